What follows belongs to an exercise in optimizing a design on an open flow for small area; a production flow would make more cautious choices.
Where RTL was checked, it was by simulation tests only, not by an equivalence proof against the original.
The runs stand in the order in which they began. Some may have run side by side, so a run need not build on the results above it, and the first need not be the original design.
The series may have gaps, and a smaller design here may also do less where the tests do not look.
The RTL of runs 2, 5 and 6 was laid out without a check of its function.

<file path="design/flow/design.v">
module NCO (clk, rst, step, out);
parameter STEP_SIZE = 16;
parameter ADDR_WIDTH = 8;
parameter LUT_WIDTH = 16; 
localparam FRACT_WIDTH = STEP_SIZE - ADDR_WIDTH;
input clk;
input rst;
input [STEP_SIZE - 1 : 0] step;
output reg [LUT_WIDTH - 1 : 0] out;
reg signed [LUT_WIDTH - 1 : 0] LUT [2 ** ADDR_WIDTH - 1 : 0];
reg [STEP_SIZE + FRACT_WIDTH - 1 : 0] ph_accum;
always @(posedge clk) begin
    if (rst)
        ph_accum <= 0;
    else
        ph_accum <= ph_accum + step;
end
initial begin
    $readmemh("nco_sine.hex", LUT);
end
wire dither;
assign dither = 0;
reg [ADDR_WIDTH - 1 : 0] addr;
always @(posedge clk) begin
    if (rst)
        addr <= 0;
    else
        addr <= ph_accum[ADDR_WIDTH + FRACT_WIDTH - 1 : FRACT_WIDTH];
end
always @ (posedge clk)
	begin
		out <= LUT[addr];
	end
endmodule
</file>
<file path="design/flow/nco_sine.hex">
0000
0192
0324
04b5
0646
07d6
0964
0af1
0c7c
0e06
0f8d
1112
1294
1413
1590
1709
187e
19ef
1b5d
1cc6
1e2b
1f8c
20e7
223d
238e
24da
2620
2760
289a
29ce
2afb
2c21
2d41
2e5a
2f6c
3076
3179
3274
3368
3453
3537
3612
36e5
37b0
3871
392b
39db
3a82
3b21
3bb6
3c42
3cc5
3d3f
3daf
3e15
3e72
3ec5
3f0f
3f4f
3f85
3fb1
3fd4
3fec
3ffb
4000
3ffb
3fec
3fd4
3fb1
3f85
3f4f
3f0f
3ec5
3e72
3e15
3daf
3d3f
3cc5
3c42
3bb6
3b21
3a82
39db
392b
3871
37b0
36e5
3612
3537
3453
3368
3274
3179
3076
2f6c
2e5a
2d41
2c21
2afb
29ce
289a
2760
2620
24da
238e
223d
20e7
1f8c
1e2b
1cc6
1b5d
19ef
187e
1709
1590
1413
1294
1112
0f8d
0e06
0c7c
0af1
0964
07d6
0646
04b5
0324
0192
0000
fe6e
fcdc
fb4b
f9ba
f82a
f69c
f50f
f384
f1fa
f073
eeee
ed6c
ebed
ea70
e8f7
e782
e611
e4a3
e33a
e1d5
e074
df19
ddc3
dc72
db26
d9e0
d8a0
d766
d632
d505
d3df
d2bf
d1a6
d094
cf8a
ce87
cd8c
cc98
cbad
cac9
c9ee
c91b
c850
c78f
c6d5
c625
c57e
c4df
c44a
c3be
c33b
c2c1
c251
c1eb
c18e
c13b
c0f1
c0b1
c07b
c04f
c02c
c014
c005
c000
c005
c014
c02c
c04f
c07b
c0b1
c0f1
c13b
c18e
c1eb
c251
c2c1
c33b
c3be
c44a
c4df
c57e
c625
c6d5
c78f
c850
c91b
c9ee
cac9
cbad
cc98
cd8c
ce87
cf8a
d094
d1a6
d2bf
d3df
d505
d632
d766
d8a0
d9e0
db26
dc72
ddc3
df19
e074
e1d5
e33a
e4a3
e611
e782
e8f7
ea70
ebed
ed6c
eeee
f073
f1fa
f384
f50f
f69c
f82a
f9ba
fb4b
fcdc
fe6e
</file>
<file path="design/flow/run.sh">
#!/bin/bash
# synth_recipe.tcl (not shown) runs the flow's synth.tcl, then flattens the netlist and writes it again
# the make line also repeats each setting of config.mk as NAME=value (left out here)
make -C /OpenROAD-flow-scripts/flow DESIGN_CONFIG=/design/flow/config.mk WORK_HOME=/design/flow/orfs CLKGATE_MAP_FILE= SYNTH_SCRIPT=/design/flow/synth_recipe.tcl finish
</file>
<file path="design/flow/config.mk">
export PLATFORM = sky130hd
export DESIGN_NAME = NCO
export DESIGN_NICKNAME = NCO
export VERILOG_FILES = /design/flow/design.v
export SDC_FILE = /design/flow/constraint.sdc
export NUM_CORES = 8
export LEC_CHECK = 0
export CAP_MARGIN = 20
export CORE_MARGIN = 2
export CORE_UTILIZATION = 40
export SLEW_MARGIN = 20
</file>
<file path="design/flow/constraint.sdc">
create_clock -name core_clock -period 4.0 [get_ports {clk}]
set_input_delay 0.8000 -clock core_clock [delete_from_list [all_inputs] [get_ports {clk}]]
set_output_delay 0.8000 -clock core_clock [all_outputs]
set_load 0.01 [all_outputs]
</file>
==> impl_metrics.ini, run 1 <==
[grt]
met1_usage_pct = 44.6
grt_pass1_vias = 7067
grt_pass1_wl_mm = 42.8
grt_antenna_before_repair = 1
grt_util_met2_pct = 50.8
grt_overflow = 0
top_usage_layer = met2
met3_usage_pct = 11.2
grt_start_max_net_pins = 105
grtUsageTotal_pct = 34.4

[logic_synthesis]
synth_xor_area_share_pct = 1.59
synth_flop_cell = dfxtp_1
synthArstFlopShare_pct = 0
syn_nets = 945
syn_inst = 896
yosysWarnings = 1
syn_area_per_cell_um2 = 6.77
synth_top_family_by_area = compound AO/OA/AOI/OAI gates
netlist-cell-type-count = 75
syn-cell-area_um2 = 6070
synth_fa_ha_area_share_pct = 6.51
synth_compound_area_share_pct = 42.9
synth_edf_count = 0
ys_seq_area_share_pct = 13.2
synth.area.mux_share_pct = 2.84
synthSimpleGateAreaFrac_pct = 24.4
synth_seq_cells = 40

[timing]
clock_skew_ps = 3.00
hold_viol = 0
setup_tns_ps = 0
slew_viol_final = 0
finalSetupViolCount = 0
rsz0062_at_grt = no
slew_headroom_pct = 30.3
finalCritPeriodShare_pct = 83.9
fmax_mhz = 298
worst_pin_slew_ps = 1040
final.min_clock_period_ps = 3350

[cts]
postCtsResizedCells = 0
clk_latency_ps = 300
cts_sinks = 40
numCtsBuffers = 5
clock-root-buffer = clkbuf_16
cts_tree = yes
htreeDepth = 2
cts.clk_slew.worst_paths_ps = 70
post_cts_buffers = 0
hold_buffers = 0
cts_max_path_buffers = 2

[floorplan]
die_h_um = 127
row_count = 45
core_um2 = 15000
ios = 34
design.die.area_um2 = 16200
fp.dieW_um = 127
start_util_pct = 40.4

[finish]
fin_cells = 1057
nFillCells = 1571
num_antenna_cells = 0
multiInputGateArea_um2 = 4750
stdcell_area_um2 = 6640
layout-drive-gt1-share_pct = 7.59
layout.nets = 917
seqCellArea_um2 = 812
area_growth_pct = 9.38

[placement]
place_area_um2 = 6470
place_hpwl_mm = 18.7
io_buffers = 33
place_inst = 1049
gp_congestion = 1.08

[drt]
dr.pass1.iters = 6
vias = 7759
drt_iter0_drc = 1842
detail-route-antenna-nets = 0
wl_mm = 27.9
drc_errors = 0
wl_per_cell_um = 26.4
viasPerCell = 7.34

[worst_setup_path]
start_kind = flip-flop
worst-path-buf-inv = 1
worstPathCellList = buf_4, ha_1, nand2_1, a41o_1, nor4b_1, a31oi_1, a2bb2oi_1
crit_family = simple AND/OR/NAND/NOR gates
critPathRequiredTime_ps = 4170
critPathMaxStageDelay_ps = 780
cp.arrival_ps = 3520
crit_fanout = 29
cp_slowest_cell = nor4b_1
critPathCaptureType = flip-flop
crit_type = flip-flop to flip-flop

[run]
drv_cap = 0

[outcome]
status = finished clean

[min_path]
hold_path_class = flip-flop to flip-flop
-- worst paths after layout --
check | from | end | slack (ps) | depth (start not counted)
setup / recovery | addr[1]$_SDFF_PP0_ | out[9]$_DFF_P_ | 650 | 7
hold / removal | ph_accum[10]$_SDFF_PP0_ | addr[2]$_SDFF_PP0_ | 460 | 1
setup reg to reg | addr[1]$_SDFF_PP0_ | out[9]$_DFF_P_ | 650 | 7
hold reg to reg | ph_accum[10]$_SDFF_PP0_ | addr[2]$_SDFF_PP0_ | 460 | 1
-- kinds of logic (layout without fill, tap and decap cells) --
| kind of cell | count (synthesis) | in the layout |
|---|---|---|
| adder cells (fa/ha/maj) | 31 | 31 |
| AND/OR/NAND/NOR | 301 | 301 |
| AO/OA/AOI/OAI | 383 | 383 |
| buffers and inverters | 117 | 90 |
| flip-flops | 40 | 40 |
| multiplexers | 13 | 13 |
| XOR/XNOR | 11 | 11 |
-- cell type report --
type | count | share of cell area [%]
multi-input combinational | 739 | 71.5
clock buffer | 5 | 1.88
sequential | 40 | 12.2
inverter | 17 | 0.961
timing repair buffer | 65 | 9.16
clock inverter | 3 | 0.697
tap | 188 | 3.54
-- synth_stat cells, types with 23 or more instances --
cell      instances  area [um2]
a211oi_1         39         293
clkbuf_1         44         165
buf_2            43         215
ha_1             30         375
nor2_1           71         267
nand3_1          23         115
nor3_1           31         155
o21ai_0          81         405
dfxtp_1          40         801
nor2b_1          32         200
a21oi_1          79         395
nand2b_1         23         144
nand2_1          72         270
-- metrics by stage --
stage / utilization [%] / setup slack [ps] / hold WS [ps]
after floorplan: - / 1340 / 442
after global placement: 43.0 / 716 / 449
after detailed placement: 43.0 / 736 / 451
after CTS: 44.2 / 1010 / 462
after global routing: 44.2 / 592 / 471
final: 44.2 / 646 / 461
-- cell usage in the layout, fill, tap and decap left out, types with 6 or more instances in the layout --
cell	n
dfxtp_1	35
o311ai_0	13
nand3_1	23
clkdlybuf4s50_1	33
o22ai_1	12
nor3_1	31
a211oi_1	39
nand2b_1	23
nor2b_1	32
a21oi_1	79
a21o_1	10
o21ai_0	81
a31oi_1	21
inv_1	15
a221oi_1	12
ha_1	30
nand4_1	6
or2_2	8
o211ai_1	12
and2_1	7
o31ai_1	7
nand2_1	72
a2111oi_0	7
buf_4	29
mux2i_1	6
a311oi_1	17
xnor2_1	6
nor2_1	71
-- flip-flops by register name (all words and copies together), names as in the netlist --
name,flops
ph_accum,16
out,16
addr,8
-- layer usage --
| metal | vias up | wire length (um) |
|---|---|---|
| li1 | 3360 | - |
| met1 | 3493 | 10300 |
| met2 | 736 | 11500 |
| met3 | 168 | 4050 |
| met4 | 2 | 1950 |
| met5 | - | 18 |
Power of run 1 is not shown: the default activity estimate is doubtful for this run.
==> run 2, diff against run 1 <==
==> design/flow/design.v (replaced) <==
module NCO (clk, rst, step, out);
input clk;
input rst;
input [15:0] step;
output [15:0] out;
reg [15:0] ph;
reg [7:0] addr;
wire [16:0] acc_c;
wire [15:0] acc_s;
assign acc_c[0] = 1'b0;
assign acc_s[0] = ph[0] ^ step[0] ^ acc_c[0];
assign acc_c[1] = (ph[0] & step[0]) | (acc_c[0] & (ph[0] ^ step[0]));
assign acc_s[1] = ph[1] ^ step[1] ^ acc_c[1];
assign acc_c[2] = (ph[1] & step[1]) | (acc_c[1] & (ph[1] ^ step[1]));
assign acc_s[2] = ph[2] ^ step[2] ^ acc_c[2];
assign acc_c[3] = (ph[2] & step[2]) | (acc_c[2] & (ph[2] ^ step[2]));
assign acc_s[3] = ph[3] ^ step[3] ^ acc_c[3];
assign acc_c[4] = (ph[3] & step[3]) | (acc_c[3] & (ph[3] ^ step[3]));
assign acc_s[4] = ph[4] ^ step[4] ^ acc_c[4];
assign acc_c[5] = (ph[4] & step[4]) | (acc_c[4] & (ph[4] ^ step[4]));
assign acc_s[5] = ph[5] ^ step[5] ^ acc_c[5];
assign acc_c[6] = (ph[5] & step[5]) | (acc_c[5] & (ph[5] ^ step[5]));
assign acc_s[6] = ph[6] ^ step[6] ^ acc_c[6];
assign acc_c[7] = (ph[6] & step[6]) | (acc_c[6] & (ph[6] ^ step[6]));
assign acc_s[7] = ph[7] ^ step[7] ^ acc_c[7];
assign acc_c[8] = (ph[7] & step[7]) | (acc_c[7] & (ph[7] ^ step[7]));
assign acc_s[8] = ph[8] ^ step[8] ^ acc_c[8];
assign acc_c[9] = (ph[8] & step[8]) | (acc_c[8] & (ph[8] ^ step[8]));
assign acc_s[9] = ph[9] ^ step[9] ^ acc_c[9];
assign acc_c[10] = (ph[9] & step[9]) | (acc_c[9] & (ph[9] ^ step[9]));
assign acc_s[10] = ph[10] ^ step[10] ^ acc_c[10];
assign acc_c[11] = (ph[10] & step[10]) | (acc_c[10] & (ph[10] ^ step[10]));
assign acc_s[11] = ph[11] ^ step[11] ^ acc_c[11];
assign acc_c[12] = (ph[11] & step[11]) | (acc_c[11] & (ph[11] ^ step[11]));
assign acc_s[12] = ph[12] ^ step[12] ^ acc_c[12];
assign acc_c[13] = (ph[12] & step[12]) | (acc_c[12] & (ph[12] ^ step[12]));
assign acc_s[13] = ph[13] ^ step[13] ^ acc_c[13];
assign acc_c[14] = (ph[13] & step[13]) | (acc_c[13] & (ph[13] ^ step[13]));
assign acc_s[14] = ph[14] ^ step[14] ^ acc_c[14];
assign acc_c[15] = (ph[14] & step[14]) | (acc_c[14] & (ph[14] ^ step[14]));
assign acc_s[15] = ph[15] ^ step[15] ^ acc_c[15];
assign acc_c[16] = (ph[15] & step[15]) | (acc_c[15] & (ph[15] ^ step[15]));
always @(posedge clk) begin
    if (rst) begin
        ph <= 16'd0;
        addr <= 8'd0;
    end else begin
        ph <= acc_s;
        addr <= ph[15:8];
    end
end
wire [5:0] k = addr[5:0];
wire kz = |k;
reg [5:0] bk;
reg bx, by;
always @(posedge clk) begin
    bk <= addr[6] ? 6'd0 - k : k;
    bx <= addr[7] & (addr[6] | kz);
    by <= addr[6] & ~kz;
end
wire [13:0] q;
nco_rom rom (.k(bk), .q(q));
wire xn = bx & (|bk);
wire [5:0] nz;
assign nz[0] = 1'b0;
assign nz[1] = q[0];
assign nz[2] = nz[1] | q[1];
assign nz[3] = nz[2] | q[2];
assign nz[4] = nz[3] | q[3];
assign nz[5] = nz[4] | q[4];
assign out[5:0] = q[5:0] ^ ({6{bx}} & nz);
assign out[13:6] = q[13:6] ^ {8{xn}};
assign out[14] = bx | by;
assign out[15] = bx;
endmodule
module nco_rom (k, q);
input [5:0] k;
output [13:0] q;
  wire new_n21, new_n22, new_n23, new_n24, new_n25, new_n26, new_n28,
    new_n29, new_n30, new_n31, new_n32, new_n33, new_n34, new_n35, new_n36,
    new_n37, new_n39, new_n40, new_n41, new_n42, new_n43, new_n44, new_n45,
    new_n46, new_n47, new_n48, new_n49, new_n50, new_n51, new_n52, new_n54,
    new_n55, new_n56, new_n57, new_n58, new_n59, new_n60, new_n61, new_n62,
    new_n63, new_n64, new_n65, new_n66, new_n67, new_n68, new_n69, new_n70,
    new_n71, new_n72, new_n73, new_n74, new_n75, new_n76, new_n77, new_n78,
    new_n79, new_n80, new_n81, new_n82, new_n83, new_n84, new_n85, new_n86,
    new_n87, new_n88, new_n89, new_n90, new_n92, new_n93, new_n94, new_n95,
    new_n96, new_n97, new_n98, new_n99, new_n100, new_n101, new_n102,
    new_n103, new_n104, new_n105, new_n106, new_n107, new_n108, new_n109,
    new_n110, new_n111, new_n112, new_n113, new_n114, new_n116, new_n117,
    new_n118, new_n119, new_n120, new_n121, new_n122, new_n123, new_n124,
    new_n125, new_n126, new_n127, new_n128, new_n129, new_n130, new_n131,
    new_n132, new_n133, new_n134, new_n135, new_n136, new_n137, new_n138,
    new_n139, new_n141, new_n142, new_n143, new_n144, new_n145, new_n146,
    new_n147, new_n148, new_n149, new_n150, new_n151, new_n152, new_n154,
    new_n155, new_n156, new_n157, new_n158, new_n159, new_n160, new_n161,
    new_n162, new_n163, new_n164, new_n165, new_n166, new_n167, new_n168,
    new_n169, new_n171, new_n172, new_n173, new_n174, new_n175, new_n176,
    new_n177, new_n178, new_n179, new_n180, new_n181, new_n182, new_n184,
    new_n185, new_n186, new_n187, new_n188, new_n189, new_n190, new_n191,
    new_n192, new_n193, new_n194, new_n195, new_n196, new_n197, new_n198,
    new_n199, new_n200, new_n202, new_n203, new_n204, new_n205, new_n206,
    new_n207, new_n208, new_n209, new_n210, new_n211, new_n212, new_n213,
    new_n214, new_n215, new_n216, new_n217, new_n218, new_n219, new_n220,
    new_n221, new_n222, new_n224, new_n225, new_n226, new_n227, new_n228,
    new_n229, new_n230, new_n231, new_n232, new_n233, new_n234, new_n236,
    new_n237, new_n238, new_n239, new_n240, new_n241, new_n242, new_n243,
    new_n244, new_n245, new_n246, new_n247, new_n248, new_n249, new_n250,
    new_n251, new_n253, new_n254, new_n255, new_n256, new_n257, new_n258,
    new_n259, new_n260, new_n261, new_n262, new_n263, new_n264, new_n265,
    new_n266, new_n267;
  assign new_n21 = ~k[5] & k[2];
  assign new_n22 = ~k[3] & k[1];
  assign new_n23 = new_n21 & new_n22;
  assign new_n24 = k[4] & new_n23;
  assign new_n25 = k[4] & k[3];
  assign new_n26 = ~k[5] & ~new_n25;
  assign q[13] = new_n24 | ~new_n26;
  assign new_n28 = ~k[4] & k[3];
  assign new_n29 = ~k[5] & ~new_n28;
  assign new_n30 = k[5] & k[3];
  assign new_n31 = k[1] & k[0];
  assign new_n32 = ~k[2] & ~new_n31;
  assign new_n33 = ~new_n30 & new_n32;
  assign new_n34 = ~new_n29 & ~new_n33;
  assign new_n35 = k[2] & k[1];
  assign new_n36 = k[4] & ~k[3];
  assign new_n37 = ~new_n35 & new_n36;
  assign q[12] = new_n34 | new_n37;
  assign new_n39 = k[5] & ~k[2];
  assign new_n40 = ~new_n21 & ~new_n39;
  assign new_n41 = new_n28 & ~new_n40;
  assign new_n42 = ~k[5] & new_n35;
  assign new_n43 = ~k[4] & ~k[3];
  assign new_n44 = ~new_n39 & new_n43;
  assign new_n45 = ~new_n42 & new_n44;
  assign new_n46 = ~new_n41 & ~new_n45;
  assign new_n47 = ~k[2] & new_n31;
  assign new_n48 = ~k[4] & new_n47;
  assign new_n49 = ~k[5] & ~k[2];
  assign new_n50 = new_n25 & new_n49;
  assign new_n51 = ~new_n24 & ~new_n50;
  assign new_n52 = ~new_n48 & new_n51;
  assign q[11] = new_n46 & new_n52;
  assign new_n54 = new_n46 & new_n48;
  assign new_n55 = k[4] & k[1];
  assign new_n56 = ~k[0] & new_n55;
  assign new_n57 = k[2] & new_n56;
  assign new_n58 = ~k[5] & new_n57;
  assign new_n59 = ~new_n54 & ~new_n58;
  assign new_n60 = k[4] & ~k[1];
  assign new_n61 = ~k[1] & ~k[0];
  assign new_n62 = ~new_n60 & ~new_n61;
  assign new_n63 = k[3] & new_n21;
  assign new_n64 = k[2] & new_n28;
  assign new_n65 = ~k[2] & new_n36;
  assign new_n66 = ~new_n64 & ~new_n65;
  assign new_n67 = ~new_n63 & new_n66;
  assign new_n68 = ~new_n62 & ~new_n67;
  assign new_n69 = ~k[4] & new_n30;
  assign new_n70 = new_n35 & new_n69;
  assign new_n71 = ~k[5] & ~k[3];
  assign new_n72 = ~k[2] & ~k[1];
  assign new_n73 = ~new_n35 & ~new_n72;
  assign new_n74 = new_n71 & ~new_n73;
  assign new_n75 = k[5] & ~k[1];
  assign new_n76 = k[2] & new_n75;
  assign new_n77 = ~k[4] & new_n76;
  assign new_n78 = ~new_n74 & ~new_n77;
  assign new_n79 = ~new_n70 & new_n78;
  assign new_n80 = k[2] & ~k[0];
  assign new_n81 = k[1] & new_n43;
  assign new_n82 = new_n80 & new_n81;
  assign new_n83 = ~k[5] & ~new_n31;
  assign new_n84 = ~k[2] & ~k[0];
  assign new_n85 = new_n60 & new_n84;
  assign new_n86 = ~new_n22 & ~new_n85;
  assign new_n87 = new_n83 & ~new_n86;
  assign new_n88 = ~new_n82 & ~new_n87;
  assign new_n89 = new_n79 & new_n88;
  assign new_n90 = ~new_n68 & new_n89;
  assign q[10] = new_n59 & new_n90;
  assign new_n92 = k[5] & new_n31;
  assign new_n93 = ~new_n28 & ~new_n36;
  assign new_n94 = ~new_n29 & ~new_n93;
  assign new_n95 = ~new_n92 & ~new_n94;
  assign new_n96 = k[4] & ~new_n73;
  assign new_n97 = ~new_n95 & ~new_n96;
  assign new_n98 = ~new_n47 & ~new_n97;
  assign new_n99 = ~k[3] & ~new_n98;
  assign new_n100 = ~new_n57 & ~new_n92;
  assign new_n101 = new_n25 & new_n100;
  assign new_n102 = new_n21 & new_n101;
  assign new_n103 = ~new_n61 & new_n64;
  assign new_n104 = ~new_n74 & ~new_n103;
  assign new_n105 = ~new_n31 & ~new_n104;
  assign new_n106 = ~k[4] & k[1];
  assign new_n107 = ~new_n60 & ~new_n106;
  assign new_n108 = k[0] & new_n49;
  assign new_n109 = ~new_n107 & new_n108;
  assign new_n110 = ~k[4] & new_n61;
  assign new_n111 = ~new_n21 & new_n110;
  assign new_n112 = ~new_n109 & ~new_n111;
  assign new_n113 = ~new_n105 & new_n112;
  assign new_n114 = ~new_n102 & new_n113;
  assign q[9] = ~new_n99 & new_n114;
  assign new_n116 = ~new_n79 & new_n80;
  assign new_n117 = ~new_n43 & ~new_n116;
  assign new_n118 = new_n76 & new_n117;
  assign new_n119 = ~new_n85 & ~new_n106;
  assign new_n120 = ~k[5] & ~new_n119;
  assign new_n121 = ~new_n47 & ~new_n120;
  assign new_n122 = k[3] & ~new_n121;
  assign new_n123 = k[4] & ~new_n49;
  assign new_n124 = k[1] & ~new_n123;
  assign new_n125 = ~new_n75 & ~new_n124;
  assign new_n126 = ~k[3] & ~k[0];
  assign new_n127 = ~new_n125 & new_n126;
  assign new_n128 = ~new_n71 & ~new_n123;
  assign new_n129 = ~k[1] & k[0];
  assign new_n130 = ~new_n128 & new_n129;
  assign new_n131 = new_n39 & new_n110;
  assign new_n132 = ~k[4] & new_n80;
  assign new_n133 = k[4] & new_n30;
  assign new_n134 = ~new_n132 & ~new_n133;
  assign new_n135 = k[1] & ~new_n134;
  assign new_n136 = ~new_n131 & ~new_n135;
  assign new_n137 = ~new_n130 & new_n136;
  assign new_n138 = ~new_n127 & new_n137;
  assign new_n139 = ~new_n122 & new_n138;
  assign q[8] = new_n118 | ~new_n139;
  assign new_n141 = k[3] & ~new_n75;
  assign new_n142 = new_n59 & ~new_n141;
  assign new_n143 = new_n80 & ~new_n142;
  assign new_n144 = ~k[0] & ~new_n107;
  assign new_n145 = ~new_n92 & ~new_n144;
  assign new_n146 = k[3] & ~new_n145;
  assign new_n147 = ~k[4] & new_n71;
  assign new_n148 = ~new_n39 & new_n60;
  assign new_n149 = ~new_n65 & ~new_n148;
  assign new_n150 = ~new_n147 & new_n149;
  assign new_n151 = k[0] & ~new_n150;
  assign new_n152 = ~new_n146 & ~new_n151;
  assign q[7] = new_n143 | ~new_n152;
  assign new_n154 = ~new_n49 & ~new_n117;
  assign new_n155 = ~new_n35 & ~new_n39;
  assign new_n156 = new_n25 & ~new_n155;
  assign new_n157 = ~k[1] & new_n28;
  assign new_n158 = new_n49 & new_n157;
  assign new_n159 = k[1] & new_n39;
  assign new_n160 = ~new_n158 & ~new_n159;
  assign new_n161 = ~new_n156 & new_n160;
  assign new_n162 = ~k[0] & ~new_n161;
  assign new_n163 = new_n65 & ~new_n75;
  assign new_n164 = ~new_n25 & ~new_n55;
  assign new_n165 = k[0] & ~new_n164;
  assign new_n166 = ~new_n39 & ~new_n42;
  assign new_n167 = new_n165 & new_n166;
  assign new_n168 = ~new_n163 & ~new_n167;
  assign new_n169 = ~new_n162 & new_n168;
  assign q[6] = new_n154 | ~new_n169;
  assign new_n171 = new_n76 & ~new_n165;
  assign new_n172 = new_n84 & new_n157;
  assign new_n173 = new_n39 & new_n106;
  assign new_n174 = ~new_n23 & ~new_n173;
  assign new_n175 = ~new_n172 & new_n174;
  assign new_n176 = k[2] & k[0];
  assign new_n177 = ~k[3] & ~new_n176;
  assign new_n178 = ~new_n107 & new_n177;
  assign new_n179 = ~new_n39 & new_n55;
  assign new_n180 = ~new_n177 & new_n179;
  assign new_n181 = ~new_n178 & ~new_n180;
  assign new_n182 = new_n175 & new_n181;
  assign q[5] = new_n171 | ~new_n182;
  assign new_n184 = k[2] & new_n94;
  assign new_n185 = ~k[0] & ~new_n76;
  assign new_n186 = new_n36 & new_n49;
  assign new_n187 = ~new_n63 & ~new_n157;
  assign new_n188 = ~new_n186 & new_n187;
  assign new_n189 = new_n185 & new_n188;
  assign new_n190 = ~new_n184 & new_n189;
  assign new_n191 = new_n26 & new_n107;
  assign new_n192 = ~new_n22 & ~new_n133;
  assign new_n193 = ~new_n191 & new_n192;
  assign new_n194 = k[2] & ~new_n193;
  assign new_n195 = ~new_n26 & new_n33;
  assign new_n196 = ~k[4] & ~new_n64;
  assign new_n197 = ~new_n158 & new_n196;
  assign new_n198 = k[0] & ~new_n197;
  assign new_n199 = ~new_n195 & new_n198;
  assign new_n200 = ~new_n194 & new_n199;
  assign q[4] = ~new_n190 & ~new_n200;
  assign new_n202 = new_n73 & ~new_n81;
  assign new_n203 = ~k[5] & k[1];
  assign new_n204 = k[0] & ~new_n21;
  assign new_n205 = ~new_n203 & new_n204;
  assign new_n206 = ~new_n202 & new_n205;
  assign new_n207 = ~k[3] & k[2];
  assign new_n208 = new_n61 & new_n207;
  assign new_n209 = ~new_n111 & new_n208;
  assign new_n210 = ~new_n56 & ~new_n157;
  assign new_n211 = new_n39 & ~new_n210;
  assign new_n212 = ~new_n209 & ~new_n211;
  assign new_n213 = ~new_n206 & new_n212;
  assign new_n214 = k[0] & new_n36;
  assign new_n215 = ~new_n110 & ~new_n214;
  assign new_n216 = new_n83 & ~new_n124;
  assign new_n217 = new_n215 & new_n216;
  assign new_n218 = new_n94 & new_n129;
  assign new_n219 = ~new_n93 & new_n108;
  assign new_n220 = ~new_n70 & ~new_n219;
  assign new_n221 = ~new_n218 & new_n220;
  assign new_n222 = ~new_n217 & new_n221;
  assign q[1] = ~new_n213 | ~new_n222;
  assign new_n224 = new_n101 & ~q[1];
  assign new_n225 = new_n83 & ~new_n84;
  assign new_n226 = ~new_n68 & ~new_n225;
  assign new_n227 = ~k[4] & ~new_n226;
  assign new_n228 = ~new_n39 & new_n100;
  assign new_n229 = ~new_n61 & new_n93;
  assign new_n230 = ~new_n228 & ~new_n229;
  assign new_n231 = new_n44 & ~new_n80;
  assign new_n232 = ~new_n47 & ~new_n231;
  assign new_n233 = ~new_n230 & new_n232;
  assign new_n234 = ~new_n227 & new_n233;
  assign q[3] = ~new_n224 & new_n234;
  assign new_n236 = ~new_n123 & ~new_n207;
  assign new_n237 = k[0] & ~new_n35;
  assign new_n238 = ~new_n236 & new_n237;
  assign new_n239 = ~k[5] & ~new_n84;
  assign new_n240 = ~new_n215 & new_n239;
  assign new_n241 = ~new_n87 & ~new_n240;
  assign new_n242 = ~new_n238 & new_n241;
  assign new_n243 = ~new_n57 & ~new_n208;
  assign new_n244 = ~new_n21 & ~new_n44;
  assign new_n245 = ~new_n243 & new_n244;
  assign new_n246 = ~k[3] & new_n47;
  assign new_n247 = ~new_n30 & ~new_n106;
  assign new_n248 = new_n84 & ~new_n247;
  assign new_n249 = ~new_n158 & ~new_n248;
  assign new_n250 = ~new_n246 & new_n249;
  assign new_n251 = ~new_n245 & new_n250;
  assign q[2] = ~new_n242 | ~new_n251;
  assign new_n253 = new_n203 & q[3];
  assign new_n254 = ~new_n80 & ~new_n109;
  assign new_n255 = ~new_n118 & new_n254;
  assign new_n256 = new_n36 & ~new_n255;
  assign new_n257 = k[4] & new_n39;
  assign new_n258 = new_n107 & new_n176;
  assign new_n259 = ~new_n257 & ~new_n258;
  assign new_n260 = k[3] & ~new_n259;
  assign new_n261 = new_n244 & ~new_n257;
  assign new_n262 = new_n31 & ~new_n261;
  assign new_n263 = ~new_n69 & ~new_n75;
  assign new_n264 = ~k[0] & ~new_n263;
  assign new_n265 = ~new_n262 & ~new_n264;
  assign new_n266 = ~new_n260 & new_n265;
  assign new_n267 = ~new_n256 & new_n266;
  assign q[0] = new_n253 | ~new_n267;
endmodule
--- a/design/flow/config.mk
+++ b/design/flow/config.mk
@@ -7,5 +7,6 @@
 export LEC_CHECK = 0
+export ABC_AREA = 1
 export CAP_MARGIN = 20
 export CORE_MARGIN = 2
-export CORE_UTILIZATION = 40
+export CORE_UTILIZATION = 70
 export SLEW_MARGIN = 20
removed: design/flow/nco_sine.hex
==> run 2 against run 1 <==
  * The layout now fails its checks (setup timing)
  * Register-to-register slack worse by 2700 ps
  * Synthesized area down 58%
  * Cell area down 52%
  * Critical endpoint is now ph[14]$_SDFF_PP0_
==> impl_metrics.ini, run 2 <==
[logic_synthesis]
synthSimpleGateAreaFrac_pct = 30.5
yosysMostFrequentCell = nand2_1
syn_inst = 365
synth_top_area_share_pct = 24.9
synthArstFlopShare_pct = 0
synth_compound_area_share_pct = 10.9
synth_top_family_by_area = simple AND/OR/NAND/NOR gates
syn_nets = 410
synth_edf_count = 0
syn-cell-area_um2 = 2580
yosysWarnings = 1
netlist-cell-type-count = 38
synthTopCellsByArea = dfxtp_1, fa_1, nand2_1
syn_area_per_cell_um2 = 7.06
synth_commonest_cells = nand2_1, nor2_1, inv_1, dfxtp_1, nand3_1
synth_fa_ha_area_share_pct = 17.2
ys_seq_area_share_pct = 24.9
synth_top_area_cell = dfxtp_1
synth_flop_cell = dfxtp_1
synth_seq_cells = 32
synth.area.mux_share_pct = 0
synth_xor_area_share_pct = 5.44

[finish]
layout_common_cells = nand2_1, nor2_1, inv_1
largestRegisters = ph: 16 flops, addr: 8 flops, bk: 6 flops
fin_cells = 452
layout-drive-gt1-share_pct = 17.6
area_growth_pct = 22.9
largest_register = ph
largest_reg_flops = 16
layout.nets = 448
num_antenna_cells = 0
mostFrequentLayoutCell = nand2_1
stdcell_area_um2 = 3170

[min_path]
hold_path_class = flip-flop to flip-flop

[cts]
post_cts_buffers = 0
htreeDepth = 2
numCtsBuffers = 5
cts_sinks = 32
cts_tree = yes
clk_latency_ps = 290
cts.clk_slew.worst_paths_ps = 70
hold_buffers = 0
cts_max_path_buffers = 2
clock-root-buffer = clkbuf_8

[timing]
rsz0062_at_grt = yes
hold_viol = 0
fmax_mhz = 158
clock_skew_ps = 8.07
slew_headroom_pct = 41.4
fin_ws_ps = -2310
slew_viol_final = 0
final.min_clock_period_ps = 6310
finalCritPeriodShare_pct = 158
setup_tns_ps = -11050
worst_pin_slew_ps = 877
finalSetupViolCount = 8

[floorplan]
ios = 34
fp.dieW_um = 64.7
design.die.area_um2 = 4180
start_util_pct = 71.4
row_count = 22
die_h_um = 64.7
core_um2 = 3610

[grt]
top_usage_layer = met2
grt_pass1_wl_mm = 16.0
grt_pass1_vias = 3092
grt_antenna_before_repair = 0
grt_overflow = 0
met3_usage_pct = 19.3
grtUsageTotal_pct = 52.2
grt_util_met2_pct = 80.3
met1_usage_pct = 54.3
grt_start_max_net_pins = 25

[placement]
place_inst = 444
io_buffers = 33
gp_congestion = 1.14
place_area_um2 = 3020
place_hpwl_mm = 6.08

[drt]
wl_per_cell_um = 22.4
detail-route-antenna-nets = 0
dr.pass1.iters = 15
drt_iter0_drc = 821
drc_errors = 0
wl_mm = 10.1
viasPerCell = 6.76
vias = 3057

[worst_setup_path]
crit_fanout = 1
cp.arrival_ps = 6530
critPathRequiredTime_ps = 4210
start_kind = input port
crit_type = input port to flip-flop
critPathCaptureType = flip-flop

[outcome]
status = failed layout checks
violations = setup timing

[run]
drv_cap = 0
-- run 2: changes by cell type after synthesis, sizes merged, moves of 21 or more --
cell | before | now
a21oi | 79 | 12
o21ai | 81 | 17
buf | 55 | 8
inv | 15 | 57
clkbuf | 45 | 4
a211oi | 39 | 4
nor2b | 33 | 0
nor3 | 31 | 5
nand2b | 23 | 0
a31oi | 21 | 0
-- run 2: cell families after synthesis --
family                     after synthesis
adders and majority gates               27
DFF                                     32
buffers and inverters                   69
and+or+nand+nor                        175
xor gates and xnor gates                16
AOI/OAI and AO/OA                       46
-- run 2: cell type report --
cell class	count	area (um2)
Clock buffer	6	72.6
Fill cell	189	440
Sequential cell	32	644
Timing Repair Buffer	43	409
Tap cell	48	60.1
Inverter	57	214
Multi-Input combinational cell	264	1730
Clock inverter	2	35.0
-- run 2: stage by stage --
step / util, % / setup slack [ps] / hold slack [ps]
2_1_floorplan: - / -2010 / 351
3_3_place_gp: 83.7 / -2590 / 362
3_5_place_dp: 83.7 / -2680 / 374
4_1_cts: 87.0 / -2270 / 392
5_1_grt: 87.8 / -2360 / 399
6_report: 87.8 / -2310 / 390
-- run 2: metal layers --
layer / vias up / part of all wire, %
met4: 0 / 14
met3: 178 / 13
met2: 350 / 43
met5: - / 0
li1: 1227 / -
met1: 1302 / 30
-- run 2: worst paths after layout --
path / start / end / slack, ps / cells after the start
worst max-delay path: step[0] / ph[14]$_SDFF_PP0_ / -2310 / 18
worst min-delay path: addr[0]$_SDFF_PP0_ / bk[0]$_DFF_P_ / 390 / 0
worst max register to register: ph[0]$_SDFF_PP0_ / ph[14]$_SDFF_PP0_ / -2050 / 17
worst min register to register: addr[0]$_SDFF_PP0_ / bk[0]$_DFF_P_ / 390 / 0
-- run 2: what timing repair did --
action | 4_1_cts | 5_1_grt
pin swaps | 4 | 2
endpoints found under the setup margin | 9 | 14
hold endpoints to repair | 0 | 0
resized for setup | 13 | 13
gates cloned | 0 | 0
-- run 2: critical path: stages --
cell,delay (ps)
buf_8,100
ha_4,160
fa_2,410
fa_2,390
fa_2,420
fa_2,380
fa_2,350
fa_2,350
fa_2,350
fa_2,350
fa_2,350
fa_2,350
fa_2,370
fa_2,360
fa_2,350
fa_2,550
inv_2,50
nor2_2,90
Power of run 2 is not shown: the default activity estimate is doubtful for this run.
==> run 3, diff against run 2 <==
--- a/design/flow/design.v
+++ b/design/flow/design.v
@@ -5,46 +5,55 @@
 output [15:0] out;
-reg [15:0] ph;
+reg [7:0] pl;
+reg cy;
+reg [7:0] sh;
 reg [7:0] addr;
-wire [16:0] acc_c;
-wire [15:0] acc_s;
-assign acc_c[0] = 1'b0;
-assign acc_s[0] = ph[0] ^ step[0] ^ acc_c[0];
-assign acc_c[1] = (ph[0] & step[0]) | (acc_c[0] & (ph[0] ^ step[0]));
-assign acc_s[1] = ph[1] ^ step[1] ^ acc_c[1];
-assign acc_c[2] = (ph[1] & step[1]) | (acc_c[1] & (ph[1] ^ step[1]));
-assign acc_s[2] = ph[2] ^ step[2] ^ acc_c[2];
-assign acc_c[3] = (ph[2] & step[2]) | (acc_c[2] & (ph[2] ^ step[2]));
-assign acc_s[3] = ph[3] ^ step[3] ^ acc_c[3];
-assign acc_c[4] = (ph[3] & step[3]) | (acc_c[3] & (ph[3] ^ step[3]));
-assign acc_s[4] = ph[4] ^ step[4] ^ acc_c[4];
-assign acc_c[5] = (ph[4] & step[4]) | (acc_c[4] & (ph[4] ^ step[4]));
-assign acc_s[5] = ph[5] ^ step[5] ^ acc_c[5];
-assign acc_c[6] = (ph[5] & step[5]) | (acc_c[5] & (ph[5] ^ step[5]));
-assign acc_s[6] = ph[6] ^ step[6] ^ acc_c[6];
-assign acc_c[7] = (ph[6] & step[6]) | (acc_c[6] & (ph[6] ^ step[6]));
-assign acc_s[7] = ph[7] ^ step[7] ^ acc_c[7];
-assign acc_c[8] = (ph[7] & step[7]) | (acc_c[7] & (ph[7] ^ step[7]));
-assign acc_s[8] = ph[8] ^ step[8] ^ acc_c[8];
-assign acc_c[9] = (ph[8] & step[8]) | (acc_c[8] & (ph[8] ^ step[8]));
-assign acc_s[9] = ph[9] ^ step[9] ^ acc_c[9];
-assign acc_c[10] = (ph[9] & step[9]) | (acc_c[9] & (ph[9] ^ step[9]));
-assign acc_s[10] = ph[10] ^ step[10] ^ acc_c[10];
-assign acc_c[11] = (ph[10] & step[10]) | (acc_c[10] & (ph[10] ^ step[10]));
-assign acc_s[11] = ph[11] ^ step[11] ^ acc_c[11];
-assign acc_c[12] = (ph[11] & step[11]) | (acc_c[11] & (ph[11] ^ step[11]));
-assign acc_s[12] = ph[12] ^ step[12] ^ acc_c[12];
-assign acc_c[13] = (ph[12] & step[12]) | (acc_c[12] & (ph[12] ^ step[12]));
-assign acc_s[13] = ph[13] ^ step[13] ^ acc_c[13];
-assign acc_c[14] = (ph[13] & step[13]) | (acc_c[13] & (ph[13] ^ step[13]));
-assign acc_s[14] = ph[14] ^ step[14] ^ acc_c[14];
-assign acc_c[15] = (ph[14] & step[14]) | (acc_c[14] & (ph[14] ^ step[14]));
-assign acc_s[15] = ph[15] ^ step[15] ^ acc_c[15];
-assign acc_c[16] = (ph[15] & step[15]) | (acc_c[15] & (ph[15] ^ step[15]));
+wire [8:0] lo_c;
+wire [7:0] lo_s;
+assign lo_c[0] = 1'b0;
+assign lo_s[0] = pl[0] ^ step[0] ^ lo_c[0];
+assign lo_c[1] = (pl[0] & step[0]) | (lo_c[0] & (pl[0] ^ step[0]));
+assign lo_s[1] = pl[1] ^ step[1] ^ lo_c[1];
+assign lo_c[2] = (pl[1] & step[1]) | (lo_c[1] & (pl[1] ^ step[1]));
+assign lo_s[2] = pl[2] ^ step[2] ^ lo_c[2];
+assign lo_c[3] = (pl[2] & step[2]) | (lo_c[2] & (pl[2] ^ step[2]));
+assign lo_s[3] = pl[3] ^ step[3] ^ lo_c[3];
+assign lo_c[4] = (pl[3] & step[3]) | (lo_c[3] & (pl[3] ^ step[3]));
+assign lo_s[4] = pl[4] ^ step[4] ^ lo_c[4];
+assign lo_c[5] = (pl[4] & step[4]) | (lo_c[4] & (pl[4] ^ step[4]));
+assign lo_s[5] = pl[5] ^ step[5] ^ lo_c[5];
+assign lo_c[6] = (pl[5] & step[5]) | (lo_c[5] & (pl[5] ^ step[5]));
+assign lo_s[6] = pl[6] ^ step[6] ^ lo_c[6];
+assign lo_c[7] = (pl[6] & step[6]) | (lo_c[6] & (pl[6] ^ step[6]));
+assign lo_s[7] = pl[7] ^ step[7] ^ lo_c[7];
+assign lo_c[8] = (pl[7] & step[7]) | (lo_c[7] & (pl[7] ^ step[7]));
+wire [8:0] hi_c;
+wire [7:0] hi_s;
+assign hi_c[0] = cy;
+assign hi_s[0] = addr[0] ^ sh[0] ^ hi_c[0];
+assign hi_c[1] = (addr[0] & sh[0]) | (hi_c[0] & (addr[0] ^ sh[0]));
+assign hi_s[1] = addr[1] ^ sh[1] ^ hi_c[1];
+assign hi_c[2] = (addr[1] & sh[1]) | (hi_c[1] & (addr[1] ^ sh[1]));
+assign hi_s[2] = addr[2] ^ sh[2] ^ hi_c[2];
+assign hi_c[3] = (addr[2] & sh[2]) | (hi_c[2] & (addr[2] ^ sh[2]));
+assign hi_s[3] = addr[3] ^ sh[3] ^ hi_c[3];
+assign hi_c[4] = (addr[3] & sh[3]) | (hi_c[3] & (addr[3] ^ sh[3]));
+assign hi_s[4] = addr[4] ^ sh[4] ^ hi_c[4];
+assign hi_c[5] = (addr[4] & sh[4]) | (hi_c[4] & (addr[4] ^ sh[4]));
+assign hi_s[5] = addr[5] ^ sh[5] ^ hi_c[5];
+assign hi_c[6] = (addr[5] & sh[5]) | (hi_c[5] & (addr[5] ^ sh[5]));
+assign hi_s[6] = addr[6] ^ sh[6] ^ hi_c[6];
+assign hi_c[7] = (addr[6] & sh[6]) | (hi_c[6] & (addr[6] ^ sh[6]));
+assign hi_s[7] = addr[7] ^ sh[7] ^ hi_c[7];
+assign hi_c[8] = (addr[7] & sh[7]) | (hi_c[7] & (addr[7] ^ sh[7]));
 always @(posedge clk) begin
     if (rst) begin
-        ph <= 16'd0;
+        pl <= 8'd0;
+        cy <= 1'b0;
+        sh <= 8'd0;
         addr <= 8'd0;
     end else begin
-        ph <= acc_s;
-        addr <= ph[15:8];
+        pl <= lo_s;
+        cy <= lo_c[8];
+        sh <= step[15:8];
+        addr <= hi_s;
     end
==> run 3 against run 2 <==
  * Now clean on timing, DRC and antenna
  * Clock skew shrank 0.85 ps
  * First-iteration DRC count decreased by 44%
  * Critical path type unchanged
  * Non-clock buffer count stayed put
  * Synthesized cell count grew 2.5%
  * Worst setup slack better by 2500 ps
  * Highest routed layer unchanged
==> impl_metrics.ini, run 3 <==
[finish]
layout_common_cells = nand2_1, inv_1, nor2_1
layout-drive-gt1-share_pct = 14.6
mostFrequentLayoutCell = nand2_1
largestRegisters = addr: 8 flops, pl: 8 flops, sh: 8 flops
layout.nets = 458
nFillCells = 231
num_antenna_cells = 0
area_growth_pct = 17.1

[worst_setup_path]
cp.arrival_ps = 4060
crit_type = input port to flip-flop
critPathRequiredTime_ps = 4210
crit_fanout = 1
critPathMaxStageDelay_ps = 410
start_kind = input port
cp_slowest_cell = clkdlybuf4s50_1
critPathCaptureType = flip-flop
worstPathCellList = clkdlybuf4s50_1, ha_1, fa_2, fa_2, fa_1, fa_1, fa_1, inv_1, fa_1, fa_1, nor2_1
crit_top_cell = fa_1

[logic_synthesis]
synth_compound_area_share_pct = 11.2
synth_flop_cell = dfxtp_1
syn_inst = 374
yosysWarnings = 1
synth_top_area_cell = dfxtp_1
synth_fa_ha_area_share_pct = 16.7
synth_commonest_cells = nand2_1, inv_1, nor2_1, dfxtp_1, nand3_1
synth_seq_cells = 33
syn_area_per_cell_um2 = 7.51
netlist-cell-type-count = 49
synth_top_area_share_pct = 23.5
synthArstFlopShare_pct = 0
synthSimpleGateAreaFrac_pct = 31.2
ys_seq_area_share_pct = 23.5
synth.area.mux_share_pct = 0
yosysMostFrequentCell = nand2_1
synth_edf_count = 0
synthTopCellsByArea = dfxtp_1, fa_1, nand2_1
syn-cell-area_um2 = 2810
synth_xor_area_share_pct = 4.99
syn_nets = 421
synth_top_family_by_area = simple AND/OR/NAND/NOR gates

[drt]
detail-route-antenna-nets = 0
drc_errors = 0
wl_per_cell_um = 18.6
dr.pass1.iters = 5
drt_iter0_drc = 463
vias = 2803
wl_mm = 8.61
viasPerCell = 6.07

[cts]
numCtsBuffers = 5
htreeDepth = 2
post_cts_buffers = 0
clock-root-buffer = clkbuf_8
cts_tree = yes
cts_max_path_buffers = 2
clk_latency_ps = 290
cts_sinks = 33
cts.clk_slew.worst_paths_ps = 70

[grt]
grt_overflow = 0
grtUsageTotal_pct = 42.1
grt_antenna_before_repair = 0
grt_pass1_vias = 2761
grt_start_max_net_pins = 26
grt_pass1_wl_mm = 13.7

[timing]
worst_pin_slew_ps = 892
hold_viol = 0
finalSetupViolCount = 0
clock_skew_ps = 7.22
slew_viol_final = 0
setup_tns_ps = 0
slew_headroom_pct = 40.4
final.min_clock_period_ps = 3850
fmax_mhz = 260
finalCritPeriodShare_pct = 96.2

[floorplan]
start_util_pct = 71.2
die_h_um = 67.3
row_count = 23
core_um2 = 3940
ios = 34
fp.dieW_um = 67.3
design.die.area_um2 = 4540

[placement]
gp_congestion = 1.07
place_hpwl_mm = 5.95
io_buffers = 33

[run]
drv_cap = 0

[min_path]
hold_path_class = flip-flop to flip-flop

[outcome]
status = finished clean
run 3: cell types whose count changed after synthesis, sizes merged, moves of 2 or more:
cell,previous run,this run
a211oi,4,2
a221oi,0,2
a21oi,12,14
nor2,62,60
o21ai,17,19
ha,13,15
o22ai,1,3
inv,57,60
run 3: logic make-up after synthesis:
logic type | after synthesis
flip-flops | 33
buffers and inverters | 73
XOR/XNOR | 16
AO/OA/AOI/OAI | 51
adder cells (fa/ha/maj) | 29
AND/OR/NAND/NOR | 172
run 3: area by class of cell:
| type | instances | area [um2] | share of cell area (%) |
|---|---|---|---|
| Timing Repair Buffer | 43 | 405 | 12.3 |
| Clock inverter | 1 | 30.0 | 0.913 |
| Multi-Input combinational cell | 268 | 1800 | 54.8 |
| Sequential cell | 33 | 663 | 20.2 |
| Inverter | 60 | 238 | 7.23 |
| Tap cell | 50 | 62.6 | 1.90 |
| Clock buffer | 7 | 86.3 | 2.62 |
run 3: repair_timing:
item / in CTS / in global routing
endpoints found under the hold margin: 0 / 0
endpoints found under the setup margin: 0 / 4
hold buffers: 0 / 0
gates resized for setup: 0 / 4
run 3: path summary, 6_finish.rpt:
| check | startpoint | end | slack, ps | depth (start not counted) |
|---|---|---|---|---|
| worst max register to register | addr[0]$_SDFF_PP0_ | addr[7]$_SDFF_PP0_ | 170 | 12 |
| worst min-delay path | addr[0]$_SDFF_PP0_ | bk[0]$_DFF_P_ | 380 | 0 |
| worst max-delay path | step[0] | pl[7]$_SDFF_PP0_ | 150 | 11 |
| worst min register to register | addr[0]$_SDFF_PP0_ | bk[0]$_DFF_P_ | 380 | 0 |
run 3: per-stage QoR:
| stage | hold WS (ps) | utilization (%) | setup slack (ps) | cell area [um2] | cells |
|---|---|---|---|---|---|
| 3_3_place_gp | 362 | 80.3 | -123 | 3170 | 454 |
| 3_5_place_dp | 377 | 80.3 | -211 | 3170 | 454 |
| 2_1_floorplan | 351 | - | 361 | 2810 | 374 |
| 5_1_grt | 383 | 83.4 | -13.3 | 3290 | 462 |
| 6_report | 380 | 83.4 | 153 | 3290 | 462 |
| 4_1_cts | 383 | 83.2 | 37.1 | 3280 | 462 |
run 3: critical path: cells and delay by family:
kind / cells / cell delay [ps]
simple gates: 1 / 100
fa+ha+maj: 8 / 2660
buf+inv: 2 / 490
run 3: routing by layer:
layer / wire length [um] / GRT usage (%) / vias up
met1: 2970 / 45.2 / 1249
li1: - / - / 1259
met5: 0 / 0 / -
met4: 649 / 29.6 / 0
met3: 711 / 10.3 / 66
met2: 4290 / 72.2 / 229
Power of run 3 is not shown: the default activity estimate is doubtful for this run.
==> run 4, diff against run 3 <==
--- a/design/flow/design.v
+++ b/design/flow/design.v
@@ -9,2 +9,3 @@
 reg [7:0] addr;
+reg r1;
 wire [8:0] lo_c;
@@ -48,13 +49,13 @@
 always @(posedge clk) begin
-    if (rst) begin
+    r1 <= rst;
+    cy <= lo_c[8];
+    sh <= step[15:8];
+    if (rst)
         pl <= 8'd0;
-        cy <= 1'b0;
-        sh <= 8'd0;
-        addr <= 8'd0;
-    end else begin
+    else
         pl <= lo_s;
-        cy <= lo_c[8];
-        sh <= step[15:8];
+    if (rst | r1)
+        addr <= 8'd0;
+    else
         addr <= hi_s;
-    end
 end
==> design/flow/flow/run.sh (new file) <==
#!/bin/bash
# Own layout flow: the standard synthesis, then the combinational logic is
# re-mapped for area (flip-flops kept as synthesized), then the standard
# floorplan-to-finish with 1x port buffers. Each tool's output goes to a log here.
set -euo pipefail
HERE=$(pwd)
R=$HERE/orfs/results/$FLOW_PLATFORM/NCO/base
LIBF=$FLOW_HOME/platforms/$FLOW_PLATFORM/lib/sky130_fd_sc_hd__tt_025C_1v80.lib
export BUFFER_PORTS_ARGS="-buffer_cell sky130_fd_sc_hd__buf_1"

bash standard.sh synth > log_1_standard_synth.txt 2>&1
cp $R/1_2_yosys.v $HERE/synth_standard.v
LIB=$LIBF IN=$HERE/synth_standard.v OUT=$HERE/synth_reopt.v TOP=$FLOW_TOP \
  ABCSCRIPT=$HERE/flow/opt.abc yosys -c $HERE/flow/reopt.tcl > log_2_reopt.txt 2>&1
cp $HERE/synth_reopt.v $R/1_2_yosys.v
touch $R/1_2_yosys.v
bash standard.sh finish > log_3_standard_finish.txt 2>&1
==> design/flow/flow/opt.abc (new file) <==
strash
dc2
&get -n
&deepsyn -T 60
&put
dch
amap
==> design/flow/flow/reopt.tcl (new file) <==
# Re-map the combinational logic of a mapped netlist; flip-flop instances are kept as they are.
yosys -import
set lib $::env(LIB)
read_liberty -ignore_miss_func $lib
read_verilog $::env(IN)
hierarchy -top $::env(TOP)
# keep sequential cells as black boxes
foreach m [list sky130_fd_sc_hd__dfxtp_1 sky130_fd_sc_hd__dfxtp_2 sky130_fd_sc_hd__dfxtp_4 sky130_fd_sc_hd__conb_1] { catch { blackbox $m } }
flatten
opt_clean -purge
stat
# cells ABC may not use: the platform's don't-use cells and clock/delay cells
set dont_use {}
set fh [open $lib r]
foreach line [split [read $fh] "\n"] {
  if {[regexp {^\s*cell\s*\(\s*"?(sky130_fd_sc_hd__[A-Za-z0-9_]+)"?\s*\)} $line -> c]} {
    if {[regexp {lpflow|probe|clk|dly|buf_|bufinv|bufbuf|conb|decap|fill|tap|diode|ebuf|einv|mux4} $c]} { lappend dont_use -dont_use $c }
  }
}
close $fh
abc -script $::env(ABCSCRIPT) -liberty $lib {*}$dont_use
opt_clean -purge
hilomap -singleton -hicell sky130_fd_sc_hd__conb_1 HI -locell sky130_fd_sc_hd__conb_1 LO
insbuf -buf sky130_fd_sc_hd__buf_4 A X
splitnets
opt_clean -purge
tee -o $::env(OUT).stat stat -liberty $lib
write_verilog -noattr -nohex -nodec $::env(OUT)
==> design/flow/standard.sh (new file) <==
#!/bin/bash
# synth_recipe.tcl (not shown) runs the flow's synth.tcl, then flattens the netlist and writes it again
# the make line also repeats each setting of config.mk as NAME=value (left out here)
make -C /OpenROAD-flow-scripts/flow DESIGN_CONFIG=/design/flow/config.mk WORK_HOME=/design/flow/orfs CLKGATE_MAP_FILE= SYNTH_SCRIPT=/design/flow/synth_recipe.tcl "${@:-finish}"
--- a/design/flow/config.mk
+++ b/design/flow/config.mk
@@ -7,6 +7,6 @@
 export LEC_CHECK = 0
-export ABC_AREA = 1
-export CAP_MARGIN = 20
+export CAP_MARGIN = 0
 export CORE_MARGIN = 2
-export CORE_UTILIZATION = 70
-export SLEW_MARGIN = 20
+export CORE_UTILIZATION = 40
+export GPL_TIMING_DRIVEN = 0
+export SLEW_MARGIN = 0
removed: design/flow/run.sh
==> run 4 against run 3 <==
  * Via count is 0.50% lower
  * Clock-buffer cell count fell by 1
  * Worst setup slack lost 89 ps
  * Non-clock buffer count rose by 14
  * Global-route usage decreased by 19 points
  * Critical path depth rose by 4
  * Flip-flop and latch count increased by 1
  * Worst hold slack better by 1.7 ps
  * Critical path type is now flip-flop to output pin
==> impl_metrics.ini, run 4 <==
[finish]
area_growth_pct = 31.8
layout.nets = 423
nFillCells = 508
largestRegisters = addr: 8 flops, pl: 8 flops, sh: 8 flops
mostFrequentLayoutCell = nor2_1
stdcell_area_um2 = 2890
layout-drive-gt1-share_pct = 19.5
num_antenna_cells = 0
layout_common_cells = nor2_1, a21oi_1, nand2_1, dfxtp_1

[timing]
fin_ws_ps = 63.6
worst_pin_slew_ps = 630
hold-worst-slack_ps = 381
final.min_clock_period_ps = 3940
slew_viol_final = 0
clock_skew_ps = 9.12
fmax_mhz = 254
hold_viol = 0
slew_headroom_pct = 56.9
finalSetupViolCount = 0
rsz0062_at_grt = yes
finalCritPeriodShare_pct = 98.4

[cts]
cts_sinks = 34
clk_latency_ps = 290
numCtsBuffers = 5
clock-root-buffer = clkbuf_8
cts_max_path_buffers = 2
cts_tree = yes
htreeDepth = 2
cts.clk_slew.worst_paths_ps = 70

[worst_setup_path]
timing.rr.start = cy$_DFF_P_
cp_slowest_cell = or4_4
worst-path-buf-inv = 3
ff2ff_setup_slack_ps = 1530
cp_num_cells = 15
cp.arrival_ps = 3140
start_kind = flip-flop
critPathMaxStageDelay_ps = 540
crit_top_cell = nor2_4
crit_fanout = 5
regToRegEndpoint = addr[7]$_SDFF_PP0_
worstPathCellList = clkinvlp_4, nor2_4, nor2_4, a222oi_1, o311ai_1, or4_4, nor2_4, nor2_2, o21ai_2, nand2_1, nand2_2, o21ai_4, buf_4, o22ai_1, clkbuf_2
critPathRequiredTime_ps = 3200
crit_family = simple AND/OR/NAND/NOR gates
crit_end = out[10]
crit_type = flip-flop to output pin
critPathCaptureType = output pin
reg2reg_depth = 15
startpoint = bk[3]$_DFF_P_

[drt]
vias = 2789
wl_per_cell_um = 14.7
dr.pass1.iters = 6
viasPerCell = 5.86
detail-route-antenna-nets = 0
drt_iter0_drc = 427
wl_mm = 7.02
drc_errors = 0

[grt]
grt_pass1_vias = 2425
top_usage_layer = met2
grt_start_max_net_pins = 17
grt_pass1_wl_mm = 11.0
grt_util_met2_pct = 38.0
grt_overflow = 0
met3_usage_pct = 3.84
grt_antenna_before_repair = 0
grtUsageTotal_pct = 22.9
met1_usage_pct = 25.9

[logic_synthesis]
syn_area_per_cell_um2 = 6.44
syn_inst = 340
syn-cell-area_um2 = 2190
yosysWarnings = 1
syn_nets = 358

[placement]
gp_congestion = 1.03
io_buffers = 33
place_hpwl_mm = 4.63
place_ws_ps = -715
place_area_um2 = 2400

[floorplan]
fp.dieW_um = 78.0
row_count = 26
start_util_pct = 42.1
die_h_um = 78.0
design.die.area_um2 = 6080
ios = 34
core_um2 = 5200

[run]
drv_cap = 0

[min_path]
hold_path_class = flip-flop to flip-flop
hold_start = addr[0]$_SDFF_PP0_

[outcome]
status = finished clean
-- run 4: repair_timing --
item                                    CTS  global route
cloned                                    1             1
hold buffers                              0             0
resized for setup                        43            32
setup buffers                            12            11
endpoints found under the setup margin   11             9
pin swaps                                 3            12
-- run 4: worst min path at each step --
stage                    endpoint  depth (start not counted)
finish              bk[0]$_DFF_P_                          0
global placement    bk[0]$_DFF_P_                          0
global route        bk[0]$_DFF_P_                          0
floorplan           bk[0]$_DFF_P_                          0
detailed placement  bk[0]$_DFF_P_                          0
CTS                 bk[0]$_DFF_P_                          0
-- run 4: cell type report --
type | count | area [um2] | area share [%]
Inverter | 30 | 139 | 4.81
Buffer | 1 | 7.51 | 0.260
Multi-Input combinational cell | 276 | 1530 | 53.1
Clock buffer | 6 | 82.6 | 2.86
Sequential cell | 34 | 703 | 24.4
Tap cell | 70 | 87.6 | 3.03
Timing Repair inverter | 1 | 7.51 | 0.260
Timing Repair Buffer | 56 | 315 | 10.9
Clock inverter | 2 | 12.5 | 0.433
-- run 4: through the flow --
step,setup TNS (ps),instances,utilization [%]
floorplan,0,340,-
global placement,-6040,443,46.2
detailed placement,-5230,443,46.2
CTS,0,464,51.7
global route,-700,476,55.5
finish,0,476,55.5
-- run 4: per-layer routing --
metal | wire length [um] | share of wire, %
met1 | 2690 | 38
met2 | 3280 | 47
met3 | 568 | 8.1
met4 | 479 | 6.8
met5 | 0 | 0
Power of run 4 is not shown: the default activity estimate is doubtful for this run.
==> run 5, diff against run 4 <==
--- a/design/flow/design.v
+++ b/design/flow/design.v
@@ -61,14 +61,11 @@
 end
-wire [5:0] k = addr[5:0];
-wire kz = |k;
-reg [5:0] bk;
-reg bx, by;
-always @(posedge clk) begin
-    bk <= addr[6] ? 6'd0 - k : k;
-    bx <= addr[7] & (addr[6] | kz);
-    by <= addr[6] & ~kz;
-end
+wire m = addr[6];
+wire sg = addr[7];
+wire kz = |addr[5:0];
+wire [5:0] k = m ? 6'd0 - addr[5:0] : addr[5:0];
+wire pk = m & ~kz;                
+wire neg = sg & (m | kz);         
 wire [13:0] q;
-nco_rom rom (.k(bk), .q(q));
-wire xn = bx & (|bk);
+nco_rom rom (.k(k), .q(q));
+wire xn = neg & kz;
 wire [5:0] nz;
@@ -80,6 +77,9 @@
 assign nz[5] = nz[4] | q[4];
-assign out[5:0] = q[5:0] ^ ({6{bx}} & nz);
-assign out[13:6] = q[13:6] ^ {8{xn}};
-assign out[14] = bx | by;
-assign out[15] = bx;
+reg [15:0] out;
+always @(posedge clk) begin
+    out[5:0] <= q[5:0] ^ ({6{neg}} & nz);
+    out[13:6] <= q[13:6] ^ {8{xn}};
+    out[14] <= neg | pk;
+    out[15] <= neg;
+end
 endmodule
==> run 5 against run 4 <==
  * Still clean
  * Clock-buffer cell count is 1 lower
  * Via count is 2.6% lower
  * Sequential share of layout area is 4.6 points higher
  * Wire length fell by 2.5%
  * Register-to-register slack lost 1200 ps
  * Utilization fell by 5.5 points
  * First-iteration DRC count down 7.7%
  * Worst setup slack better by 270 ps
  * Critical path type is now flip-flop to flip-flop
==> impl_metrics.ini, run 5 <==
[min_path]
hold_path_class = flip-flop to flip-flop
holdPathStages = 2
hold_start = pl[0]$_SDFF_PP0_
min_to = pl[0]$_SDFF_PP0_

[floorplan]
design.die.area_um2 = 6630
row_count = 28
start_util_pct = 41.0
fp.dieW_um = 81.4
core_um2 = 5850
die_h_um = 81.4
ios = 34

[timing]
setup_tns_ps = 0
finalCritPeriodShare_pct = 91.7
fmax_mhz = 272
finalSetupViolCount = 0
hold_viol = 0
fin_ws_ps = 330
worst_pin_slew_ps = 641
slew_viol_final = 0
clock_skew_ps = 8.36
final.min_clock_period_ps = 3670
slew_headroom_pct = 57.3

[logic_synthesis]
syn_inst = 374
yosysWarnings = 1
syn_area_per_cell_um2 = 6.41
syn-cell-area_um2 = 2400
syn_nets = 392

[drt]
dr.pass1.iters = 6
drc_errors = 0
wl_per_cell_um = 13.7
wl_mm = 6.85
vias = 2717
viasPerCell = 5.44
detail-route-antenna-nets = 0
drt_iter0_drc = 394

[grt]
grt_start_max_net_pins = 16
grt_overflow = 0
grtUsageTotal_pct = 21.7
grt_antenna_before_repair = 0
grt_pass1_vias = 2360
grt_pass1_wl_mm = 10.9

[worst_setup_path]
ff2ff_setup_slack_ps = 330
crit_type = flip-flop to flip-flop
timing.rr.start = addr[0]$_SDFF_PP0_
critPathRequiredTime_ps = 4190
start_kind = flip-flop
regToRegEndpoint = out[8]$_DFF_P_
critPathCaptureType = flip-flop
reg2reg_depth = 22
cp.arrival_ps = 3860
crit_fanout = 15

[outcome]
status = finished clean

[finish]
fin_cells = 499
num_antenna_cells = 0
final_core_util_pct = 49.9
mostFrequentLayoutCell = nor2_1
layout_common_cells = nor2_1, dfxtp_1, nand2_1
area_growth_pct = 21.8
layout.nets = 441
largest_register = out
layout-drive-gt1-share_pct = 8.02
largest_reg_flops = 16

[cts]
clock-root-buffer = clkbuf_8
cts_max_path_buffers = 2
htreeDepth = 2
cts_sinks = 42
cts_tree = yes
hold_buffers = 0
cts.clk_slew.worst_paths_ps = 90
numCtsBuffers = 5
clk_latency_ps = 300

[placement]
place_ws_ps = -1240
place_inst = 483
place_hpwl_mm = 5.03
gp_congestion = 0.970
io_buffers = 33

[run]
drv_cap = 0
==> run 5: cell type report <==
cell class                      count  area, um2
Multi-Input combinational cell    297       1520
Inverter                           35        138
Sequential cell                    42        845
Clock inverter                      3       68.8
Fill cell                         618       2930
Clock buffer                        5       68.8
Timing Repair Buffer               42        191
Tap cell                           75       93.8
==> run 5: per-layer routing <==
layer | part of all wire (%) | GRT usage (%) | routed length [um]
met3 | 8.2 | 4.18 | 562
met1 | 41 | 27.0 | 2840
met4 | 4.6 | 13.1 | 313
met5 | 0 | 0 | 0
met2 | 46 | 34.6 | 3140
==> run 5: repair_timing <==
| item | in CTS | in global routing |
|---|---|---|
| setup buffers | 1 | 7 |
| gates resized for setup | 21 | 14 |
| pin swaps | 1 | 1 |
| endpoints found under the setup margin | 12 | 5 |
==> run 5: worst max-delay path by stage <==
stage / start / end / slack [ps] / cells after the start
2_1_floorplan: addr[0]$_SDFF_PP0_ / out[8]$_DFF_P_ / 270 / 22
3_3_place_gp: addr[0]$_SDFF_PP0_ / out[8]$_DFF_P_ / -1420 / 20
3_5_place_dp: addr[0]$_SDFF_PP0_ / out[8]$_DFF_P_ / -1240 / 22
4_1_cts: addr[0]$_SDFF_PP0_ / out[5]$_DFF_P_ / 50 / 17
5_1_grt: addr[6]$_SDFF_PP0_ / out[8]$_DFF_P_ / -20 / 20
6_report: addr[0]$_SDFF_PP0_ / out[8]$_DFF_P_ / 330 / 22
==> run 5: stage by stage <==
step	area [um2]	hold WS, ps
floorplan	2400	467
global placement	2620	480
detailed placement	2620	484
CTS	2820	498
global route	2920	561
finish	2920	494
==> run 5: worst max-delay path, stage by stage, from the launching register on <==
cell,delay [ps]
dfxtp_4,420
nor2_4,150
inv_1,160
nor2_4,160
nand2_2,130
nor2_2,220
a21oi_4,80
buf_4,180
nand2_1,200
nor2_1,140
nor3_1,250
a21oi_2,60
o21ai_1,230
o2111a_1,230
o21ai_1,90
o21ai_1,200
inv_1,90
nor2_1,140
nand2_1,70
o21ai_1,100
a21oi_1,110
nand2_1,70
o21ai_0,60
Power of run 5 is not shown: the default activity estimate is doubtful for this run.
==> run 6, diff against run 5 <==
--- a/design/flow/flow/run.sh
+++ b/design/flow/flow/run.sh
@@ -9,2 +9,3 @@
 export BUFFER_PORTS_ARGS="-buffer_cell sky130_fd_sc_hd__buf_1"
+export CTS_ARGS="-sink_clustering_enable -repair_clock_nets -dont_use_dummy_load"
 
--- a/design/flow/config.mk
+++ b/design/flow/config.mk
@@ -9,3 +9,3 @@
 export CORE_MARGIN = 2
-export CORE_UTILIZATION = 40
+export CORE_UTILIZATION = 70
 export GPL_TIMING_DRIVEN = 0
==> run 6 against run 5 <==
  * Still clean
  * Cell count decreased by 6.6%
  * Utilization increased by 34 points
  * Maximum frequency decreased by 2.7%
  * Register-to-register slack got worse by 100 ps
  * Critical path depth unchanged
  * Largest cell class unchanged
  * Highest routed layer unchanged
==> impl_metrics.ini, run 6 <==
[logic_synthesis]
syn-cell-area_um2 = 2400
syn_area_per_cell_um2 = 6.41
syn_inst = 374
syn_nets = 392
yosysWarnings = 1

[cts]
htreeDepth = 2
clk_latency_ps = 360
cts_max_path_buffers = 2
cts_sinks = 42
clock-root-buffer = clkbuf_4
cts.clk_slew.worst_paths_ps = 120
numCtsBuffers = 5
cts_tree = yes

[drt]
routed.top_layer = met4
detail-route-antenna-nets = 0
viasPerCell = 6.33
wl_per_cell_um = 14.8
wl_met1_mm = 2.47
drt_iter0_drc = 714
wl_mm = 6.88
met3WireLength_um = 816
dr.pass1.iters = 8
drc_errors = 0
met2_length_mm = 3.15
vias = 2950

[placement]
io_buffers = 33
place_area_um2 = 2580
place_inst = 453
gp_congestion = 1.10
place_hpwl_mm = 4.84

[timing]
clock_skew_ps = 17.0
finalCritPeriodShare_pct = 94.3
finalSetupViolCount = 0
hold_viol = 0
hold-worst-slack_ps = 508
worst_pin_slew_ps = 656
final.min_clock_period_ps = 3770
slew_headroom_pct = 55.7
slew_viol_final = 0
fmax_mhz = 265

[worst_setup_path]
critPathMaxStageDelay_ps = 430
worstPathCellList = nor2_4, inv_1, nor2_4, nand2_2, or3_4, o21ai_4, inv_4, nor2_4, inv_1, nor2_1, nor3_1, a21oi_2, o21ai_1, o2111a_1, o21ai_2, o21ai_1, inv_1, nor2_1, nand2_1, o21ai_0, a21oi_2, o21ai_0
critPathRequiredTime_ps = 4220
cp_slowest_cell = dfxtp_4
cp.arrival_ps = 4000
crit_type = flip-flop to flip-flop
crit_fanout = 15
critPathCaptureType = flip-flop
start_kind = flip-flop

[min_path]
hold_path_class = flip-flop to flip-flop

[outcome]
status = finished clean

[finish]
nFillCells = 225
area_growth_pct = 16.0
stdcell_area_um2 = 2780
mostFrequentLayoutCell = nor2_1
layout.nets = 440
num_antenna_cells = 0
fin_cells = 466
largest_register = out
layout-drive-gt1-share_pct = 7.86
largest_reg_flops = 16
final_core_util_pct = 84.0
layout_common_cells = nor2_1, dfxtp_1, nand2_1

[floorplan]
row_count = 21
design.die.area_um2 = 3910
ios = 34
start_util_pct = 72.4
core_um2 = 3310
die_h_um = 62.5
fp.dieW_um = 62.5

[grt]
grtUsageTotal_pct = 34.9
grt_start_max_net_pins = 16
grt_antenna_before_repair = 0
grt_overflow = 0
grt_pass1_wl_mm = 11.1
grt_pass1_vias = 2638

[run]
drv_cap = 0
[run 6: per-layer routing]
metal / up-vias / track usage, %
li1: 1401 / -
met1: 1227 / 40.8
met2: 253 / 58.1
met3: 69 / 10.1
met4: 0 / 17.5
met5: - / 0
[run 6: final timing paths]
path	slack [ps]	from	cells past startpoint	to
worst max-delay path	230	addr[0]$_SDFF_PP0_	22	out[8]$_DFF_P_
worst min-delay path	510	pl[0]$_SDFF_PP0_	2	pl[0]$_SDFF_PP0_
worst max register to register	230	addr[0]$_SDFF_PP0_	22	out[8]$_DFF_P_
worst min register to register	510	pl[0]$_SDFF_PP0_	2	pl[0]$_SDFF_PP0_
[run 6: critical path, delay by kind of cell, from the launching register on]
kind,cells,cell delay [ps]
buffers and inverters,4,550
flip-flops,1,430
AO/OA/AOI/OAI,9,1210
AND/OR/NAND/NOR,9,1450
[run 6: timing repair]
action                     4_1_cts  5_1_grt
hold buffers                     0        0
pin swaps                        1        2
gates resized for setup         18       18
cloned                           0        0
setup endpoints to repair       10        5
buffers inserted                 0        8
[run 6: area by class of cell]
class                           count  area [um2]  area share [%]
Multi-Input combinational cell    297        1520            54.8
Tap cell                           46        57.6            2.07
Clock buffer                        5        37.5            1.35
Inverter                           35         134            4.81
Sequential cell                    42         845            30.4
Timing Repair Buffer               41         184            6.61
[run 6: stage by stage]
step / worst slack, ps / setup TNS [ps]
floorplan: 274 / 0
global placement: -1010 / -4560
detailed placement: -1000 / -4420
CTS: 16.2 / 0
global route: -59.4 / -59.4
finish: 226 / 0
Power of run 6 is not shown: the default activity estimate is doubtful for this run.
==> run 7, diff against run 6 <==
--- a/design/flow/design.v
+++ b/design/flow/design.v
@@ -61,11 +61,14 @@
 end
-wire m = addr[6];
-wire sg = addr[7];
-wire kz = |addr[5:0];
-wire [5:0] k = m ? 6'd0 - addr[5:0] : addr[5:0];
-wire pk = m & ~kz;                
-wire neg = sg & (m | kz);         
+wire [5:0] k = addr[5:0];
+wire kz = |k;
+reg [5:0] bk;
+reg bx, by;
+always @(posedge clk) begin
+    bk <= addr[6] ? 6'd0 - k : k;
+    bx <= addr[7] & (addr[6] | kz);
+    by <= addr[6] & ~kz;
+end
 wire [13:0] q;
-nco_rom rom (.k(k), .q(q));
-wire xn = neg & kz;
+nco_rom rom (.k(bk), .q(q));
+wire xn = bx & (|bk);
 wire [5:0] nz;
@@ -77,9 +80,6 @@
 assign nz[5] = nz[4] | q[4];
-reg [15:0] out;
-always @(posedge clk) begin
-    out[5:0] <= q[5:0] ^ ({6{neg}} & nz);
-    out[13:6] <= q[13:6] ^ {8{xn}};
-    out[14] <= neg | pk;
-    out[15] <= neg;
-end
+assign out[5:0] = q[5:0] ^ ({6{bx}} & nz);
+assign out[13:6] = q[13:6] ^ {8{xn}};
+assign out[14] = bx | by;
+assign out[15] = bx;
 endmodule
==> design/flow/flow/opt.abc (replaced) <==
strash
dc2
&get -n
&deepsyn -T 60
&put
dch
map -D 1500
==> run 7 against run 6 <==
  * Critical path depth is 9 lower
  * Utilization is 3.5 points higher
  * Worst hold slack worse by 69 ps
  * Flip-flop and latch count fell by 8
  * Register-to-register slack improved by 1100 ps
  * Critical endpoint is now out[11]
  * Largest cell class unchanged
==> impl_metrics.ini, run 7 <==
[timing]
slew_headroom_pct = 63.9
fin_ws_ps = 129
fmax_mhz = 258
finalSetupViolCount = 0
final.min_clock_period_ps = 3870
slew_viol_final = 0
hold-worst-slack_ps = 439
clock_skew_ps = 10.9
finalCritPeriodShare_pct = 96.8
worst_pin_slew_ps = 541
hold_viol = 0

[outcome]
status = finished clean

[drt]
detail-route-antenna-nets = 0
vias = 2746
drc_errors = 0
dr.pass1.iters = 13
wl_per_cell_um = 15.4
drt_iter0_drc = 916
wl_mm = 6.84
viasPerCell = 6.17

[floorplan]
row_count = 20
ios = 34
start_util_pct = 73.9
fp.dieW_um = 61.0
core_um2 = 3080
design.die.area_um2 = 3720
die_h_um = 61.0

[logic_synthesis]
syn-cell-area_um2 = 2270
syn_nets = 366
syn_area_per_cell_um2 = 6.54
syn_inst = 348
yosysWarnings = 1

[cts]
cts.clk_slew.worst_paths_ps = 90
htreeDepth = 2
numCtsBuffers = 5
cts_tree = yes
clk_latency_ps = 320
cts_sinks = 34
cts_max_path_buffers = 2
clock-root-buffer = clkbuf_4
hold_buffers = 0

[worst_setup_path]
regToRegEndpoint = addr[7]$_SDFF_PP0_
critPathCaptureType = output pin
timing.rr.start = addr[0]$_SDFF_PP0_
critPathMaxStageDelay_ps = 530
ff2ff_setup_slack_ps = 1360
crit_fanout = 15
critPathRequiredTime_ps = 3200
cp.arrival_ps = 3070
crit_family = compound AO/OA/AOI/OAI gates
worstPathCellList = inv_1, nor2_2, nor2_1, a21oi_1, o21ai_0, o2111ai_1, a21oi_1, nor2_1, a21oi_2, a21oi_4, buf_12, xor2_1, buf_1
worst-path-buf-inv = 3
crit_type = flip-flop to output pin
cp_slowest_cell = dfxtp_2
start_kind = flip-flop
reg2reg_depth = 10

[finish]
largestRegisters = addr: 8 flops, pl: 8 flops, sh: 8 flops
fin_cells = 445
layout.nets = 421
mostFrequentLayoutCell = nand2_1
area_growth_pct = 18.4
layout_common_cells = nand2_1, nor2_1, inv_1
layout-drive-gt1-share_pct = 12.5
num_antenna_cells = 0
final_core_util_pct = 87.5

[grt]
grt_pass1_wl_mm = 10.1
grt_overflow = 0
grt_pass1_vias = 2270
grt_antenna_before_repair = 0
grtUsageTotal_pct = 37.3
grt_start_max_net_pins = 18

[placement]
place_ws_ps = -382
gp_congestion = 1.23
place_inst = 425
io_buffers = 33
place_hpwl_mm = 4.36

[run]
drv_cap = 0

[min_path]
hold_path_class = flip-flop to flip-flop
hold_start = addr[0]$_SDFF_PP0_
holdPathStages = 0
min_to = bk[0]$_DFF_P_
==> run 7: layer usage <==
metal / wire length (um) / GRT usage, %
met1: 2380 / 42.2
met2: 3050 / 60.5
met3: 839 / 13.9
met4: 574 / 20.8
met5: 0 / 0
==> run 7: how the worst max path moves through the flow <==
stage / start / to / slack, ps / cells after the start
final: bk[2]$_DFF_P_ / out[11] / 130 / 13
after global routing: bk[5]$_DFF_P_ / out[9] / -40 / 14
after CTS: bk[0]$_DFF_P_ / out[10] / 8 / 14
after detailed placement: bk[4]$_DFF_P_ / out[5] / -380 / 16
after global placement: bk[4]$_DFF_P_ / out[5] / -370 / 16
after floorplan: bk[4]$_DFF_P_ / out[5] / 340 / 14
==> run 7: worst reg2reg max path: cells and delay by family, from the launching register on <==
kind            cells  cell delay (ps)
compound gates      5              770
fa+ha+maj           3             1180
simple gates        2              230
flops               1              370
==> run 7: through the flow <==
step	setup TNS, ps	instance area, um2
floorplan	0	2270
CTS	0	2530
finish	0	2690
detailed placement	-2380	2450
global placement	-2180	2450
global route	-78.7	2690
==> run 7: timing repair <==
item	CTS	global route
setup buffers	1	13
cloned	0	1
gates resized for setup	7	22
endpoints found under the setup margin	9	11
==> run 7: layout make-up <==
cell class	count	area [um2]
Inverter	46	184
Timing Repair inverter	1	7.51
Sequential cell	34	701
Timing Repair Buffer	47	239
Tap cell	44	55.1
Multi-Input combinational cell	267	1460
Fill cell	176	385
Clock buffer	5	37.5
Buffer	1	7.51
Power of run 7 is not shown: the default activity estimate is doubtful for this run.

==> afterwards: timing with drivers on the ports <==
How much do the figures lean on ideal ports? The routed layouts below were timed once more, with nothing changed but the port constraints. Step 1 sets driving cells, clkbuf_16 on the clock port and buf_2 on the other inputs (assumed; they add their load-dependent delay and slew). Step 2, shift: input delay + t, output delay - t, t = (earliest + latest rising clock arrival at the registers) / 2. This alone moves slack from input paths to output paths. Slacks: ideal / step 1 / step 2; pairs: ideal / step 1.
run	t (ns)	slack for setup (ns)	worst slew at a driven data input, ns
run 1	0.341	0.646 / 0.646 / 0.646	0.03
run 2	0.311	-2.313 / -2.325 / -2.636	0.06
run 3	0.308	0.153 / 0.148 / -0.161	0.05
run 4	0.306	0.064 / 0.040 / 0.347	0.04
run 5	0.326	0.330 / 0.330 / 0.330	0.03
run 6	0.369	0.226 / 0.226 / 0.226	0.03
run 7	0.334	0.129 / 0.107 / 0.441	0.03
With both steps, setup timing fails in run 3, where it was met with ideal ports. For run 2, which loses most, drivers alone change the setup slack by -0.012 ns; drivers and shift together by -0.323 ns.
